This is an optimization exercise on Yosys and OpenROAD, whose aim is small area, not a production implementation.
The RTL was checked by simulation tests, not by an equivalence proof against the original design.
Runs are listed by start time; runs that overlapped did not see each other's results, and the first one shown may already differ from the original design.
Some runs may be left out. An edit can pass the tests and still lose a function that they never use.

==> flow/design.v <==
`timescale 1ns / 1ps
module Clock_Div(
    input clk_in,
    input [3:0] div,
    input rst,
    output reg clk_out,
    output reg rise,
    output reg fall
    );
 reg [2:0] count;
 reg clk_div2;
 reg clk_div4;
 reg clk_div8;
 reg clk_next;
 always@(posedge clk_in or posedge rst)
  begin
   if(rst)
    begin
     count<=3'b0;
    end
   else
    begin
     if(count==3'b111)
      begin
       count<=3'b0;
      end
     else
      begin
       count<=count+1'b1;
      end
    end
  end
 always@(posedge clk_in or posedge rst)
  begin
   if(rst)
    begin
     clk_div2<=1'b0;
     clk_div4<=1'b0;
     clk_div8<=1'b0;
    end
   else
    begin
     clk_div2<=count[0];
     clk_div4<=count[1];
     clk_div8<=count[2];
    end
  end
 always@(*)
  begin
   case(div)
    4'b0100: begin clk_out=clk_div4; clk_next=count[1]; end
    4'b1000: begin clk_out=clk_div8; clk_next=count[2]; end
    default: begin clk_out=clk_div2; clk_next=count[0]; end
   endcase
   if(rst)
    begin
     clk_out=1'b0;
     clk_next=1'b0;
    end
   rise=~clk_out&clk_next;
   fall=clk_out&~clk_next;
  end
endmodule
`timescale 1ns / 1ps
module SR_Control(
    input [170-1:0] din,
    input clk,
    input clk_div,
    input rise,
    input rst,
    input start,
    output reg din_sr,
    output reg load_sr,
    output clk_sr
    );
reg [4:0] current_state_out, next_state_out;
reg [7:0] count;
parameter s0=5'b00001;
parameter s1=5'b00010;
parameter s2=5'b00100;
parameter s3=5'b01000;
parameter s4=5'b10000;
assign clk_sr=~rst&&~clk_div||~rst&&clk_div&&load_sr;    
always@(posedge clk or posedge rst)
 begin
  if(rst)
   begin
   current_state_out<=s0;
   end
  else if(rise)
   begin
   current_state_out<=next_state_out;
   end
 end  
always@(current_state_out or rst or start or count)
 begin
  if(rst)
   begin
    next_state_out=s0;
   end
  else
   begin
    case(current_state_out)
     s0:
       begin
        if(start) begin next_state_out=s1; end
        else begin next_state_out=s0; end
       end
     s1: begin next_state_out=s2; end
     s2:
       begin
        if(count==170) 
         begin
         next_state_out=s3;
         end
        else
         begin
         next_state_out=s2;
         end
       end
     s3:
       begin
       next_state_out=s4;
       end
     s4:
       begin
       next_state_out=s0;
       end
     default: next_state_out=s0;
    endcase
   end
 end
always@(posedge clk or posedge rst)
begin
 if(rst)
  begin
  count<=8'b0;
  din_sr<=1'b0;
  load_sr<=1'b0;
  end
 else if(rise)
  begin
   case(next_state_out)
    s0:
      begin
      count<=8'b0;
      din_sr<=1'b0;
      load_sr<=1'b0;
      end
    s1:
      begin
      count<=8'b0;
      din_sr<=1'b0;
      load_sr<=1'b0;
      end
    s2:
      begin
       count<=count+1'b1;
       din_sr<=din[count];
       load_sr<=1'b0;
      end
    s3:
      begin
      count<=8'b0;
      din_sr<=1'b0;
      load_sr<=1'b1;
      end
    s4:
      begin
      count<=8'b0;
      din_sr<=1'b0;
      load_sr<=1'b0;
      end
    default:
      begin
      count<=8'b0;
      din_sr<=1'b0;
      load_sr<=1'b0;
      end
   endcase
  end
end
endmodule
`timescale 1ns / 1ps
module Recieve_Data(
    input dout_sr,
    input clk,
    input fall,
    input rst,
    input load_sr,
    output reg [170-1:0] dout
    );
reg [2:0] current_state_in, next_state_in;
reg [170-1:0] dout_tmp;
reg [7:0] cnt;    
parameter s0=3'b001;
parameter s1=3'b010;
parameter s2=3'b100;
always@(posedge clk or posedge rst)
begin
if(rst)
 begin
 current_state_in<=s0;
 end
else if(fall)
 begin
 current_state_in<=next_state_in;
 end
end
always@(current_state_in or rst or load_sr or cnt)
begin
if(rst)
 begin
 next_state_in=s0;
 end
else
 begin
  case(current_state_in)
    s0: next_state_in=(load_sr==1'b1)?s1:s0; 
    s1: next_state_in=s2;     
    s2: next_state_in=(cnt==170)?s0:s2;
    default: next_state_in=s0;
  endcase
 end
end
always@(posedge clk or posedge rst)
begin
 if(rst)
 begin
  cnt<=8'b0;
  dout_tmp<=170'b0;
 end
 else if(fall)
 begin
  case(next_state_in)
   s0:
     begin
     cnt<=8'b0;
     dout_tmp<=170'b0;
     end
   s1:
     begin
     cnt<=8'b0;
     dout_tmp<=170'b0;
     end
   s2:
     begin
     cnt<=cnt+1'b1;
     dout_tmp[cnt]<=dout_sr;
     end
   default:
     begin
     cnt<=8'b0;
     dout_tmp<=170'b0;
     end
   endcase
 end
end
always@(posedge clk or posedge rst)
begin
 if(rst)
  begin
   dout<=170'b0;
  end
 else if(fall)
  begin
   if(cnt==170)
    begin
     dout<=dout_tmp;
    end
   else
    begin
     dout<=dout;
    end
  end
end
endmodule
`timescale 1ns / 1ps
module Top_SR(
    input clk_in,
    input rst,
    input [3:0] div,
    input start,
    input [170-1:0] din,
    input dout_sr,
    output clk_sr,
    output din_sr,
    output load_sr,
    output [170-1:0] dout
    );
wire clk_div;
wire rise;
wire fall;
Clock_Div clock_div_0(
        .clk_in(clk_in),
        .div(div),
        .rst(rst),
        .clk_out(clk_div),
        .rise(rise),
        .fall(fall)
        );
SR_Control sr_control_0(
         .din(din),
         .clk(clk_in),
         .clk_div(clk_div),
         .rise(rise),
         .rst(rst),
         .start(start),
         .din_sr(din_sr),
         .load_sr(load_sr),
         .clk_sr(clk_sr)
        );
Recieve_Data recieve_data_0(
        .dout_sr(dout_sr),
        .clk(clk_in),
        .fall(fall),
        .rst(rst),
        .load_sr(load_sr),
        .dout(dout)
        );                         
endmodule
==> flow/run.sh <==
#!/bin/bash
# synth_recipe.tcl (not shown) runs the flow's synth.tcl, then flattens the netlist and writes it again
# the make line also repeats each setting of config.mk as NAME=value (left out here)
make -C /OpenROAD-flow-scripts/flow DESIGN_CONFIG=/design/flow/config.mk WORK_HOME=/design/flow/orfs CLKGATE_MAP_FILE= SYNTH_SCRIPT=/design/flow/synth_recipe.tcl finish
==> flow/config.mk <==
export PLATFORM = sky130hd
export DESIGN_NAME = Top_SR
export DESIGN_NICKNAME = Top_SR
export VERILOG_FILES = /design/flow/design.v
export SDC_FILE = /design/flow/constraint.sdc
export NUM_CORES = 4
export LEC_CHECK = 0
export CAP_MARGIN = 20
export CORE_MARGIN = 2
export CORE_UTILIZATION = 40
export SLEW_MARGIN = 20
==> flow/constraint.sdc <==
create_clock -name core_clock -period 5.0 [get_ports {clk_in}]
set_input_delay 1.0000 -clock core_clock [delete_from_list [all_inputs] [get_ports {clk_in}]]
set_output_delay 1.0000 -clock core_clock [all_outputs]
set_load 0.01 [all_outputs]
==> results of run 1 <==
-- Yosys cell counts, types with 3 or more instances --
master / count / share of area [%]
o21ai_1: 35 / 0.95
clkbuf_1: 74 / 1.5
nand2b_1: 9 / 0.31
a22oi_1: 3 / 0.12
o21a_1: 4 / 0.16
a2111oi_0: 3 / 0.14
nand3_1: 18 / 0.49
a22o_1: 90 / 4.3
o2bb2ai_1: 30 / 1.4
or2_2: 4 / 0.14
and3b_1: 3 / 0.14
nor2_1: 63 / 1.3
nand2_1: 50 / 1.0
buf_6: 6 / 0.37
mux2_2: 171 / 10
nand3b_1: 3 / 0.12
o31ai_1: 6 / 0.25
nor4_4: 4 / 0.46
xnor2_1: 3 / 0.14
a21oi_1: 13 / 0.35
ha_1: 7 / 0.48
nor4_1: 74 / 2.5
a32o_1: 15 / 0.82
buf_4: 14 / 0.57
buf_2: 59 / 1.6
nand4_1: 25 / 0.85
xor2_1: 3 / 0.14
o21ai_0: 149 / 4.1
o211ai_1: 17 / 0.70
nor3_1: 61 / 1.7
inv_1: 15 / 0.31
a31oi_1: 6 / 0.20
mux4_2: 43 / 5.3
nor2b_1: 12 / 0.41
or3_1: 8 / 0.27
dfrtp_1: 370 / 50
and2_0: 3 / 0.10
a211oi_1: 3 / 0.12
buf_1: 5 / 0.10
mux2i_1: 11 / 0.60
o22ai_1: 5 / 0.17
o311ai_0: 16 / 0.76
nor3b_1: 3 / 0.12
a41oi_1: 5 / 0.24
-- sequential cells by signal (all words and copies together) (netlist names) --
register	flops
clock_div_0.clk_div4	1
sr_control_0.current_state_out	5
sr_control_0.load_sr	1
sr_control_0.din_sr	1
clock_div_0.count	3
clock_div_0.clk_div8	1
sr_control_0.count	8
recieve_data_0.dout	170
clock_div_0.clk_div2	1
recieve_data_0.cnt	8
recieve_data_0.dout_tmp	170
recieve_data_0.current_state_in	3
-- cell type report --
cell class                      count  area (µm²)  share of cell area [%]
Sequential cell                   372        9320                    39.4
Inverter                           17        67.6                   0.286
Antenna cell                        1        2.50                  0.0106
Clock inverter                     15         163                   0.689
Tap cell                          600         751                    3.18
Clock buffer                       57        1170                    4.95
Multi-Input combinational cell   1029        8300                    35.1
Timing Repair Buffer              388        3850                    16.3
-- through the flow --
step	instance area, µm²	setup slack [ns]	TNS (ns)	hold WS [ns]
floorplan	18500	-3.12	-1419.78	0.373
global placement	22200	0.970	0	0.396
detailed placement	22300	0.899	0	0.397
CTS	23600	0.950	0	0.409
global route	23600	0.843	0	0.433
finish	23600	0.964	0	0.410
-- worst min-delay path by stage --
stage | from | to | slack [ns] | cells after the start
2_1_floorplan | clock_div_0.count[2] | clock_div_0.clk_div8 | 0.37 | 0
3_3_place_gp | clock_div_0.count[2] | clock_div_0.clk_div8 | 0.40 | 0
3_5_place_dp | clock_div_0.count[2] | clock_div_0.clk_div8 | 0.40 | 0
4_1_cts | clock_div_0.count[2] | clock_div_0.clk_div8 | 0.41 | 0
5_1_grt | clock_div_0.count[2] | clock_div_0.clk_div8 | 0.43 | 0
6_report | clock_div_0.count[2] | clock_div_0.clk_div8 | 0.41 | 0
-- cells by family (layout without fill, tap and decap cells) --
| logic type | Yosys count | in the layout | share of synthesized area (%) |
|---|---|---|---|
| compound gates | 428 | 428 | 16.5 |
| xor+xnor | 6 | 6 | 0.286 |
| fa+ha+maj | 7 | 7 | 0.477 |
| buf+inv | 176 | 477 | 4.54 |
| flops | 372 | 372 | 50.7 |
| mux | 225 | 225 | 16.4 |
| other cells | 0 | 1 | 0 |
| simple gates | 363 | 363 | 11.1 |
-- critical path, cell delays in order --
cell and delay (ns):
clkdlybuf4s50_1 0.51, nor2b_1 0.19, o21ai_0 0.26, o221a_2 0.47
a21oi_1 0.12, clkdlybuf4s50_1 0.49
-- layer usage --
metal	wire length, µm	vias to the layer above
met4	1440	0
met3	3350	85
li1	-	6574
met5	0	-
met1	25000	7337
met2	25500	577
==> results.txt, run 1 <==
- Status: finished clean
- Setup crit start kind: primary input
- Chip Width: 218 µm
- Fmax: 248 MHz
- Nets: 2035
- Wire per inst: 22.3 µm
- Starting Density: 40.4%
- EDFF count, synth: 0
- Core Rows: 78
- Clk slew on worst S/H paths: 0.05 ns
- Final Slew Violations: 0
- Post-route ant nets: 0
- Via Count: 14.6k
- Fin crit period: 4.04 ns
- Initial antenna violation count: 1
- Worst skew pair latency: 0.56 ns
- Post-Syn Area: 18400 µm²
- TritonRoute pass-1 iters: 5
- Critical path arrival: 3.04 ns
- Synth Flop Type: dfrtp_1
- Number of global-route vias before repair: 14.5k
- Worst r2r path cells: 9
- Die Y: 218 µm
- Worst Tran Pin Value: 1.11 ns
- Tcrit/Tclk final: 80.7%
- CTS tree: built
- GR peak layer: met2
- Hold Buf Count CTS: 0
- Crit Path Class: primary input to output port
- Total gr overflow: 0
- Htree depth: 2
- Synth Register Bits: 372
- CTS-repair resized insts: 0
- Post-DP HPWL: 36.9 mm
- Placeable core region: 45400 µm²
- Max cap viols: 0
- GR Util met1: 33.2%
- Max-slew headroom: 25.9%
- WL final: 55.3 mm
- Avg Vias per Cell: 5.88
- Layout fillers: 3986
- Clock sinks: 372
- Share of flip-flops with an asynchronous set or reset: 100%
- Hold/Removal Path Class: flip-flop to flip-flop
- Leading cell type in the layout, fill and taps excluded: dfrtp_1
- GRT Util Overall: 23.1%
- Pin count of the biggest net entering global routing: 186
- Fin. Hold Viols: 0
- Worst r2r dst: recieve_data_0.dout_tmp[68]
- Crit path launch: div[3]
- Top Ports: 351
- Synthesized netlist cell count: 1577
- Mean Syn Cell Area: 11.6 µm²
- Worst R2R Start: recieve_data_0.cnt[0]
- Clock Tree Buf Depth: 3
- Syn-to-layout area delta: 28.7%
- First-pass GRT wire length: 86.4 mm
- Finished Layout Cells: 2479
- Met3 Resource Use GR: 3.35%
- RSZ-0062 raised after global routing: no
- CP max FO: 13
- Fin util: 52.0%
- FF-to-FF setup slack: 1.17 ns
- GP Congestion: 0.853
- Req. time, crit path: 4.00 ns
- Mapped Nets: 1762
- Seq/Total Area, Yosys: 50.7%
- Cts bufs inserted: 42
- Die footprint: 47600 µm²
- Met2 GRT Util: 36.0%
- Distinct cells, synth: 87
- Drt drc: 0
- Port bufs: 350
- CTS Root Buffer Type: clkbuf_16
- Iter 0 DRT Violations: 1330
- Synth Warn #: 3
- Worst Skew: 0.0163 ns
- Dpl cells: 2405
- Worst setup endpoint: clk_sr
- Share of cells above drive strength 1: 19.1%
- Post-CTS Setup Bufs: 0
- Critical Path Sink Type: output port
- Commonest non-fill, non-tap cells in the layout: dfrtp_1 (367), clkdlybuf4s50_1 (350), mux2_2 (167), o21ai_0 (149), a22o_1 (90)
- Final setup fails: 0
Power of run 1 is not shown: the default activity estimate is doubtful for this run.
==> run 2, diff against run 1 <==
==> flow/design.v (replaced) <==
`timescale 1ns / 1ps
module Clock_Div(
    input clk_in,
    input [3:0] div,
    input rst,
    output reg clk_out,
    output rise,
    output fall
    );
 reg [2:0] count;
 wire clk_next = (div == 4'b0100) ? count[1] :
                 (div == 4'b1000) ? count[2] : count[0];
 always @(posedge clk_in or posedge rst)
  if (rst) begin
   count   <= 3'b0;
   clk_out <= 1'b0;
  end else begin
   count   <= count + 1'b1;
   clk_out <= clk_next;
  end
 assign rise = ~clk_out & clk_next;
 assign fall = clk_out & ~clk_next;
endmodule
`timescale 1ns / 1ps
module SR_Control(
    input [170-1:0] din,
    input clk,
    input clk_div,
    input rise,
    input rst,
    input start,
    output reg din_sr,
    output load_sr,
    output clk_sr
    );
 reg [7:0] c;
 wire idle = (c == 8'd173);
 assign load_sr = (c == 8'd171);
 assign clk_sr = ~rst & (~clk_div | load_sr);
 always @(posedge clk or posedge rst)
  if (rst) begin
   c      <= 8'd173;
   din_sr <= 1'b0;
  end else if (rise) begin
   if (idle) begin
    if (start) c <= 8'd0;
   end else
    c <= c + 1'b1;
   din_sr <= (c < 170) ? din[c] : 1'b0;
  end
endmodule
`timescale 1ns / 1ps
module Recieve_Data(
    input dout_sr,
    input clk,
    input fall,
    input rst,
    input load_sr,
    output reg [170-1:0] dout
    );
 reg [170-1:0] dout_tmp;
 reg [7:0] r;
 wire idle = (r == 8'd171);
 always @(posedge clk or posedge rst)
  if (rst)
   r <= 8'd171;
  else if (fall) begin
   if (idle) begin
    if (load_sr) r <= 8'd0;
   end else
    r <= r + 1'b1;
  end
 always @(posedge clk)
  if (fall)
   dout_tmp <= {dout_sr, dout_tmp[170-1:1]};
 always @(posedge clk or posedge rst)
  if (rst)
   dout <= 170'b0;
  else if (fall && r == 8'd170)
   dout <= dout_tmp;
endmodule
`timescale 1ns / 1ps
module Top_SR(
    input clk_in,
    input rst,
    input [3:0] div,
    input start,
    input [170-1:0] din,
    input dout_sr,
    output clk_sr,
    output din_sr,
    output load_sr,
    output [170-1:0] dout
    );
wire clk_div;
wire rise;
wire fall;
Clock_Div clock_div_0(
        .clk_in(clk_in),
        .div(div),
        .rst(rst),
        .clk_out(clk_div),
        .rise(rise),
        .fall(fall)
        );
SR_Control sr_control_0(
         .din(din),
         .clk(clk_in),
         .clk_div(clk_div),
         .rise(rise),
         .rst(rst),
         .start(start),
         .din_sr(din_sr),
         .load_sr(load_sr),
         .clk_sr(clk_sr)
        );
Recieve_Data recieve_data_0(
        .dout_sr(dout_sr),
        .clk(clk_in),
        .fall(fall),
        .rst(rst),
        .load_sr(load_sr),
        .dout(dout)
        );                         
endmodule
==> run 2 against run 1 <==
Area after synthesis fell by 23%. Via count shrank 45%. Global-route usage shrank 5.9 points. Maximum frequency is 4.7% higher. Critical endpoint unchanged. Largest cell class unchanged. Worst hold slack gained 0.022 ns.
==> results.txt, run 2 <==
- Htree depth: 2 (unchanged)
- Diodes inserted: 0 (-1)
- Worst r2r dst: sr_control_0.din_sr
- Mean Syn Cell Area: 18.6 µm² (+60%)
- Avg Vias per Cell: 4.98 (-15%)
- Top Ports: 351 (unchanged)
- Share of flip-flops with an asynchronous set or reset: 52.9% (-47 points)
- Mapped Nets: 945 (-46%)
- Worst Skew: 0.0114 ns (-0.00486 ns)
- Port bufs: 350 (unchanged)
- Die footprint: 36900 µm² (-22%)
- Seq/Total Area, Yosys: 69.9% (+19 points)
- Leading cell type in the layout, fill and taps excluded: clkdlybuf4s50_1
- CP max FO: 25 (+12)
- Setup crit start kind: flip-flop
- Critical path arrival: 2.86 ns (-0.18 ns)
- Placeable core region: 34700 µm² (-24%)
- CTS Root Buffer Type: clkbuf_16
- GRT Util Overall: 17.2% (-5.9 points)
- Post-DP HPWL: 21.5 mm (-42%)
- Crit path launch: sr_control_0.c[0]
- Fmax: 259 MHz (+4.7%)
- Nets: 1309 (-36%)
- Crit Path Class: flip-flop to output port
- Worst setup endpoint: clk_sr
- Drt drc: 0 (unchanged)
- Final setup fails: 0 (unchanged)
- Post-Syn Area: 14200 µm² (-23%)
- Worst skew pair latency: 0.52 ns (-0.04 ns)
- Hold/Removal Path Class: flip-flop to flip-flop
- Via Count: 8025 (-45%)
- Chip Width: 192 µm (-12%)
- Critical Path Sink Type: output port
- Synth Register Bits: 361 (-3.0%)
- Starting Density: 40.8% (+0.34 points)
- GP Congestion: 0.817 (-4.2%)
- Yosys top cell area share: 36.1% (-14 points)
- Total gr overflow: 0 (unchanged)
- Worst Tran Pin Value: 1.08 ns (-0.0300 ns)
- Status: finished clean
- Req. time, crit path: 4.00 ns (about the same)
- Initial antenna violation count: 1 (unchanged)
- Final Slew Violations: 0 (unchanged)
- Hold Buf Count CTS: 0 (unchanged)
- Clock sinks: 361 (-3.0%)
- Largest cells by area after synthesis: edfxtp_1 (36%), dfrtp_1 (32%), mux2_1 (8.0%), mux4_2 (6.4%), mux2_2 (6.0%)
- Fin. Hold Viols: 0 (unchanged)
- Number of global-route vias before repair: 8357 (-42%)
- TritonRoute pass-1 iters: 4 (-1)
- Max-slew headroom: 27.9% (+2.0 points)
- Cts bufs inserted: 38 (-9.5%)
- Core Rows: 68 (-13%)
- Fin crit period: 3.86 ns (-0.180 ns)
- Regs by FF count: recieve_data_0.dout x170, recieve_data_0.dout_tmp x170
- Worst R2R Start: sr_control_0.c[0]
- Wire per inst: 19.6 µm (-12%)
- Final TNS setup: 0 ns (unchanged)
- Count leader, synth: dfrtp_1
- Synthesized netlist cell count: 762 (-52%)
- Synth Flop Type: dfrtp_1
- Distinct cells, synth: 53 (-39%)
- Max cap viols: 0 (unchanged)
- Iter 0 DRT Violations: 449 (-66%)
- Post-CTS Setup Bufs: 0 (unchanged)
- First-pass GRT wire length: 49.0 mm (-43%)
- Post-route ant nets: 0 (unchanged)
- Syn-to-layout area delta: 36.6%
- Die Y: 192 µm (-12%)
- CTS-repair resized insts: 0 (unchanged)
- Worst r2r path cells: 7 (-2)
- Synth area leader: edfxtp_1
- Dpl cells: 1541 (-36%)
- Finished Layout Cells: 1611 (-35%)
- Clock Tree Buf Depth: 3 (unchanged)
- Clk slew on worst S/H paths: 0.06 ns (about the same)
- Synth Warn #: 3 (unchanged)
- Share of cells above drive strength 1: 17.4% (-1.7 points)
- WL final: 31.5 mm (-43%)
- CTS tree: built
- FF-to-FF setup slack: 1.77 ns (+0.60 ns)
- Pin count of the biggest net entering global routing: 171 (-8.1%)
- RSZ-0062 raised after global routing: no
- Commonest non-fill, non-tap cells in the layout: clkdlybuf4s50_1 (350), dfrtp_1 (181), edfxtp_1 (170), mux2_1 (100), mux2_2 (75)
- EDFF count, synth: 170 (+170)
- Tcrit/Tclk final: 77.1% (-3.6 points)
- Post-synth top cells: dfrtp_1 (181), edfxtp_1 (170), mux2_1 (100), mux2_2 (75), mux4_2 (40)
-- run 2: cell count changes after synthesis, sizes merged, moves of 22 or more --
cell / change
nand2: -37
dfrtp: -189
nor2: -57
nand4: -22
a22o: -90
o2bb2ai: -30
nor4: -78
buf: -52
o21ai: -178
nor3: -59
edfxtp: +170
clkbuf: -69
-- run 2: cell families after synthesis --
kind of cell / synth area share [%]
XOR/XNOR: 0.743
adder cells (fa/ha/maj): 0.442
buffers and inverters: 2.68
AND/OR/NAND/NOR: 2.67
AO/OA/AOI/OAI: 2.13
flip-flops: 69.9
multiplexers: 21.4
-- run 2: worst min path at each step --
stage	start	endpoint	depth (start not counted)
final	recieve_data_0.dout_tmp[39]	recieve_data_0.dout_tmp[38]	0
after global routing	recieve_data_0.dout_tmp[39]	recieve_data_0.dout_tmp[38]	0
after CTS	recieve_data_0.dout_tmp[39]	recieve_data_0.dout_tmp[38]	0
after detailed placement	recieve_data_0.dout_tmp[39]	recieve_data_0.dout_tmp[38]	0
after global placement	recieve_data_0.dout_tmp[25]	recieve_data_0.dout_tmp[24]	0
after floorplan	recieve_data_0.dout_tmp[11]	recieve_data_0.dout_tmp[10]	0
-- run 2: layer usage --
| layer | track usage (%) | up-vias | part of all wire (%) |
|---|---|---|---|
| met2 | 26.1 | 225 | 46 |
| met5 | 0 | - | 0.041 |
| met4 | 5.11 | 2 | 2.2 |
| met3 | 4.66 | 51 | 6.6 |
| met1 | 24.4 | 4103 | 46 |
| li1 | - | 3644 | - |
-- run 2: final cells by class --
| cell class | instances | area (µm²) |
|---|---|---|
| flip-flops and latches | 361 | 9900 |
| well taps | 455 | 569 |
| clock buffers | 60 | 1150 |
| inverters | 11 | 50.0 |
| repair buffers | 362 | 3670 |
| clock inverters | 10 | 116 |
| multi-input cells | 352 | 3880 |
| fillers | 2854 | 15400 |
-- run 2: critical path, cell delays in order, from the launching register on --
cell	delay, ns
dfstp_2	1.03
ha_1	0.31
nand4b_1	0.20
a21oi_1	0.22
clkdlybuf4s50_1	0.56
-- run 2: through the flow --
step	instance area [µm²]	setup WS [ns]	hold WS, ns	utilization [%]
finish	19300	1.14	0.432	55.7
global route	19300	0.898	0.447	55.7
CTS	19300	1.05	0.435	55.7
detailed placement	18100	0.981	0.427	52.1
global placement	18100	1.03	0.421	52.1
floorplan	14200	0.0724	0.420	-
Power of run 2 is not shown: the default activity estimate is doubtful for this run.
==> run 3, diff against run 2 <==
--- a/flow/design.v
+++ b/flow/design.v
@@ -56,11 +56,14 @@
     input fall,
     input rst,
     input load_sr,
-    output reg [170-1:0] dout
+    output [170-1:0] dout
     );
- reg [170-1:0] dout_tmp;
+ reg [170-1:0] tmp_n;
+ reg [170-1:0] dout_n;
+ reg nvalid;
  reg [7:0] r;
  wire idle = (r == 8'd171);
+ wire done = fall && (r == 8'd170);
  always @(posedge clk or posedge rst)
   if (rst)
    r <= 8'd171;
@@ -70,14 +73,18 @@
    end else
     r <= r + 1'b1;
   end
+ always @(posedge clk or posedge rst)
+  if (rst)
+   nvalid <= 1'b1;
+  else if (done)
+   nvalid <= 1'b0;
  always @(posedge clk)
   if (fall)
-   dout_tmp <= {dout_sr, dout_tmp[170-1:1]};
- always @(posedge clk or posedge rst)
-  if (rst)
-   dout <= 170'b0;
-  else if (fall && r == 8'd170)
-   dout <= dout_tmp;
+   tmp_n <= {~dout_sr, tmp_n[170-1:1]};
+ always @(posedge clk)
+  if (done)
+   dout_n <= tmp_n;
+ assign dout = ~(dout_n | {170{nvalid}});
 endmodule
 `timescale 1ns / 1ps
 module Top_SR(
==> run 3 against run 2 <==
Design area fell by 2.4%. Clock skew rose by 0.019 ns. Global-route usage rose by 0.64 points. Register-to-register slack improved by 0.43 ns. Non-clock buffer count fell by 1. First-iteration DRC count rose by 23%. Critical path depth fell by 1. Worst hold slack got worse by 0.011 ns. Sequential share of layout area rose by 5.9 points. Via count fell by 1.8%. Area after synthesis fell by 3.4%. Die area fell by 3.3%.
==> results.txt, run 3 <==
- Mapped Nets: 957 (+1.3%)
- GRT Util Overall: 17.9% (+0.64 points)
- Fin crit period: 3.73 ns (-0.130 ns)
- Max-slew headroom: 31.7% (+3.8 points)
- EDFF count, synth: 340 (+100%)
- Core Rows: 67 (-1.5%)
- Placeable core region: 33600 µm² (-3.2%)
- Die Y: 189 µm (-1.7%)
- Avg Vias per Cell: 4.89 (-1.9%)
- Fin. Hold Viols: 0 (unchanged)
- Fmax: 268 MHz (+3.5%)
- Setup crit start kind: flip-flop
- Post-CTS Setup Bufs: 0 (unchanged)
- Post-DP HPWL: 21.5 mm (about the same)
- Hold/Removal Path Class: flip-flop to flip-flop
- CTS Root Buffer Type: clkbuf_16
- Starting Density: 40.7% (-0.095 points)
- Critical Path Sink Type: output port
- CP max stage delay: 1.14 ns (+0.11 ns)
- Max cap viols: 0 (unchanged)
- Wire per inst: 20.0 µm (+2.0%)
- CTS tree: built
- Status: finished clean
- Worst Skew: 0.0309 ns (+0.0195 ns)
- Synth Flop Type: edfxtp_1
- Layout fillers: 2624 (-8.1%)
- Synth Warn #: 3 (unchanged)
- Met2 GRT Util: 28.1% (+2.0 points)
- Crit Path Class: flip-flop to output port
- RSZ-0062 raised after global routing: no
- Critical path arrival: 2.73 ns (-0.13 ns)
- Via Count: 7877 (-1.8%)
- Pin count of the biggest net entering global routing: 175 (+2.3%)
- Port bufs: 350 (unchanged)
- Distinct cells, synth: 59 (+11%)
- Clk slew on worst S/H paths: 0.06 ns (about the same)
- Largest cells by area after synthesis: edfxtp_1 (75%), nor2_1 (5.0%), mux4_2 (4.9%), dfstp_2 (2.1%), dfrtp_1 (2.0%)
- Post-Syn Area: 13700 µm² (-3.4%)
- Synth area leader: edfxtp_1
- CP Buf/Inv Count: 2 (+1)
- Synthesized netlist cell count: 774 (+1.6%)
- Yosys top cell area share: 74.7% (+39 points)
- Worst R2R Start: sr_control_0.c[0]
- Diodes inserted: 0 (unchanged)
- Hold Path Sink: recieve_data_0.tmp_n[72]
- Hold Buf Count CTS: 0 (unchanged)
- FF-to-FF setup slack: 2.20 ns (+0.43 ns)
- CTS-repair resized insts: 0 (unchanged)
- Count leader, synth: edfxtp_1
- Worst r2r path cells: 7 (unchanged)
- Tcrit/Tclk final: 74.5% (-2.6 points)
- Die footprint: 35700 µm² (-3.3%)
- GR Util met1: 23.3% (-1.1 points)
- Number of global-route vias before repair: 8358 (+0.012%)
- Commonest non-fill, non-tap cells in the layout: clkdlybuf4s50_1 (350), edfxtp_1 (340), nor2_1 (183), clkbuf_16 (38), mux4_2 (30)
- CP max FO: 83 (+230%)
- Regs by FF count: recieve_data_0.dout_n x170, recieve_data_0.tmp_n x170
- Share of cells above drive strength 1: 10.1% (-7.3 points)
- Post-route ant nets: 0 (unchanged)
- GR peak layer: met2
- Initial antenna violation count: 0 (-1)
- Largest delay share family, worst path: flip-flops
- Hold depth: 0 (unchanged)
- Fin util: 56.1% (+0.42 points)
- GP Congestion: 0.800 (-2.1%)
- Cts bufs inserted: 37 (-2.6%)
- First-pass GRT wire length: 49.0 mm (about the same)
- Worst Tran Pin Value: 1.02 ns (-0.0577 ns)
- Synth Register Bits: 362 (+0.28%)
- Htree depth: 2 (unchanged)
- Total gr overflow: 0 (unchanged)
- Final Slew Violations: 0 (unchanged)
- Worst skew pair latency: 0.52 ns (about the same)
- Top Ports: 351 (unchanged)
- Share of flip-flops with an asynchronous set or reset: 6.08% (-47 points)
- Final setup fails: 0 (unchanged)
- Mean Syn Cell Area: 17.7 µm² (-4.9%)
- Leading cell type in the layout, fill and taps excluded: clkdlybuf4s50_1
- Chip Width: 189 µm (-1.7%)
- Post-synth top cells: edfxtp_1 (340), nor2_1 (183), mux4_2 (30), clkbuf_1 (20), mux2i_1 (20)
- WL final: 32.2 mm (+2.0%)
- Slowest stage cell, crit path: dfstp_4
- Clock Tree Buf Depth: 3 (unchanged)
- Cell Chain, Critical Path: buf_4, nor2_1, clkdlybuf4s50_1
- TritonRoute pass-1 iters: 6 (+2)
- Req. time, crit path: 4.00 ns (about the same)
- Syn-to-layout area delta: 38.0%
- Hold path start: recieve_data_0.tmp_n[73]
- Nets: 1322 (+0.99%)
- Clock sinks: 362 (+0.28%)
- Met3 Resource Use GR: 6.51% (+1.8 points)
- Seq/Total Area, Yosys: 78.8% (+8.9 points)
- Drt drc: 0 (unchanged)
- Worst r2r dst: sr_control_0.din_sr
- Iter 0 DRT Violations: 553 (+23%)
-- run 3: cell count changes after synthesis, sizes merged, moves of 14 or more --
cell | before | now
buf | 32 | 15
clkbuf | 6 | 20
dfrtp | 181 | 11
edfxtp | 170 | 340
mux2 | 175 | 6
nor2 | 8 | 183
-- run 3: worst max-delay path by stage --
stage                                from                    endpoint  slack (ns)  depth (start not counted)
floorplan                          div[1]    recieve_data_0.dout_n[0]       -1.33                          5
global placement                   div[1]    recieve_data_0.dout_n[6]        1.17                          7
detailed placement                 div[1]  recieve_data_0.dout_n[169]        1.10                          7
CTS                 recieve_data_0.nvalid                   dout[160]        1.19                          3
global route        recieve_data_0.nvalid                    dout[10]        1.07                          3
finish              recieve_data_0.nvalid                   dout[160]        1.27                          3
-- run 3: routing by layer --
metal | wire [µm] | vias up
li1 | - | 3671
met1 | 13700 | 3901
met2 | 14800 | 251
met3 | 2920 | 54
met4 | 730 | 0
met5 | 0 | -
-- run 3: kinds of logic (layout without fill, tap and decap cells) --
family | count (synthesis) | after routing | synth area share, %
flops | 362 | 362 | 78.8
simple gates | 241 | 241 | 7.63
mux | 61 | 61 | 7.86
buf+inv | 48 | 438 | 1.77
compound gates | 45 | 45 | 2.74
xor+xnor | 12 | 12 | 0.769
fa+ha+maj | 5 | 5 | 0.457
-- run 3: stage by stage --
step                hold WS, ns  instance area, µm²  TNS, ns  worst slack, ns  std cells
floorplan                 0.400               13700  -226.83            -1.33        774
global placement          0.408               17700        0             1.17       1548
detailed placement        0.414               17700        0             1.10       1548
CTS                       0.428               18900        0             1.19       1612
global route              0.434               18900        0             1.07       1612
finish                    0.421               18900        0             1.27       1612
-- run 3: layout make-up --
class / count / area (µm²) / share of cell area, %
clock buffer: 45 / 987 / 5.23
tap: 448 / 561 / 2.97
multi-input combinational: 364 / 2670 / 14.2
sequential: 362 / 10800 / 57.1
inverter: 13 / 52.6 / 0.278
timing repair buffer: 361 / 3620 / 19.2
clock inverter: 19 / 195 / 1.03
Power of run 3 is not shown: the default activity estimate is doubtful for this run.
==> run 4, diff against run 3 <==
==> flow/flow/run.sh (new file) <==
#!/bin/bash
cp standard.sh standard_sh_copy.txt
cat >> "$FLOW_CONFIG" <<'EOC'
export BUFFER_PORTS_ARGS = -buffer_cell sky130_fd_sc_hd__buf_1
export CTS_ARGS = -sink_clustering_enable -repair_clock_nets -dont_use_dummy_load
EOC
bash standard.sh > standard.log 2>&1
==> flow/standard.sh (new file) <==
#!/bin/bash
# synth_recipe.tcl (not shown) runs the flow's synth.tcl, then flattens the netlist and writes it again
# the make line also repeats each setting of config.mk as NAME=value (left out here)
make -C /OpenROAD-flow-scripts/flow DESIGN_CONFIG=/design/flow/config.mk WORK_HOME=/design/flow/orfs CLKGATE_MAP_FILE= SYNTH_SCRIPT=/design/flow/synth_recipe.tcl "${@:-finish}"
--- a/flow/config.mk
+++ b/flow/config.mk
@@ -9,3 +9,5 @@
 export CORE_MARGIN = 2
 export CORE_UTILIZATION = 40
 export SLEW_MARGIN = 20
+export BUFFER_PORTS_ARGS = -buffer_cell sky130_fd_sc_hd__buf_1
+export CTS_ARGS = -sink_clustering_enable -repair_clock_nets -dont_use_dummy_load
removed: flow/run.sh
==> run 4 against run 3 <==
First-iteration DRC count rose by 23%. Clock skew rose by 0.035 ns. Cell count fell by 1.6%. Clock-buffer cell count fell by 6. Routed wire length fell by 7.9%. Design area fell by 13%. Worst hold slack got worse by 0.0079 ns. Utilization fell by 7.2 points. Largest cell class unchanged. Maximum frequency rose by 5.9%. Area after synthesis did not move. Register-to-register slack got worse by 0.04 ns.
==> results.txt, run 4 <==
- Chip Width: 189 µm (unchanged)
- Top Ports: 351 (unchanged)
- GP Congestion: 0.849 (+6.1%)
- Starting Density: 40.7% (unchanged)
- Register Area: 10800 µm² (unchanged)
- Worst Tran Pin Value: 1.09 ns (+0.0654 ns)
- Seq/Total Area, Yosys: 78.8% (unchanged)
- CP max stage delay: 1.23 ns (+0.09 ns)
- Placeable core region: 33600 µm² (unchanged)
- CTS-repair resized insts: 0 (unchanged)
- Critical Path Sink Type: output port
- Post-CTS Setup Bufs: 0 (unchanged)
- RSZ-0062 raised after global routing: no
- CTS Root Buffer Type: clkbuf_16
- Levels on crit path: 3 (unchanged)
- Cell Chain, Critical Path: buf_4, nor2_1, buf_1
- Req. time, crit path: 4.00 ns (about the same)
- Share of flip-flops with an asynchronous set or reset: 6.08% (unchanged)
- WL final: 29.6 mm (-7.9%)
- Synth Warn #: 3 (unchanged)
- Number of global-route vias before repair: 7893 (-5.6%)
- Core Rows: 67 (unchanged)
- TritonRoute pass-1 iters: 4 (-2)
- Leading cell type in the layout, fill and taps excluded: buf_1
- Fin crit period: 3.52 ns (-0.208 ns)
- Clock sinks: 362 (unchanged)
- Crit Path Class: flip-flop to output port
- Hold/Removal Path Class: flip-flop to flip-flop
- Post-Syn Area: 13700 µm² (unchanged)
- Final TNS setup: 0 ns (unchanged)
- Hold depth: 0 (unchanged)
- Post-route ant nets: 0 (unchanged)
- EDFF count, synth: 340 (unchanged)
- Synth Flop Type: edfxtp_1
- Slowest stage cell, crit path: dfstp_4
- Htree depth: 2 (unchanged)
- Largest cells by area after synthesis: edfxtp_1 (75%), nor2_1 (5.0%), mux4_2 (4.9%), dfstp_2 (2.1%), dfrtp_1 (2.0%)
- Fin. Hold Viols: 0 (unchanged)
- Yosys top cell area share: 74.7% (unchanged)
- Status: finished clean
- Setup crit start kind: flip-flop
- Iter 0 DRT Violations: 682 (+23%)
- Crit path launch: recieve_data_0.nvalid
- Max-slew headroom: 27.4% (-4.4 points)
- Worst setup endpoint: dout[132]
- Mean Syn Cell Area: 17.7 µm² (unchanged)
- Port bufs: 350 (unchanged)
- Max cap viols: 0 (unchanged)
- Worst skew pair latency: 0.52 ns (about the same)
- Mapped Nets: 957 (unchanged)
- Clk slew on worst S/H paths: 0.05 ns (about the same)
- Worst r2r dst: sr_control_0.c[6]
- Share of cells above drive strength 1: 9.40% (-0.73 points)
- Synthesized netlist cell count: 774 (unchanged)
- GRT Util Overall: 16.1% (-1.8 points)
- Count leader, synth: edfxtp_1
- Critical path arrival: 2.52 ns (-0.21 ns)
- CTS tree: built
- Worst R2R Start: sr_control_0.c[1]
- Via Count: 7927 (+0.63%)
- Post-DP HPWL: 19.2 mm (-11%)
- Fmax: 284 MHz (+5.9%)
- Drt drc: 0 (unchanged)
- Hold Buf Count CTS: 0 (unchanged)
- First-pass GRT wire length: 44.7 mm (-8.7%)
- Area of the multi-input gates: 2670 µm² (unchanged)
- Worst r2r path cells: 8 (+1)
- Tcrit/Tclk final: 70.4% (-4.2 points)
- Final Slew Violations: 0 (unchanged)
- Cts bufs inserted: 39 (+5.4%)
- Pin count of the biggest net entering global routing: 175 (unchanged)
- Die Y: 189 µm (unchanged)
- Synth Register Bits: 362 (unchanged)
- Wire per inst: 18.7 µm (-6.4%)
- Commonest non-fill, non-tap cells in the layout: buf_1 (350), edfxtp_1 (340), nor2_1 (183), clkbuf_16 (39), mux4_2 (30)
- Largest delay share family, worst path: flip-flops
- Distinct cells, synth: 59 (unchanged)
- Final setup fails: 0 (unchanged)
- Nets: 1323 (+0.076%)
- CP Buf/Inv Count: 2 (unchanged)
- FF-to-FF setup slack: 2.16 ns (-0.04 ns)
- Die footprint: 35700 µm² (unchanged)
- Clock Tree Buf Depth: 3 (unchanged)
- WHS: 0.413 ns (-0.00790 ns)
- CP max FO: 103 (+24%)
- Avg Vias per Cell: 5.00 (+2.3%)
- Regs by FF count: recieve_data_0.dout_n x170, recieve_data_0.tmp_n x170
- Total gr overflow: 0 (unchanged)
- Diodes inserted: 0 (unchanged)
- Post-synth top cells: edfxtp_1 (340), nor2_1 (183), mux4_2 (30), clkbuf_1 (20), mux2i_1 (20)
- Syn-to-layout area delta: 20.3%
- Worst Skew: 0.0656 ns (+0.0347 ns)
- Initial antenna violation count: 0 (unchanged)
- Layout fillers: 2911 (+11%)
- Synth area leader: edfxtp_1
run 4: cell counts after synthesis:
No cell type changed its count.
run 4: stage by stage:
step | area [µm²] | util, % | setup slack (ns) | std cells
2_1_floorplan | 13700 | - | -1.33 | 774
3_3_place_gp | 15500 | 46.0 | 1.62 | 1547
3_5_place_dp | 15500 | 46.0 | 1.56 | 1547
4_1_cts | 16500 | 48.9 | 1.45 | 1586
5_1_grt | 16500 | 48.9 | 1.30 | 1586
6_report | 16500 | 48.9 | 1.48 | 1586
run 4: logic make-up (layout without fill, tap and decap cells):
group	after synthesis	after routing	synth area share (%)
buffers and inverters	48	412	1.77
DFF	362	362	78.8
AOI/OAI and AO/OA	45	45	2.74
adders and majority gates	5	5	0.457
and+or+nand+nor	241	241	7.63
xor gates and xnor gates	12	12	0.769
muxes	61	61	7.86
run 4: cell type report:
class	count	area share [%]
inverters	13	0.319
flip-flops and latches	362	65.5
repair buffers	360	8.59
multi-input cells	364	16.2
clock buffers	39	5.93
well taps	448	3.41
run 4: worst reg2reg max path: cells and delay by family, from the launching register on:
| family | cells | cell delay [ns] |
|---|---|---|
| AO/OA/AOI/OAI | 1 | 0.56 |
| XOR/XNOR | 1 | 0.13 |
| adder cells (fa/ha/maj) | 1 | 0.18 |
| buffers and inverters | 2 | 0.53 |
| flip-flops | 1 | 0.78 |
| AND/OR/NAND/NOR | 3 | 0.58 |
run 4: how the worst min path moves through the flow:
| stage | start | endpoint | slack [ns] |
|---|---|---|---|
| detailed placement | recieve_data_0.tmp_n[0] | recieve_data_0.dout_n[0] | 0.42 |
| floorplan | recieve_data_0.tmp_n[0] | recieve_data_0.dout_n[0] | 0.40 |
| finish | recieve_data_0.tmp_n[81] | recieve_data_0.dout_n[81] | 0.41 |
| global route | recieve_data_0.tmp_n[0] | recieve_data_0.dout_n[0] | 0.44 |
| CTS | recieve_data_0.tmp_n[81] | recieve_data_0.dout_n[81] | 0.42 |
| global placement | recieve_data_0.tmp_n[0] | recieve_data_0.dout_n[0] | 0.40 |
run 4: routing by layer:
metal / share of wire (%) / wire [µm] / GRT usage [%]
met2: 46 / 13700 / 24.9
met4: 2.1 / 625 / 4.69
met3: 6.7 / 1970 / 3.41
met1: 45 / 13300 / 23.1
met5: 0 / 0 / 0
Power of run 4 is not shown: the default activity estimate is doubtful for this run.
==> run 5, diff against run 4 <==
==> flow/flow/run.sh (replaced) <==
#!/bin/bash
cat >> "$FLOW_CONFIG" <<'EOC'
export BUFFER_PORTS_ARGS = -buffer_cell sky130_fd_sc_hd__buf_1
export CTS_ARGS = -sink_clustering_enable -repair_clock_nets -dont_use_dummy_load -buf_list {sky130_fd_sc_hd__clkbuf_4 sky130_fd_sc_hd__clkbuf_8} -sink_clustering_size 20
EOC
bash standard.sh > standard.log 2>&1
--- a/flow/config.mk
+++ b/flow/config.mk
@@ -10,4 +10,4 @@
 export CORE_UTILIZATION = 40
 export SLEW_MARGIN = 20
 export BUFFER_PORTS_ARGS = -buffer_cell sky130_fd_sc_hd__buf_1
-export CTS_ARGS = -sink_clustering_enable -repair_clock_nets -dont_use_dummy_load
+export CTS_ARGS = -sink_clustering_enable -repair_clock_nets -dont_use_dummy_load -buf_list {sky130_fd_sc_hd__clkbuf_4 sky130_fd_sc_hd__clkbuf_8} -sink_clustering_size 20
==> run 5 against run 4 <==
Still clean. First-iteration DRC count decreased by 12%. Clock skew decreased by 0.0076 ns. Utilization decreased by 0.65 points. Synthesized cell count unchanged. Area after synthesis unchanged. Non-clock buffer count unchanged. Via count increased by 0.23%. Largest cell class unchanged.
==> results.txt, run 5 <==
- Initial antenna violation count: 0 (unchanged)
- Iter 0 DRT Violations: 597 (-12%)
- Top Ports: 351 (unchanged)
- CTS Root Buffer Type: clkbuf_8
- Drt drc: 0 (unchanged)
- Clk slew on worst S/H paths: 0.05 ns (about the same)
- Worst skew pair latency: 0.57 ns (+0.05 ns)
- Crit Path Class: flip-flop to output port
- Nets: 1339 (+1.2%)
- Core Rows: 67 (unchanged)
- Yosys top cell area share: 74.7% (unchanged)
- Number of global-route vias before repair: 7956 (+0.80%)
- Chip Width: 189 µm (unchanged)
- GRT Util Overall: 16.0% (-0.10 points)
- GP Congestion: 0.849 (unchanged)
- Synth Flop Type: edfxtp_1
- Final Slew Violations: 0 (unchanged)
- Synthesized netlist cell count: 774 (unchanged)
- Pin count of the biggest net entering global routing: 175 (unchanged)
- Cts bufs inserted: 55 (+41%)
- Port bufs: 350 (unchanged)
- Total gr overflow: 0 (unchanged)
- Area of the multi-input gates: 2670 µm² (unchanged)
- TritonRoute pass-1 iters: 4 (unchanged)
- Final setup fails: 0 (unchanged)
- Worst Tran Pin Value: 1.12 ns (+0.0274 ns)
- Critical path arrival: 2.56 ns (+0.04 ns)
- Fin crit period: 3.56 ns (+0.0378 ns)
- Regs by FF count: recieve_data_0.dout_n x170, recieve_data_0.tmp_n x170
- CP max FO: 103 (unchanged)
- Syn-to-layout area delta: 18.7%
- Post-synth top cells: edfxtp_1 (340), nor2_1 (183), mux4_2 (30), clkbuf_1 (20), mux2i_1 (20)
- Commonest non-fill, non-tap cells in the layout: buf_1 (350), edfxtp_1 (340), nor2_1 (183), clkbuf_8 (55), mux4_2 (30)
- Critical Path Sink Type: output port
- Post-DP HPWL: 19.2 mm (unchanged)
- Layout fillers: 2965 (+1.9%)
- Max cap viols: 0 (unchanged)
- Fin. Hold Viols: 0 (unchanged)
- Clock Tree Buf Depth: 3 (unchanged)
- Starting Density: 40.7% (unchanged)
- Largest cells by area after synthesis: edfxtp_1 (75%), nor2_1 (5.0%), mux4_2 (4.9%), dfstp_2 (2.1%), dfrtp_1 (2.0%)
- Crit path launch: recieve_data_0.nvalid
- Wire per inst: 18.5 µm (-1.0%)
- Share of cells above drive strength 1: 10.7% (+1.3 points)
- EDFF count, synth: 340 (unchanged)
- Post-route ant nets: 0 (unchanged)
- Hold/Removal Path Class: flip-flop to flip-flop
- CP max stage delay: 1.23 ns (about the same)
- Worst Skew: 0.0580 ns (-0.00760 ns)
- Register Area: 10800 µm² (unchanged)
- Mean Syn Cell Area: 17.7 µm² (unchanged)
- WL final: 29.6 mm (about the same)
- Clock sinks: 362 (unchanged)
- Synth Warn #: 3 (unchanged)
- Synth Register Bits: 362 (unchanged)
- Post-CTS Setup Bufs: 0 (unchanged)
- Die Y: 189 µm (unchanged)
- Fmax: 281 MHz (-1.1%)
- Placeable core region: 33600 µm² (unchanged)
- Avg Vias per Cell: 4.96 (-0.77%)
- Distinct cells, synth: 59 (unchanged)
- Tcrit/Tclk final: 71.1% (+0.76 points)
- Status: finished clean
- Synth area leader: edfxtp_1
- Share of flip-flops with an asynchronous set or reset: 6.08% (unchanged)
- Slowest stage cell, crit path: dfstp_4
- Diodes inserted: 0 (unchanged)
- Hold path start: recieve_data_0.tmp_n[81]
- Worst R2R Start: sr_control_0.c[0]
- Fin util: 48.3% (-0.65 points)
- Largest delay share family, worst path: flip-flops
- CTS-repair resized insts: 0 (unchanged)
- RSZ-0062 raised after global routing: no
- First-pass GRT wire length: 44.6 mm (-0.38%)
- Hold Buf Count CTS: 0 (unchanged)
- Mapped Nets: 957 (unchanged)
- Die footprint: 35700 µm² (unchanged)
- Via Count: 7945 (+0.23%)
- Post-Syn Area: 13700 µm² (unchanged)
- Cell Chain, Critical Path: buf_4, nor2_1, buf_1
- Leading cell type in the layout, fill and taps excluded: buf_1
- CP Buf/Inv Count: 2 (unchanged)
- Max-slew headroom: 25.5% (-1.8 points)
- Setup crit start kind: flip-flop
- Htree depth: 2 (unchanged)
- Req. time, crit path: 4.00 ns (about the same)
- Seq/Total Area, Yosys: 78.8% (unchanged)
- Count leader, synth: edfxtp_1
- CTS tree: built
-- run 5: path summary, 6_finish.rpt --
path                                       endpoint  slack (ns)  cells past startpoint
max                                       dout[117]        1.44                      3
min                        recieve_data_0.tmp_n[80]        0.42                      0
max reg2reg                     sr_control_0.din_sr        2.15                      7
min reg2reg                recieve_data_0.tmp_n[80]        0.42                      0
max in group asynchronous         sr_control_0.c[1]        3.77                      2
min in group asynchronous      clock_div_0.count[0]        0.65                      2
-- run 5: final cells by class --
class | instances | share of cell area, %
sequential | 362 | 66.4
multi-input combinational | 364 | 16.5
tap | 448 | 3.45
inverter | 13 | 0.324
clock buffer | 55 | 4.66
timing repair buffer | 360 | 8.71
-- run 5: logic make-up (layout without fill, tap and decap cells) --
logic type | count (synthesis) | count (layout) | share of synthesized area [%]
adder cells (fa/ha/maj) | 5 | 5 | 0.457
AND/OR/NAND/NOR | 241 | 241 | 7.63
XOR/XNOR | 12 | 12 | 0.769
flip-flops | 362 | 362 | 78.8
multiplexers | 61 | 61 | 7.86
AO/OA/AOI/OAI | 45 | 45 | 2.74
buffers and inverters | 48 | 428 | 1.77
-- run 5: per-layer routing --
layer / track usage, % / vias to the layer above / share of wire [%]
met5: 0 / - / 0
met4: 4.57 / 0 / 1.8
met3: 3.56 / 45 / 6.7
met2: 24.8 / 280 / 46
met1: 22.9 / 3960 / 45
li1: - / 3660 / -
-- run 5: through the flow --
step           setup WS [ns]  cells  setup TNS [ns]  instance area [µm²]  hold slack (ns)
2_1_floorplan          -1.33    774         -226.83                13700            0.400
3_3_place_gp            1.62   1547               0                15500            0.405
3_5_place_dp            1.56   1547               0                15500            0.419
4_1_cts                 1.41   1602               0                16200            0.415
5_1_grt                 1.25   1602               0                16200            0.416
6_report                1.44   1602               0                16200            0.424
Power of run 5 is not shown: the default activity estimate is doubtful for this run.
==> run 6, diff against run 5 <==
==> flow/flow/run.sh (replaced) <==
#!/bin/bash
cat >> "$FLOW_CONFIG" <<'EOC'
export BUFFER_PORTS_ARGS = -buffer_cell sky130_fd_sc_hd__buf_1
export CTS_ARGS = -sink_clustering_enable -repair_clock_nets -dont_use_dummy_load -buf_list sky130_fd_sc_hd__clkbuf_16 -sink_clustering_size 25 -sink_clustering_max_diameter 60
EOC
bash standard.sh > standard.log 2>&1
--- a/flow/config.mk
+++ b/flow/config.mk
@@ -10,4 +10,4 @@
 export CORE_UTILIZATION = 40
 export SLEW_MARGIN = 20
 export BUFFER_PORTS_ARGS = -buffer_cell sky130_fd_sc_hd__buf_1
-export CTS_ARGS = -sink_clustering_enable -repair_clock_nets -dont_use_dummy_load -buf_list {sky130_fd_sc_hd__clkbuf_4 sky130_fd_sc_hd__clkbuf_8} -sink_clustering_size 20
+export CTS_ARGS = -sink_clustering_enable -repair_clock_nets -dont_use_dummy_load -buf_list sky130_fd_sc_hd__clkbuf_16 -sink_clustering_size 25 -sink_clustering_max_diameter 60
==> run 6 against run 5 <==
Flip-flop and latch count stayed put. Worst hold slack worse by 0.0049 ns. Clock-buffer cell count is 28 lower. First-iteration DRC count is 16% higher. Routed wire length is 1.4% lower. Largest cell class unchanged.
==> results.txt, run 6 <==
- Clk slew on worst S/H paths: 0.05 ns (about the same)
- Seq/Total Area, Yosys: 78.8% (unchanged)
- Largest cells by area after synthesis: edfxtp_1 (75%), nor2_1 (5.0%), mux4_2 (4.9%), dfstp_2 (2.1%), dfrtp_1 (2.0%)
- Max-slew headroom: 28.1% (+2.6 points)
- Diodes inserted: 0 (unchanged)
- Port bufs: 350 (unchanged)
- Distinct cells, synth: 59 (unchanged)
- Regs by FF count: recieve_data_0.dout_n x170, recieve_data_0.tmp_n x170
- Cts bufs inserted: 27 (-51%)
- Largest delay share family, worst path: flip-flops
- Share of flip-flops with an asynchronous set or reset: 6.08% (unchanged)
- RSZ-0062 raised after global routing: no
- Iter 0 DRT Violations: 692 (+16%)
- Post-CTS Setup Bufs: 0 (unchanged)
- Post-DP HPWL: 19.2 mm (unchanged)
- Hold/Removal Path Class: flip-flop to flip-flop
- Count leader, synth: edfxtp_1
- Pin count of the biggest net entering global routing: 175 (unchanged)
- CTS Root Buffer Type: clkbuf_16
- Drt drc: 0 (unchanged)
- Avg Vias per Cell: 4.97 (+0.20%)
- Leading cell type in the layout, fill and taps excluded: buf_1
- Final Slew Violations: 0 (unchanged)
- Clock Tree Buf Depth: 3 (unchanged)
- Synth Flop Type: edfxtp_1
- Mean Syn Cell Area: 17.7 µm² (unchanged)
- CTS tree: built
- Clock sinks: 362 (unchanged)
- Mapped Nets: 957 (unchanged)
- Status: finished clean
- WHS: 0.419 ns (-0.00488 ns)
- Fin. Hold Viols: 0 (unchanged)
- CP Buf/Inv Count: 2 (unchanged)
- Post-synth top cells: edfxtp_1 (340), nor2_1 (183), mux4_2 (30), clkbuf_1 (20), mux2i_1 (20)
- Critical Path Sink Type: output port
- Post-Syn Area: 13700 µm² (unchanged)
- Worst Tran Pin Value: 1.08 ns (-0.0384 ns)
- Yosys top cell area share: 74.7% (unchanged)
- Post-synthesis simple-gate area fraction: 7.63% (unchanged)
- Adder-cell area share of the yosys netlist: 0.457% (unchanged)
- Total gr overflow: 0 (unchanged)
- Worst skew pair latency: 0.55 ns (-0.02 ns)
- Synth Area in Compound Gates: 2.74% (unchanged)
- Crit Path Class: flip-flop to output port
- Commonest non-fill, non-tap cells in the layout: buf_1 (350), edfxtp_1 (340), nor2_1 (183), mux4_2 (30), clkbuf_16 (27)
- Placeable core region: 33600 µm² (unchanged)
- Synth area leader: edfxtp_1
- Wire per inst: 18.5 µm (+0.31%)
- Starting Density: 40.7% (unchanged)
- TritonRoute pass-1 iters: 4 (unchanged)
- Setup crit start kind: flip-flop
- Synth Area in XOR/XNOR: 0.769% (unchanged)
- First-pass GRT wire length: 43.9 mm (-1.6%)
- Fin crit period: 3.58 ns (+0.0206 ns)
- Htree depth: 1 (-1)
- Die footprint: 35700 µm² (unchanged)
- CP max FO: 103 (unchanged)
- Critical path arrival: 2.58 ns (+0.02 ns)
- Tcrit/Tclk final: 71.5% (+0.41 points)
- Post-Place Worst Slack: 1.56 ns (unchanged)
- Finished Layout Cells: 1574 (-1.7%)
- Nets: 1311 (-2.1%)
- Hold Buf Count CTS: 0 (unchanged)
- EDFF count, synth: 340 (unchanged)
- WL final: 29.2 mm (-1.4%)
- CP max stage delay: 1.23 ns (about the same)
- GP Congestion: 0.849 (unchanged)
- Dpl cells: 1547 (unchanged)
- Initial antenna violation count: 0 (unchanged)
- Worst Skew: 0.0673 ns (+0.00926 ns)
- Core Rows: 67 (unchanged)
- GRT Util Overall: 15.8% (-0.26 points)
- Via Count: 7822 (-1.5%)
- Final setup fails: 0 (unchanged)
- Share of cells above drive strength 1: 8.44% (-2.2 points)
- Die Y: 189 µm (unchanged)
- Post-route ant nets: 0 (unchanged)
- Max cap viols: 0 (unchanged)
- Cell Chain, Critical Path: buf_4, nor2_1, buf_1
- Top Ports: 351 (unchanged)
- Synth Warn #: 3 (unchanged)
- Fmax: 280 MHz (-0.58%)
- Slowest stage cell, crit path: dfstp_4
- Mux contribution to synthesized area: 7.86% (unchanged)
- Final worst slack: 1.42 ns (-0.0206 ns)
- Number of global-route vias before repair: 7738 (-2.7%)
- Largest family of logic cells by synthesized area: multiplexers
- CTS-repair resized insts: 0 (unchanged)
- Synthesized netlist cell count: 774 (unchanged)
- Syn-to-layout area delta: 18.1%
- Synth Register Bits: 362 (unchanged)
- Req. time, crit path: 4.00 ns (about the same)
- Chip Width: 189 µm (unchanged)
-- run 6: cell types whose count changed in the layout (fill, tap and decap cells not counted) --
cell       previous run  this run
clkbuf_16             0        27
clkbuf_8             55         0
-- run 6: cell type report --
type	instances	area, µm²
clock buffers	27	676
fillers	2947	17500
inverters	13	52.6
multi-input cells	364	2670
flip-flops and latches	362	10800
well taps	448	561
repair buffers	360	1410
-- run 6: final timing paths --
| kind | from | cells past startpoint | endpoint | slack [ns] |
|---|---|---|---|---|
| max | recieve_data_0.nvalid | 3 | dout[132] | 1.42 |
| min in group asynchronous | rst | 2 | clock_div_0.count[2] | 0.63 |
| min | recieve_data_0.tmp_n[83] | 0 | recieve_data_0.dout_n[83] | 0.42 |
| max reg2reg | sr_control_0.c[1] | 8 | sr_control_0.c[6] | 2.15 |
| max in group asynchronous | rst | 2 | sr_control_0.c[1] | 3.74 |
| min reg2reg | recieve_data_0.tmp_n[83] | 0 | recieve_data_0.dout_n[83] | 0.42 |
-- run 6: stage by stage --
| stage | setup TNS [ns] | area (µm²) | util (%) |
|---|---|---|---|
| after floorplan | -226.83 | 13700 | - |
| after global placement | 0 | 15500 | 46.0 |
| after detailed placement | 0 | 15500 | 46.0 |
| after CTS | 0 | 16200 | 48.1 |
| after global routing | 0 | 16200 | 48.1 |
| final | 0 | 16200 | 48.1 |
-- run 6: per-layer routing --
layer | vias up | track usage [%] | part of all wire [%]
met5 | - | 0 | 0
met1 | 3920 | 23.1 | 46
met4 | 0 | 3.67 | 1.8
li1 | 3614 | - | -
met2 | 246 | 24.7 | 46
met3 | 42 | 2.69 | 6.2
-- run 6: cell families after synthesis --
kind of cell / after synthesis
DFF: 362
and+or+nand+nor: 241
muxes: 61
buffers and inverters: 48
AOI/OAI and AO/OA: 45
xor gates and xnor gates: 12
adders and majority gates: 5
-- run 6: worst reg2reg max path: cells and delay by family, from the launching register on --
family | cells | cell delay, ns
buffers and inverters | 2 | 0.53
DFF | 1 | 0.79
adders and majority gates | 1 | 0.18
AOI/OAI and AO/OA | 1 | 0.56
and+or+nand+nor | 3 | 0.58
xor gates and xnor gates | 1 | 0.13
Power of run 6 is not shown: the default activity estimate is doubtful for this run.
==> run 7, diff against run 6 <==
==> flow/flow/run.sh (replaced) <==
#!/bin/bash
cat >> "$FLOW_CONFIG" <<'EOC'
export BUFFER_PORTS_ARGS = -buffer_cell sky130_fd_sc_hd__buf_1
export CTS_ARGS = -sink_clustering_enable -repair_clock_nets -dont_use_dummy_load -buf_list sky130_fd_sc_hd__clkbuf_8 -sink_clustering_size 12 -sink_clustering_max_diameter 50
EOC
bash standard.sh > standard.log 2>&1
--- a/flow/config.mk
+++ b/flow/config.mk
@@ -10,4 +10,4 @@
 export CORE_UTILIZATION = 40
 export SLEW_MARGIN = 20
 export BUFFER_PORTS_ARGS = -buffer_cell sky130_fd_sc_hd__buf_1
-export CTS_ARGS = -sink_clustering_enable -repair_clock_nets -dont_use_dummy_load -buf_list sky130_fd_sc_hd__clkbuf_16 -sink_clustering_size 25 -sink_clustering_max_diameter 60
+export CTS_ARGS = -sink_clustering_enable -repair_clock_nets -dont_use_dummy_load -buf_list sky130_fd_sc_hd__clkbuf_8 -sink_clustering_size 12 -sink_clustering_max_diameter 50
==> run 7 against run 6 <==
Still clean on timing, DRC and antenna. Cell count grew 0.83%. Sequential share of layout area grew 0.52 points. Design area shrank 0.77%. Area after synthesis is the same. First-iteration DRC count shrank 6.8%. Register-to-register slack is essentially flat. Synthesized cell count is the same. Routed wire length grew 0.51%. Non-clock buffer count is the same. Maximum frequency grew 0.45%. Largest cell class unchanged.
==> results.txt, run 7 <==
- Post-synthesis simple-gate area fraction: 7.63% (unchanged)
- Regs by FF count: recieve_data_0.dout_n x170, recieve_data_0.tmp_n x170
- Mean Syn Cell Area: 17.7 µm² (unchanged)
- CP max FO: 103 (unchanged)
- First-pass GRT wire length: 44.1 mm (+0.63%)
- Pin count of the biggest net entering global routing: 175 (unchanged)
- Synth Area in Compound Gates: 2.74% (unchanged)
- Avg Vias per Cell: 4.98 (+0.30%)
- Placed standard-cell area: 15500 µm² (unchanged)
- Nets: 1324 (+0.99%)
- Fin. Hold Viols: 0 (unchanged)
- Synth Register Bits: 362 (unchanged)
- CP Buf/Inv Count: 2 (unchanged)
- Chip Width: 189 µm (unchanged)
- Post-CTS Setup Bufs: 0 (unchanged)
- Largest family of logic cells by synthesized area: multiplexers
- Top Ports: 351 (unchanged)
- Synthesized netlist cell count: 774 (unchanged)
- Layout fillers: 2977 (+1.0%)
- Dpl cells: 1547 (unchanged)
- GP Congestion: 0.849 (unchanged)
- Initial antenna violation count: 0 (unchanged)
- CTS tree: built
- Largest cells by area after synthesis: edfxtp_1 (75%), nor2_1 (5.0%), mux4_2 (4.9%), dfstp_2 (2.1%), dfrtp_1 (2.0%)
- Share of flip-flops with an asynchronous set or reset: 6.08% (unchanged)
- Area of the multi-input gates: 2670 µm² (unchanged)
- Register Area: 10800 µm² (unchanged)
- Synth Area in XOR/XNOR: 0.769% (unchanged)
- Slowest stage cell, crit path: dfstp_4
- Post-DP HPWL: 19.2 mm (unchanged)
- Setup crit start kind: flip-flop
- Hold depth: 0 (unchanged)
- Req. time, crit path: 4.00 ns (about the same)
- Worst skew pair latency: 0.54 ns (about the same)
- Critical path arrival: 2.56 ns (-0.02 ns)
- Cts bufs inserted: 40 (+48%)
- Critical Path Sink Type: output port
- Die footprint: 35700 µm² (unchanged)
- Count leader, synth: edfxtp_1
- Leading cell type in the layout, fill and taps excluded: buf_1
- Synth area leader: edfxtp_1
- Starting Density: 40.7% (unchanged)
- RSZ-0062 raised after global routing: no
- Max cap viols: 0 (unchanged)
- Adder-cell area share of the yosys netlist: 0.457% (unchanged)
- Tcrit/Tclk final: 71.2% (-0.32 points)
- Cell Chain, Critical Path: buf_4, nor2_1, buf_1
- Commonest non-fill, non-tap cells in the layout: buf_1 (350), edfxtp_1 (340), nor2_1 (183), clkbuf_8 (40), mux4_2 (30)
- Final Slew Violations: 0 (unchanged)
- Number of global-route vias before repair: 7836 (+1.3%)
- Worst Tran Pin Value: 1.10 ns (+0.0237 ns)
- Core Rows: 67 (unchanged)
- Yosys top cell area share: 74.7% (unchanged)
- Post-synth top cells: edfxtp_1 (340), nor2_1 (183), mux4_2 (30), clkbuf_1 (20), mux2i_1 (20)
- Worst R2R Start: sr_control_0.c[1]
- Post-Place Worst Slack: 1.56 ns (unchanged)
- Final setup fails: 0 (unchanged)
- Synth Flop Type: edfxtp_1
- Total gr overflow: 0 (unchanged)
- Htree depth: 2 (+1)
- Iter 0 DRT Violations: 645 (-6.8%)
- Diodes inserted: 0 (unchanged)
- CTS Root Buffer Type: clkbuf_8
- FF-to-FF setup slack: 2.15 ns (about the same)
- Clock sinks: 362 (unchanged)
- WL final: 29.3 mm (+0.51%)
- Post-Syn Area: 13700 µm² (unchanged)
- Hold Path Sink: recieve_data_0.tmp_n[100]
- Port bufs: 350 (unchanged)
- Distinct cells, synth: 59 (unchanged)
- Max-slew headroom: 26.5% (-1.6 points)
- Drt drc: 0 (unchanged)
- Fin util: 47.7% (-0.37 points)
- Final instance area: 16000 µm² (-0.77%)
- Placeable core region: 33600 µm² (unchanged)
- Share of cells above drive strength 1: 9.48% (+1.0 points)
- Clk slew on worst S/H paths: 0.08 ns (+0.03 ns)
- Post-route ant nets: 0 (unchanged)
- Largest delay share family, worst path: flip-flops
- Hold Buf Count CTS: 0 (unchanged)
- CTS-repair resized insts: 0 (unchanged)
- Hold/Removal Path Class: flip-flop to flip-flop
- Final worst slack: 1.44 ns (+0.0159 ns)
- TritonRoute pass-1 iters: 5 (+1)
- Mapped Nets: 957 (unchanged)
- Worst r2r path cells: 8 (unchanged)
- Die Y: 189 µm (unchanged)
- Wire per inst: 18.5 µm (-0.31%)
- Seq/Total Area, Yosys: 78.8% (unchanged)
- Status: finished clean
- Worst Skew: 0.0547 ns (-0.0126 ns)
- Crit Path Class: flip-flop to output port
- Syn-to-layout area delta: 17.2%
- Mux contribution to synthesized area: 7.86% (unchanged)
- Via Count: 7910 (+1.1%)
- Finished Layout Cells: 1587 (+0.83%)
- Fmax: 281 MHz (+0.45%)
- CP max stage delay: 1.24 ns (about the same)
- Worst r2r dst: sr_control_0.c[6]
- GRT Util Overall: 15.9% (+0.19 points)
- Synth Warn #: 3 (unchanged)
- Clock Tree Buf Depth: 3 (unchanged)
- Hold path start: recieve_data_0.tmp_n[101]
- EDFF count, synth: 340 (unchanged)
- Fin crit period: 3.56 ns (-0.0159 ns)
run 7: cell counts after synthesis:
Identical to the previous run, type by type.
run 7: area by class of cell:
| cell class | instances | area share [%] |
|---|---|---|
| multi-input combinational | 364 | 16.7 |
| sequential | 362 | 67.2 |
| clock buffer | 40 | 3.43 |
| inverter | 13 | 0.328 |
| tap | 448 | 3.50 |
| timing repair buffer | 360 | 8.82 |
run 7: logic make-up after synthesis:
family | count (synthesis)
and+or+nand+nor | 241
buffers and inverters | 48
xor gates and xnor gates | 12
DFF | 362
adders and majority gates | 5
AOI/OAI and AO/OA | 45
muxes | 61
run 7: metal layers:
| metal | GRT usage (%) | part of all wire (%) |
|---|---|---|
| met4 | 4.48 | 2.0 |
| met2 | 24.7 | 46 |
| met5 | 0 | 0 |
| met1 | 22.9 | 45 |
| met3 | 3.35 | 7.0 |
run 7: stage by stage:
stage	TNS, ns	hold slack [ns]
after floorplan	-226.83	0.400
after global placement	0	0.405
after detailed placement	0	0.419
after CTS	0	0.411
after global routing	0	0.422
final	0	0.410
run 7: how the worst max path moves through the flow:
stage,depth (start not counted),start,slack (ns),end
2_1_floorplan,5,div[1],-1.33,recieve_data_0.dout_n[0]
4_1_cts,3,recieve_data_0.nvalid,1.41,dout[132]
5_1_grt,3,recieve_data_0.nvalid,1.25,dout[131]
6_report,3,recieve_data_0.nvalid,1.44,dout[132]
3_3_place_gp,7,div[1],1.62,recieve_data_0.dout_n[168]
3_5_place_dp,7,div[1],1.56,recieve_data_0.dout_n[169]
Power of run 7 is not shown: the default activity estimate is doubtful for this run.
==> run 8, diff against run 7 <==
--- a/flow/design.v
+++ b/flow/design.v
@@ -34,19 +34,26 @@
     output clk_sr
     );
  reg [7:0] c;
- wire idle = (c == 8'd173);
- assign load_sr = (c == 8'd171);
+ wire idle = ~c[7] & ~c[6];
+ wire [255:0] tbl = {3'b0, din, 83'b0};
+ wire [3:0] sel = 4'b1 << c[1:0];
+ wire [63:0] grp;
+ genvar g;
+ generate for (g = 0; g < 64; g = g + 1) begin : G
+  assign grp[g] = |(tbl[4*g +: 4] & sel);
+ end endgenerate
+ assign load_sr = (c == 8'd254);
  assign clk_sr = ~rst & (~clk_div | load_sr);
  always @(posedge clk or posedge rst)
   if (rst) begin
-   c      <= 8'd173;
+   c      <= 8'd0;
    din_sr <= 1'b0;
   end else if (rise) begin
    if (idle) begin
-    if (start) c <= 8'd0;
+    if (start) c <= 8'd83;
    end else
     c <= c + 1'b1;
-   din_sr <= (c < 170) ? din[c] : 1'b0;
+   din_sr <= grp[c[7:2]];
   end
 endmodule
 `timescale 1ns / 1ps
@@ -62,14 +69,14 @@
  reg [170-1:0] dout_n;
  reg nvalid;
  reg [7:0] r;
- wire idle = (r == 8'd171);
- wire done = fall && (r == 8'd170);
+ wire idle = ~r[7] & ~r[6];
+ wire done = fall & (&r);
  always @(posedge clk or posedge rst)
   if (rst)
-   r <= 8'd171;
+   r <= 8'd0;
   else if (fall) begin
    if (idle) begin
-    if (load_sr) r <= 8'd0;
+    if (load_sr) r <= 8'd85;
    end else
     r <= r + 1'b1;
   end
==> run 8 against run 7 <==
Non-clock buffer count up 4. Maximum frequency is 2.1% higher. Utilization rose by 0.20 points. Design area is 2.6% lower. Critical path type unchanged. Synthesized cell count rose by 9.3%. Flip-flop and latch count stayed put. Sequential share of layout area rose by 1.7 points. Global-route usage increased by 0.73 points. Still clean. Cell count grew 3.4%.
==> results.txt, run 8 <==
- Status: finished clean
- Max cap viols: 0 (unchanged)
- Mapped Nets: 1030 (+7.6%)
- Core Rows: 66 (-1.5%)
- FF-to-FF setup slack: 2.23 ns (+0.08 ns)
- Htree depth: 2 (unchanged)
- Placeable core region: 32600 µm² (-3.0%)
- Drt drc: 0 (unchanged)
- Slowest stage cell, crit path: dfstp_4
- CTS Root Buffer Type: clkbuf_8
- Clock sinks: 362 (unchanged)
- Final setup fails: 0 (unchanged)
- Via Count: 8434 (+6.6%)
- Distinct cells, synth: 45 (-24%)
- Seq/Total Area, Yosys: 81.1% (+2.3 points)
- First-pass GRT wire length: 42.9 mm (-2.8%)
- Fin. Hold Viols: 0 (unchanged)
- Top Ports: 351 (unchanged)
- GP Congestion: 0.768 (-9.6%)
- Fmax: 287 MHz (+2.1%)
- Syn-to-layout area delta: 17.7%
- Count leader, synth: edfxtp_1
- Die footprint: 34700 µm² (-2.9%)
- Post-route ant nets: 0 (unchanged)
- Yosys top cell area share: 76.9% (+2.3 points)
- Post-Syn Area: 13300 µm² (-2.9%)
- Share of flip-flops with an asynchronous set or reset: 6.08% (unchanged)
- Worst Skew: 0.0726 ns (+0.0179 ns)
- Post-synth top cells: edfxtp_1 (340), nor2_1 (184), a22oi_1 (75), clkbuf_1 (46), nand3_1 (42)
- Hold Path Sink: recieve_data_0.tmp_n[20]
- Final instance area: 15600 µm² (-2.6%)
- Cell Chain, Critical Path: buf_4, nor2_1, buf_1
- Chip Width: 186 µm (-1.4%)
- Share of cells above drive strength 1: 5.50% (-4.0 points)
- Crit Path Class: flip-flop to output port
- Iter 0 DRT Violations: 618 (-4.2%)
- Register Area: 10800 µm² (-0.13%)
- Area of the multi-input gates: 2300 µm² (-14%)
- Port bufs: 350 (unchanged)
- EDFF count, synth: 340 (unchanged)
- CTS tree: built
- Regs by FF count: recieve_data_0.dout_n x170, recieve_data_0.tmp_n x170
- Hold path start: recieve_data_0.tmp_n[21]
- Clk slew on worst S/H paths: 0.07 ns (about the same)
- Worst R2R Start: sr_control_0.c[0]
- Pin count of the biggest net entering global routing: 103 (-41%)
- Initial antenna violation count: 0 (unchanged)
- Commonest non-fill, non-tap cells in the layout: buf_1 (350), edfxtp_1 (340), nor2_1 (184), a22oi_1 (75), nand3_1 (42)
- CTS-repair resized insts: 0 (unchanged)
- Diodes inserted: 0 (unchanged)
- RSZ-0062 raised after global routing: no
- WL final: 31.2 mm (+6.3%)
- Hold depth: 0 (unchanged)
- Avg Vias per Cell: 5.14 (+3.1%)
- Hold/Removal Path Class: flip-flop to flip-flop
- Worst r2r dst: sr_control_0.din_sr
- CP max stage delay: 1.27 ns (+0.03 ns)
- Post-DP HPWL: 21.1 mm (+9.5%)
- GRT Util Overall: 16.7% (+0.73 points)
- Critical path arrival: 2.49 ns (-0.07 ns)
- CP Buf/Inv Count: 2 (unchanged)
- Worst r2r path cells: 8 (unchanged)
- Synthesized netlist cell count: 846 (+9.3%)
- Placed standard-cell area: 15100 µm² (-2.5%)
- Tcrit/Tclk final: 69.8% (-1.4 points)
- Largest delay share family, worst path: flip-flops
- Synth Warn #: 3 (unchanged)
- Fin crit period: 3.49 ns (-0.0724 ns)
- Worst Tran Pin Value: 0.990 ns (-0.112 ns)
- Layout fillers: 2896 (-2.7%)
- Cts bufs inserted: 38 (-5.0%)
- Synth area leader: edfxtp_1
- Starting Density: 40.7% (about the same)
- Critical Path Sink Type: output port
- Mean Syn Cell Area: 15.7 µm² (-11%)
- Final Slew Violations: 0 (unchanged)
- Req. time, crit path: 4.00 ns (about the same)
- Wire per inst: 19.0 µm (+2.8%)
- TritonRoute pass-1 iters: 7 (+2)
- Hold Buf Count CTS: 0 (unchanged)
- Setup crit start kind: flip-flop
- Number of global-route vias before repair: 7868 (+0.41%)
- Die Y: 186 µm (-1.4%)
- Nets: 1385 (+4.6%)
- Leading cell type in the layout, fill and taps excluded: buf_1
- Synth Register Bits: 362 (unchanged)
- Worst skew pair latency: 0.55 ns (about the same)
- Largest cells by area after synthesis: edfxtp_1 (77%), nor2_1 (5.2%), a22oi_1 (4.2%), dfrtp_1 (4.0%), nand3_1 (1.6%)
- Total gr overflow: 0 (unchanged)
- Synth Flop Type: edfxtp_1
- Post-CTS Setup Bufs: 0 (unchanged)
- CP max FO: 102 (-0.97%)
- Clock Tree Buf Depth: 3 (unchanged)
- Max-slew headroom: 34.0% (+7.4 points)
==> run 8: cell count changes after synthesis, moves of 6 or more <==
cell,previous run,this run
nand4_1,4,14
nor3_1,3,9
a22oi_1,2,75
dfstp_2,11,1
and2_1,7,1
dfrtp_1,11,21
buf_4,7,0
clkbuf_1,20,46
o21ai_1,4,10
nand2_1,10,25
nand3_1,7,42
mux4_2,30,0
mux2i_1,20,0
==> run 8: through the flow <==
stage | setup TNS [ns] | cells | setup slack [ns] | utilization [%] | hold WS [ns]
final | 0 | 1641 | 1.51 | 47.9 | 0.387
after global routing | 0 | 1641 | 1.32 | 47.9 | 0.406
after CTS | 0 | 1641 | 1.43 | 47.9 | 0.380
after detailed placement | 0 | 1603 | 1.59 | 46.3 | 0.405
after global placement | 0 | 1603 | 1.63 | 46.3 | 0.402
after floorplan | -219.82 | 846 | -1.29 | - | 0.400
==> run 8: logic make-up after synthesis <==
logic type / after synthesis / share of synthesized area (%)
buffers and inverters: 60 / 1.72
flip-flops: 362 / 81.1
AND/OR/NAND/NOR: 292 / 9.61
multiplexers: 1 / 0.0848
AO/OA/AOI/OAI: 118 / 6.49
adder cells (fa/ha/maj): 6 / 0.566
XOR/XNOR: 7 / 0.462
==> run 8: worst reg2reg max path, stage by stage (launching register included) <==
cell and delay, ns:
dfrtp_1 0.43, inv_1 0.10, ha_1 0.42, a22oi_1 0.28, nand3_1 0.15, a311oi_1 0.68
nand4_1 0.26, o21ai_1 0.16, o221ai_1 0.14
==> run 8: worst max-delay path by stage <==
stage | endpoint | slack (ns) | cells after the start | from
after global placement | recieve_data_0.tmp_n[53] | 1.63 | 7 | div[1]
after floorplan | recieve_data_0.dout_n[0] | -1.29 | 5 | div[1]
final | dout[13] | 1.51 | 3 | recieve_data_0.nvalid
after detailed placement | recieve_data_0.tmp_n[53] | 1.59 | 7 | div[1]
after CTS | dout[13] | 1.43 | 3 | recieve_data_0.nvalid
after global routing | dout[147] | 1.32 | 3 | recieve_data_0.nvalid
==> run 8: area by class of cell <==
| class | instances | area share [%] |
|---|---|---|
| flip-flops and latches | 362 | 68.9 |
| multi-input cells | 424 | 14.7 |
| inverters | 11 | 0.296 |
| clock buffers | 38 | 3.35 |
| repair buffers | 364 | 9.16 |
| well taps | 442 | 3.54 |
==> run 8: per-layer routing <==
| layer | vias up | track usage (%) | wire [µm] |
|---|---|---|---|
| li1 | 3873 | - | - |
| met1 | 4070 | 20.6 | 12400 |
| met2 | 414 | 28.0 | 14800 |
| met3 | 77 | 3.13 | 2390 |
| met4 | 0 | 9.04 | 1530 |
| met5 | - | 0 | 0 |
Power of run 8 is not shown: the default activity estimate is doubtful for this run.
==> run 9, diff against run 8 <==
==> flow/flow/run.sh (replaced) <==
#!/bin/bash
cat >> "$FLOW_CONFIG" <<'EOC'
export BUFFER_PORTS_ARGS = -buffer_cell sky130_fd_sc_hd__buf_1
export CTS_ARGS = -sink_clustering_enable -repair_clock_nets -dont_use_dummy_load -buf_list sky130_fd_sc_hd__clkbuf_16 -sink_clustering_size 30 -sink_clustering_max_diameter 80
EOC
bash standard.sh > standard.log 2>&1
--- a/flow/config.mk
+++ b/flow/config.mk
@@ -10,4 +10,4 @@
 export CORE_UTILIZATION = 40
 export SLEW_MARGIN = 20
 export BUFFER_PORTS_ARGS = -buffer_cell sky130_fd_sc_hd__buf_1
-export CTS_ARGS = -sink_clustering_enable -repair_clock_nets -dont_use_dummy_load -buf_list sky130_fd_sc_hd__clkbuf_8 -sink_clustering_size 12 -sink_clustering_max_diameter 50
+export CTS_ARGS = -sink_clustering_enable -repair_clock_nets -dont_use_dummy_load -buf_list sky130_fd_sc_hd__clkbuf_16 -sink_clustering_size 30 -sink_clustering_max_diameter 80
==> run 9 against run 8 <==
Still clean on timing, DRC and antenna. Sequential share of layout area grew 0.43 points. Worst hold slack gained 0.038 ns. Die area is the same. Synthesized cell count is the same. Clock-buffer cell count shrank 21. Critical path depth is the same. Maximum frequency grew 1.3%. Routed wire length shrank 2.2%. Via count shrank 1.8%. First-iteration DRC count shrank 6.5%. Worst setup slack gained 0.043 ns. Clock skew shrank 0.0032 ns. Critical path type unchanged. Critical endpoint is now dout[95].
==> results.txt, run 9 <==
- Placeable core region: 32600 µm² (unchanged)
- Top Ports: 351 (unchanged)
- Worst skew pair latency: 0.51 ns (-0.04 ns)
- Final Slew Violations: 0 (unchanged)
- CP max FO: 102 (unchanged)
- Worst r2r path cells: 8 (unchanged)
- Hold depth: 0 (unchanged)
- GRT Util Overall: 16.2% (-0.50 points)
- Clk slew on worst S/H paths: 0.10 ns (+0.03 ns)
- Status: finished clean
- Yosys top cell area share: 76.9% (unchanged)
- Die footprint: 34700 µm² (unchanged)
- Fin crit period: 3.44 ns (-0.0432 ns)
- Syn-to-layout area delta: 16.9%
- Hold path start: recieve_data_0.tmp_n[137]
- Pin count of the biggest net entering global routing: 103 (unchanged)
- Worst Skew: 0.0694 ns (-0.00321 ns)
- Post-synth top cells: edfxtp_1 (340), nor2_1 (184), a22oi_1 (75), clkbuf_1 (46), nand3_1 (42)
- Fmax: 290 MHz (+1.3%)
- Post-route ant nets: 0 (unchanged)
- Diodes inserted: 0 (unchanged)
- Max-slew headroom: 34.9% (+0.89 points)
- Drt drc: 0 (unchanged)
- Share of cells above drive strength 1: 3.82% (-1.7 points)
- Post-DP HPWL: 21.1 mm (unchanged)
- Fin. Hold Viols: 0 (unchanged)
- Nets: 1364 (-1.5%)
- Iter 0 DRT Violations: 578 (-6.5%)
- First-pass GRT wire length: 41.9 mm (-2.4%)
- Port bufs: 350 (unchanged)
- Largest cells by area after synthesis: edfxtp_1 (77%), nor2_1 (5.2%), a22oi_1 (4.2%), dfrtp_1 (4.0%), nand3_1 (1.6%)
- GP Congestion: 0.768 (unchanged)
- Critical path arrival: 2.44 ns (-0.05 ns)
- Hold Buf Count CTS: 0 (unchanged)
- Core Rows: 66 (unchanged)
- WL final: 30.5 mm (-2.2%)
- Number of global-route vias before repair: 7636 (-2.9%)
- Share of flip-flops with an asynchronous set or reset: 6.08% (unchanged)
- Tcrit/Tclk final: 68.9% (-0.86 points)
- Post-CTS Setup Bufs: 0 (unchanged)
- Htree depth: 1 (-1)
- CTS Root Buffer Type: clkbuf_16
- Wire per inst: 18.8 µm (-0.91%)
- Crit Path Class: flip-flop to output port
- Commonest non-fill, non-tap cells in the layout: buf_1 (350), edfxtp_1 (340), nor2_1 (184), a22oi_1 (75), nand3_1 (42)
- TritonRoute pass-1 iters: 5 (-2)
- Cts bufs inserted: 17 (-55%)
- Chip Width: 186 µm (unchanged)
- Total gr overflow: 0 (unchanged)
- Synthesized netlist cell count: 846 (unchanged)
- Mapped Nets: 1030 (unchanged)
- Initial antenna violation count: 0 (unchanged)
- Avg Vias per Cell: 5.11 (-0.55%)
- Die Y: 186 µm (unchanged)
- Synth Warn #: 3 (unchanged)
- Hold/Removal Path Class: flip-flop to flip-flop
- Starting Density: 40.7% (unchanged)
- RSZ-0062 raised after global routing: no
- EDFF count, synth: 340 (unchanged)
- Leading cell type in the layout, fill and taps excluded: buf_1
- Worst R2R Start: sr_control_0.c[0]
- Hold Path Sink: recieve_data_0.tmp_n[136]
- Critical Path Sink Type: output port
- Seq/Total Area, Yosys: 81.1% (unchanged)
- Max cap viols: 0 (unchanged)
- Regs by FF count: recieve_data_0.dout_n x170, recieve_data_0.tmp_n x170
- Worst r2r dst: sr_control_0.din_sr
- FF-to-FF setup slack: 2.23 ns (about the same)
- Synth Register Bits: 362 (unchanged)
- Mean Syn Cell Area: 15.7 µm² (unchanged)
- Setup crit start kind: flip-flop
- CTS-repair resized insts: 0 (unchanged)
- Worst Tran Pin Value: 0.977 ns (-0.0134 ns)
- Clock sinks: 362 (unchanged)
- CTS tree: built
- Finished Layout Cells: 1620 (-1.3%)
- Final setup fails: 0 (unchanged)
- Via Count: 8280 (-1.8%)
- Post-Syn Area: 13300 µm² (unchanged)
- Synth area leader: edfxtp_1
- Clock Tree Buf Depth: 3 (unchanged)
- Distinct cells, synth: 45 (unchanged)
- Final TNS setup: 0 ns (unchanged)
- Synth Flop Type: edfxtp_1
- Req. time, crit path: 4.00 ns (about the same)
- Count leader, synth: edfxtp_1
- Dpl cells: 1603 (unchanged)
-- run 9: cell counts after synthesis --
No cell type changed its count.
-- run 9: metrics by stage --
step	util [%]	setup slack (ns)	hold WS, ns	instance area [µm²]
5_1_grt	47.6	1.37	0.425	15500
4_1_cts	47.6	1.49	0.427	15500
3_5_place_dp	46.3	1.59	0.405	15100
3_3_place_gp	46.3	1.63	0.402	15100
2_1_floorplan	-	-1.29	0.400	13300
6_report	47.6	1.56	0.425	15500
-- run 9: worst max-delay path, stage by stage (launching register included) --
cell	delay (ns)
dfstp_4	1.26
buf_4	0.45
nor2_1	0.11
buf_1	0.14
-- run 9: routing by layer --
layer | routed length (µm) | part of all wire (%) | track usage [%]
met1 | 12100 | 40 | 20.0
met2 | 14600 | 48 | 27.6
met3 | 2430 | 8.0 | 2.96
met4 | 1390 | 4.6 | 7.69
met5 | 0 | 0 | 0
-- run 9: logic make-up (layout without fill, tap and decap cells) --
| group | count (synthesis) | in the layout | share of synthesized area [%] |
|---|---|---|---|
| AO/OA/AOI/OAI | 118 | 118 | 6.49 |
| XOR/XNOR | 7 | 7 | 0.462 |
| adder cells (fa/ha/maj) | 6 | 6 | 0.566 |
| buffers and inverters | 60 | 392 | 1.72 |
| flip-flops | 362 | 362 | 81.1 |
| multiplexers | 1 | 1 | 0.0848 |
| AND/OR/NAND/NOR | 292 | 292 | 9.61 |
-- run 9: worst max path at each step --
| stage | from | to | slack (ns) | depth (start not counted) |
|---|---|---|---|---|
| final | recieve_data_0.nvalid | dout[95] | 1.56 | 3 |
| after global routing | recieve_data_0.nvalid | dout[147] | 1.37 | 3 |
| after CTS | recieve_data_0.nvalid | dout[13] | 1.49 | 3 |
| after detailed placement | div[1] | recieve_data_0.tmp_n[53] | 1.59 | 7 |
| after global placement | div[1] | recieve_data_0.tmp_n[53] | 1.63 | 7 |
| after floorplan | div[1] | recieve_data_0.dout_n[0] | -1.29 | 5 |
-- run 9: layout make-up --
cell class | count | area (µm²)
multi-input cells | 424 | 2300
flip-flops and latches | 362 | 10800
repair buffers | 364 | 1430
well taps | 442 | 553
clock buffers | 17 | 425
inverters | 11 | 46.3
fillers | 2906 | 17100
Power of run 9 is not shown: the default activity estimate is doubtful for this run.
==> run 10, diff against run 9 <==
==> flow/flow/run.sh (replaced) <==
#!/bin/bash
cat >> "$FLOW_CONFIG" <<'EOC'
export BUFFER_PORTS_ARGS = -buffer_cell sky130_fd_sc_hd__buf_1
export CTS_ARGS = -sink_clustering_enable -repair_clock_nets -dont_use_dummy_load -buf_list sky130_fd_sc_hd__clkbuf_8 -sink_clustering_size 14 -sink_clustering_max_diameter 40
EOC
bash standard.sh > standard.log 2>&1
--- a/flow/config.mk
+++ b/flow/config.mk
@@ -10,4 +10,4 @@
 export CORE_UTILIZATION = 40
 export SLEW_MARGIN = 20
 export BUFFER_PORTS_ARGS = -buffer_cell sky130_fd_sc_hd__buf_1
-export CTS_ARGS = -sink_clustering_enable -repair_clock_nets -dont_use_dummy_load -buf_list sky130_fd_sc_hd__clkbuf_16 -sink_clustering_size 30 -sink_clustering_max_diameter 80
+export CTS_ARGS = -sink_clustering_enable -repair_clock_nets -dont_use_dummy_load -buf_list sky130_fd_sc_hd__clkbuf_8 -sink_clustering_size 14 -sink_clustering_max_diameter 40
==> run 10 against run 9 <==
Flip-flop and latch count is the same. Maximum frequency shrank 0.48%. Critical endpoint is now dout[13]. Die area is the same. Sequential share of layout area shrank 0.62 points. Worst setup slack lost 0.017 ns. Global-route usage grew 0.40 points. Area after synthesis is the same. Non-clock buffer count is the same. Critical path type unchanged.
==> results.txt, run 10 <==
- Status: finished clean
- Critical path arrival: 2.46 ns (+0.02 ns)
- CTS Root Buffer Type: clkbuf_8
- Cell Chain, Critical Path: buf_4, nor2_1, buf_1
- Fin. Hold Viols: 0 (unchanged)
- Max-slew headroom: 32.6% (-2.2 points)
- Setup crit start kind: flip-flop
- Hold/Removal Path Class: flip-flop to flip-flop
- Share of flip-flops with an asynchronous set or reset: 6.08% (unchanged)
- Synth Warn #: 3 (unchanged)
- Clock Tree Buf Depth: 3 (unchanged)
- Total gr overflow: 0 (unchanged)
- Via Count: 8453 (+2.1%)
- Tcrit/Tclk final: 69.2% (+0.33 points)
- Drt drc: 0 (unchanged)
- RSZ-0062 raised after global routing: no
- Iter 0 DRT Violations: 602 (+4.2%)
- Htree depth: 2 (+1)
- First-pass GRT wire length: 42.7 mm (+1.9%)
- Avg Vias per Cell: 5.14 (+0.60%)
- Hold Buf Count CTS: 0 (unchanged)
- Die footprint: 34700 µm² (unchanged)
- Final Slew Violations: 0 (unchanged)
- TritonRoute pass-1 iters: 7 (+2)
- Req. time, crit path: 4.00 ns (about the same)
- CTS tree: built
- Post-route ant nets: 0 (unchanged)
- CP max FO: 102 (unchanged)
- Largest delay share family, worst path: flip-flops
- Core Rows: 66 (unchanged)
- Synth area leader: edfxtp_1
- Worst Tran Pin Value: 1.01 ns (+0.0311 ns)
- Area of the multi-input gates: 2300 µm² (unchanged)
- Worst skew pair latency: 0.57 ns (+0.06 ns)
- Fmax: 289 MHz (-0.48%)
- Worst r2r dst: sr_control_0.din_sr
- Final TNS setup: 0 ns (unchanged)
- Leading cell type in the layout, fill and taps excluded: buf_1
- Share of cells above drive strength 1: 5.74% (+1.9 points)
- Post-Syn Area: 13300 µm² (unchanged)
- Hold depth: 0 (unchanged)
- Distinct cells, synth: 45 (unchanged)
- EDFF count, synth: 340 (unchanged)
- Count leader, synth: edfxtp_1
- Mapped Nets: 1030 (unchanged)
- Register Area: 10800 µm² (unchanged)
- Final instance area: 15700 µm² (+0.89%)
- GRT Util Overall: 16.6% (+0.40 points)
- Worst R2R Start: sr_control_0.c[0]
- Largest cells by area after synthesis: edfxtp_1 (77%), nor2_1 (5.2%), a22oi_1 (4.2%), dfrtp_1 (4.0%), nand3_1 (1.6%)
- Hold Path Sink: recieve_data_0.tmp_n[17]
- Fin crit period: 3.46 ns (+0.0167 ns)
- Syn-to-layout area delta: 18.0%
- WL final: 31.1 mm (+1.9%)
- Placed standard-cell area: 15100 µm² (unchanged)
- Pin count of the biggest net entering global routing: 103 (unchanged)
- Post-DP HPWL: 21.1 mm (unchanged)
- CP max stage delay: 1.26 ns (about the same)
- CP Buf/Inv Count: 2 (unchanged)
- FF-to-FF setup slack: 2.22 ns (about the same)
- Layout fillers: 2907 (+0.034%)
- Chip Width: 186 µm (unchanged)
- Starting Density: 40.7% (unchanged)
- Diodes inserted: 0 (unchanged)
- Wire per inst: 18.9 µm (+0.39%)
- Post-CTS Setup Bufs: 0 (unchanged)
- CTS-repair resized insts: 0 (unchanged)
- Top Ports: 351 (unchanged)
- Cts bufs inserted: 41 (+24)
- Initial antenna violation count: 0 (unchanged)
- Commonest non-fill, non-tap cells in the layout: buf_1 (350), edfxtp_1 (340), nor2_1 (184), a22oi_1 (75), nand3_1 (42)
- Placeable core region: 32600 µm² (unchanged)
- Post-synth top cells: edfxtp_1 (340), nor2_1 (184), a22oi_1 (75), clkbuf_1 (46), nand3_1 (42)
- Clock sinks: 362 (unchanged)
- Worst Skew: 0.106 ns (+0.0366 ns)
- Critical Path Sink Type: output port
- Seq/Total Area, Yosys: 81.1% (unchanged)
- Final setup fails: 0 (unchanged)
- Synth Flop Type: edfxtp_1
- Clk slew on worst S/H paths: 0.08 ns (-0.02 ns)
- Number of global-route vias before repair: 7878 (+3.2%)
- Synth Register Bits: 362 (unchanged)
- Synthesized netlist cell count: 846 (unchanged)
- Nets: 1388 (+1.8%)
- Worst r2r path cells: 8 (unchanged)
- Hold path start: recieve_data_0.tmp_n[18]
- Crit Path Class: flip-flop to output port
- Yosys top cell area share: 76.9% (unchanged)
- Mean Syn Cell Area: 15.7 µm² (unchanged)
- Regs by FF count: recieve_data_0.dout_n x170, recieve_data_0.tmp_n x170
- Port bufs: 350 (unchanged)
- GP Congestion: 0.768 (unchanged)
- Slowest stage cell, crit path: dfstp_4
- Max cap viols: 0 (unchanged)
- Die Y: 186 µm (unchanged)
-- run 10: changes by cell type in the layout (fill, tap and decap cells not counted) --
cell       before  now
clkbuf_8        0   41
clkbuf_16      17    0
-- run 10: cell type report --
cell class / instances / share of cell area [%]
Sequential cell: 362 / 68.7
Multi-Input combinational cell: 424 / 14.7
Inverter: 11 / 0.296
Timing Repair Buffer: 364 / 9.14
Clock buffer: 41 / 3.60
Tap cell: 442 / 3.53
-- run 10: how the worst max path moves through the flow --
stage / from / endpoint / depth (start not counted)
detailed placement: div[1] / recieve_data_0.tmp_n[53] / 7
global route: recieve_data_0.nvalid / dout[147] / 3
global placement: div[1] / recieve_data_0.tmp_n[53] / 7
CTS: recieve_data_0.nvalid / dout[13] / 3
floorplan: div[1] / recieve_data_0.dout_n[0] / 5
finish: recieve_data_0.nvalid / dout[13] / 3
-- run 10: per-stage QoR --
stage               setup slack [ns]  cells  utilization [%]  hold slack (ns)
floorplan                      -1.29    846                -            0.400
global placement                1.63   1603             46.3            0.402
detailed placement              1.59   1603             46.3            0.405
CTS                             1.45   1644             48.0            0.409
global route                    1.34   1644             48.0            0.423
finish                          1.54   1644             48.0            0.418
-- run 10: kinds of logic after synthesis --
logic type                 after synthesis  share of synthesized area, %
muxes                                    1                        0.0848
buffers and inverters                   60                          1.72
and+or+nand+nor                        292                          9.61
xor gates and xnor gates                 7                         0.462
DFF                                    362                          81.1
adders and majority gates                6                         0.566
AOI/OAI and AO/OA                      118                          6.49
-- run 10: metal layers --
layer | global-route usage [%] | wire [µm] | up-vias
met4 | 9.04 | 1470 | 0
li1 | - | - | 3876
met2 | 27.8 | 14800 | 397
met5 | 0 | 0 | -
met1 | 20.3 | 12500 | 4109
met3 | 3.21 | 2340 | 71
Power of run 10 is not shown: the default activity estimate is doubtful for this run.
==> run 11, diff against run 10 <==
--- a/flow/design.v
+++ b/flow/design.v
@@ -70,16 +70,22 @@
  reg nvalid;
  reg [7:0] r;
  wire idle = ~r[7] & ~r[6];
- wire done = fall & (&r);
+ wire done;
+ wire en = fall & (~idle | load_sr);
+ wire jump = fall & idle & load_sr;
+ wire [7:0] t;
+ assign t[0] = en;
+ genvar i;
+ generate for (i = 1; i < 8; i = i + 1) begin : T
+  assign t[i] = t[i-1] & r[i-1];
+ end endgenerate
+ wire [7:0] set = {1'b0, jump, 1'b0, jump, 1'b0, jump, 2'b0};
+ assign done = t[7] & r[7];
  always @(posedge clk or posedge rst)
   if (rst)
    r <= 8'd0;
-  else if (fall) begin
-   if (idle) begin
-    if (load_sr) r <= 8'd85;
-   end else
-    r <= r + 1'b1;
-  end
+  else
+   r <= r ^ (t | set);
  always @(posedge clk or posedge rst)
   if (rst)
    nvalid <= 1'b1;
==> flow/flow/run.sh (replaced) <==
#!/bin/bash
cat >> "$FLOW_CONFIG" <<'EOC'
export BUFFER_PORTS_ARGS = -buffer_cell sky130_fd_sc_hd__buf_1
export CTS_ARGS = -sink_clustering_enable -repair_clock_nets -dont_use_dummy_load -buf_list sky130_fd_sc_hd__clkbuf_16 -sink_clustering_size 30 -sink_clustering_max_diameter 80
EOC
bash standard.sh > standard.log 2>&1
--- a/flow/config.mk
+++ b/flow/config.mk
@@ -10,4 +10,4 @@
 export CORE_UTILIZATION = 40
 export SLEW_MARGIN = 20
 export BUFFER_PORTS_ARGS = -buffer_cell sky130_fd_sc_hd__buf_1
-export CTS_ARGS = -sink_clustering_enable -repair_clock_nets -dont_use_dummy_load -buf_list sky130_fd_sc_hd__clkbuf_8 -sink_clustering_size 14 -sink_clustering_max_diameter 40
+export CTS_ARGS = -sink_clustering_enable -repair_clock_nets -dont_use_dummy_load -buf_list sky130_fd_sc_hd__clkbuf_16 -sink_clustering_size 30 -sink_clustering_max_diameter 80
==> run 11 against run 10 <==
Still clean on timing, DRC and antenna. Flip-flop and latch count is the same. Worst hold slack gained 0.0032 ns. Maximum frequency shrank 13%. Non-clock buffer count grew 8. Global-route usage shrank 0.12 points. Largest cell class unchanged. Routed wire length shrank 3.0%. Area after synthesis shrank 0.94%.
==> results.txt, run 11 <==
- Status: finished clean
- Final instance area: 15500 µm² (-1.0%)
- Clk slew on worst S/H paths: 0.10 ns (+0.02 ns)
- Placeable core region: 32500 µm² (-0.51%)
- Commonest non-fill, non-tap cells in the layout: buf_1 (350), edfxtp_1 (340), nor2_1 (177), a22oi_1 (40), a21oi_1 (33)
- Post-DP HPWL: 21.2 mm (+0.59%)
- GP Congestion: 0.822 (+7.0%)
- Hold Path Sink: recieve_data_0.dout_n[105]
- Worst r2r path cells: 13 (+5)
- Core Rows: 66 (unchanged)
- RSZ-0062 raised after global routing: no
- Iter 0 DRT Violations: 640 (+6.3%)
- Total gr overflow: 0 (unchanged)
- Met2 GRT Util: 29.7% (+1.9 points)
- Yosys top cell area share: 77.6% (+0.73 points)
- Final Slew Violations: 0 (unchanged)
- GR peak layer: met2
- Max-slew headroom: 35.6% (+3.0 points)
- Synth Register Bits: 362 (unchanged)
- Via Count: 7959 (-5.8%)
- Fin crit period: 3.97 ns (+0.507 ns)
- Hold/Removal Path Class: flip-flop to flip-flop
- Critical Path Sink Type: flip-flop
- Max cap viols: 0 (unchanged)
- Synth area leader: edfxtp_1
- Post-Syn Area: 13100 µm² (-0.94%)
- Final setup fails: 0 (unchanged)
- Chip Width: 185 µm (-0.46%)
- Distinct cells, synth: 47 (+4.4%)
- TritonRoute pass-1 iters: 5 (-2)
- Regs by FF count: recieve_data_0.dout_n x170, recieve_data_0.tmp_n x170
- Die footprint: 34300 µm² (-0.92%)
- Number of global-route vias before repair: 7873 (-0.063%)
- Post-route ant nets: 0 (unchanged)
- Hold path start: recieve_data_0.tmp_n[105]
- Nets: 1338 (-3.6%)
- First-pass GRT wire length: 42.7 mm (about the same)
- Setup crit start kind: flip-flop
- Initial antenna violation count: 1 (+1)
- Worst r2r dst: recieve_data_0.dout_n[64]
- Mean Syn Cell Area: 16.3 µm² (+4.0%)
- Die Y: 185 µm (-0.46%)
- Final TNS setup: 0 ns (unchanged)
- EDFF count, synth: 340 (unchanged)
- CP dominant cell by count: ha_1
- Seq/Total Area, Yosys: 81.8% (+0.77 points)
- Top Ports: 351 (unchanged)
- Largest delay share family, worst path: simple AND/OR/NAND/NOR gates
- Leading cell type in the layout, fill and taps excluded: buf_1
- Share of cells above drive strength 1: 3.92% (-1.8 points)
- Wire per inst: 19.0 µm (+0.34%)
- Largest cells by area after synthesis: edfxtp_1 (78%), nor2_1 (5.1%), dfrtp_1 (4.0%), a22oi_1 (2.3%), a21oi_1 (1.3%)
- GRT Util Overall: 16.4% (-0.12 points)
- Worst Skew: 0.0651 ns (-0.0409 ns)
- CTS-repair resized insts: 0 (unchanged)
- Slowest stage cell, crit path: dfrtp_1
- GR Util met1: 18.2% (-2.1 points)
- Critical path arrival: 4.14 ns (+1.68 ns)
- Mapped Nets: 994 (-3.5%)
- WHS: 0.421 ns (+0.00316 ns)
- Port bufs: 350 (unchanged)
- Worst skew pair latency: 0.51 ns (-0.06 ns)
- Tcrit/Tclk final: 79.4% (+10 points)
- Hold Buf Count CTS: 0 (unchanged)
- Worst Tran Pin Value: 0.965 ns (-0.0437 ns)
- Hold depth: 0 (unchanged)
- Syn-to-layout area delta: 17.9% (about the same)
- FF-to-FF setup slack: 1.03 ns (-1.19 ns)
- Met3 Resource Use GR: 4.97% (+1.8 points)
- CTS Root Buffer Type: clkbuf_16
- Synth Warn #: 3 (unchanged)
- Cell Chain, Critical Path: inv_1, nor3_1, nand4_1, a21oi_1, ha_1, ha_1, and2_1, ha_1, and2_1, ha_1, and2_1, ha_4, buf_12
- CTS tree: built
- Post-CTS Setup Bufs: 0 (unchanged)
- Placed standard-cell area: 15100 µm² (-0.16%)
- Clock sinks: 362 (unchanged)
- Drt drc: 0 (unchanged)
- Synthesized netlist cell count: 806 (-4.7%)
- Share of flip-flops with an asynchronous set or reset: 6.08% (unchanged)
- Count leader, synth: edfxtp_1
- CP max FO: 49 (-52%)
- Starting Density: 40.5% (-0.18 points)
- Req. time, crit path: 5.17 ns (+1.17 ns)
- CP Buf/Inv Count: 2 (unchanged)
- Clock Tree Buf Depth: 3 (unchanged)
- Worst R2R Start: sr_control_0.c[4]
- Htree depth: 1 (-1)
- Diodes inserted: 0 (unchanged)
- Avg Vias per Cell: 5.01 (-2.6%)
- Crit Path Class: flip-flop to flip-flop
- Cts bufs inserted: 17 (-59%)
- Pin count of the biggest net entering global routing: 97 (-5.8%)
- Post-synth top cells: edfxtp_1 (340), nor2_1 (177), a22oi_1 (40), a21oi_1 (33), clkbuf_1 (32)
- Fin. Hold Viols: 0 (unchanged)
- Fmax: 252 MHz (-13%)
- WL final: 30.2 mm (-3.0%)
- CP max stage delay: 0.61 ns (-0.65 ns)
- Synth Flop Type: edfxtp_1
==> run 11: layout make-up <==
type / count / area [µm²]
Tap cell: 442 / 553
Fill cell: 2879 / 17000
Inverter: 13 / 52.6
Timing Repair Buffer: 372 / 1550
Multi-Input combinational cell: 384 / 2150
Clock buffer: 17 / 425
Sequential cell: 362 / 10800
==> run 11: worst max path at each step <==
stage | startpoint | end | slack (ns) | depth (start not counted)
2_1_floorplan | div[3] | recieve_data_0.tmp_n[0] | 0.54 | 5
3_5_place_dp | div[1] | recieve_data_0.dout_n[63] | 0.66 | 15
3_3_place_gp | div[1] | recieve_data_0.dout_n[95] | 0.68 | 15
6_report | sr_control_0.c[4] | recieve_data_0.dout_n[64] | 1.03 | 13
4_1_cts | sr_control_0.c[4] | recieve_data_0.dout_n[77] | 0.99 | 13
5_1_grt | sr_control_0.c[4] | recieve_data_0.dout_n[63] | 0.74 | 13
==> run 11: cell families (layout without fill, tap and decap cells) <==
family | Yosys count | in the layout | share of synthesized area (%)
xor gates and xnor gates | 6 | 6 | 0.400
buffers and inverters | 60 | 402 | 1.92
muxes | 2 | 2 | 0.247
adders and majority gates | 10 | 10 | 0.952
AOI/OAI and AO/OA | 140 | 140 | 7.76
and+or+nand+nor | 226 | 226 | 6.87
DFF | 362 | 362 | 81.8
==> run 11: layer usage <==
metal	wire, µm	up-vias	part of all wire, %
met5	0	-	0
met4	963	0	3.2
met3	2710	57	9.0
met2	15100	315	50
met1	11400	3872	38
li1	-	3715	-
==> run 11: metrics by stage <==
step / cells / setup WS, ns / utilization [%]
final: 1590 / 1.03 / 47.8
after global routing: 1590 / 0.745 / 47.8
after CTS: 1590 / 0.994 / 47.8
after detailed placement: 1573 / 0.664 / 46.4
after global placement: 1573 / 0.680 / 46.4
after floorplan: 806 / 0.542 / -
Power of run 11 is not shown: the default activity estimate is doubtful for this run.
==> run 12, diff against run 11 <==
--- a/flow/config.mk
+++ b/flow/config.mk
@@ -7,7 +7,8 @@
 export LEC_CHECK = 0
 export CAP_MARGIN = 20
 export CORE_MARGIN = 2
-export CORE_UTILIZATION = 40
+export CORE_UTILIZATION = 65
+export PLACE_DENSITY = 0.75
 export SLEW_MARGIN = 20
 export BUFFER_PORTS_ARGS = -buffer_cell sky130_fd_sc_hd__buf_1
 export CTS_ARGS = -sink_clustering_enable -repair_clock_nets -dont_use_dummy_load -buf_list sky130_fd_sc_hd__clkbuf_16 -sink_clustering_size 30 -sink_clustering_max_diameter 80
==> run 12 against run 11 <==
Still clean on timing, DRC and antenna. Clock-buffer cell count shrank 1. Worst hold slack worse by 0.0079 ns. Sequential share of layout area increased by 1.3 points. Area after synthesis did not move. Cell count decreased by 11%. Critical path depth is the same. Global-route usage grew 8.8 points. Maximum frequency is 2.0% higher. Synthesized cell count is the same. Non-clock buffer count shrank 5. Register-to-register slack better by 0.08 ns. Utilization increased by 28 points. Critical path type unchanged. Largest cell class unchanged.
==> results.txt, run 12 <==
- CP max stage delay: 0.60 ns (about the same)
- Synth Register Bits: 362 (unchanged)
- Setup crit start kind: flip-flop
- Share of cells above drive strength 1: 3.42% (-0.50 points)
- Synth Warn #: 3 (unchanged)
- Yosys top cell area share: 77.6% (unchanged)
- GRT Util Overall: 25.2% (+8.8 points)
- Die Y: 146 µm (-21%)
- Post-route ant nets: 0 (unchanged)
- Mux contribution to synthesized area: 0.247% (unchanged)
- Hold Buf Count CTS: 0 (unchanged)
- Final Slew Violations: 0 (unchanged)
- Max cap viols: 0 (unchanged)
- Largest delay share family, worst path: simple AND/OR/NAND/NOR gates
- RSZ-0062 raised after global routing: no
- Via Count: 8008 (+0.62%)
- Post-CTS Setup Bufs: 0 (unchanged)
- Hold/Removal Path Class: flip-flop to flip-flop
- Synth Flop Type: edfxtp_1
- TritonRoute pass-1 iters: 6 (+1)
- DRT met1 WL: 10.4 mm (-8.4%)
- Wire per inst: 19.6 µm (+3.5%)
- Clock sinks: 362 (unchanged)
- Largest family of logic cells by synthesized area: compound AO/OA/AOI/OAI gates
- Adder-cell area share of the yosys netlist: 0.952% (unchanged)
- Leading cell type in the layout, fill and taps excluded: buf_1
- Routed wl met2: 13.9 mm (-8.1%)
- Clk slew on worst S/H paths: 0.10 ns (about the same)
- Post-synth top cells: edfxtp_1 (340), nor2_1 (177), a22oi_1 (40), a21oi_1 (33), clkbuf_1 (32)
- EDFF count, synth: 340 (unchanged)
- Largest cells by area after synthesis: edfxtp_1 (78%), nor2_1 (5.1%), dfrtp_1 (4.0%), a22oi_1 (2.3%), a21oi_1 (1.3%)
- Share of flip-flops with an asynchronous set or reset: 6.08% (unchanged)
- Total gr overflow: 0 (unchanged)
- Worst Tran Pin Value: 0.880 ns (-0.0844 ns)
- Placeable core region: 20000 µm² (-38%)
- Synth Area in Compound Gates: 7.76% (unchanged)
- Count leader, synth: edfxtp_1
- Final setup fails: 0 (unchanged)
- Drt drc: 0 (unchanged)
- CTS tree: built
- Iter 0 DRT Violations: 697 (+8.9%)
- Starting Density: 65.6% (+25 points)
- Status: finished clean
- Fin. Hold Viols: 0 (unchanged)
- Synth Area in XOR/XNOR: 0.400% (unchanged)
- Post-synthesis simple-gate area fraction: 6.87% (unchanged)
- Port bufs: 350 (unchanged)
- Cts bufs inserted: 16 (-1)
- Max-slew headroom: 41.3% (+5.6 points)
- Hold depth: 0 (unchanged)
- Worst skew pair latency: 0.50 ns (about the same)
- Number of global-route vias before repair: 7879 (+0.076%)
- Critical path arrival: 4.04 ns (-0.10 ns)
- Slowest stage cell, crit path: dfrtp_1
- Levels on crit path: 13 (unchanged)
- Avg Vias per Cell: 5.67 (+13%)
- Chip Width: 146 µm (-21%)
- Worst r2r path cells: 13 (unchanged)
- First-pass GRT wire length: 41.3 mm (-3.2%)
- Cell Chain, Critical Path: inv_1, nor3_1, nand4_1, a21oi_1, ha_1, ha_1, and2_1, ha_1, and2_1, ha_1, and2_1, ha_4, buf_4
- Commonest non-fill, non-tap cells in the layout: buf_1 (350), edfxtp_1 (340), nor2_1 (177), a22oi_1 (40), a21oi_1 (33)
- Diodes inserted: 0 (unchanged)
- Req. time, crit path: 5.14 ns (-0.03 ns)
- Initial antenna violation count: 0 (-1)
- Top sig layer: met4
- Post-DP HPWL: 19.0 mm (-10%)
- Crit Path Class: flip-flop to flip-flop
- CTS-repair resized insts: 0 (unchanged)
- Top Ports: 351 (unchanged)
- GP Congestion: 0.953 (+16%)
- Regs by FF count: recieve_data_0.dout_n x170, recieve_data_0.tmp_n x170
- Worst Skew: 0.0525 ns (-0.0126 ns)
- Final TNS setup: 0 ns (unchanged)
- CP dominant cell by count: ha_1
- Core Rows: 52 (-21%)
- Critical Path Sink Type: flip-flop
- Mapped Nets: 994 (unchanged)
- CTS Root Buffer Type: clkbuf_16
- CP max FO: 39 (-20%)
- Met3 wire len: 2.22 mm (-18%)
- Mean Syn Cell Area: 16.3 µm² (unchanged)
- Tcrit/Tclk final: 77.8% (-1.5 points)
- Nets: 1332 (-0.45%)
- Post-Syn Area: 13100 µm² (unchanged)
- WL final: 27.7 mm (-8.1%)
- Distinct cells, synth: 47 (unchanged)
- Synth area leader: edfxtp_1
- Fmax: 257 MHz (+2.0%)
- Seq/Total Area, Yosys: 81.8% (unchanged)
- CP Buf/Inv Count: 2 (unchanged)
- Pin count of the biggest net entering global routing: 124 (+28%)
- Synthesized netlist cell count: 806 (unchanged)
- Syn-to-layout area delta: 15.6%
- Clock Tree Buf Depth: 3 (unchanged)
- Htree depth: 1 (unchanged)
- Fin crit period: 3.89 ns (-0.0769 ns)
- Die footprint: 21400 µm² (-38%)
[run 12: cell counts after synthesis]
Identical to the previous run, type by type.
[run 12: through the flow]
step | std cells | setup WS [ns] | util (%) | cell area (µm²) | hold WS, ns
after CTS | 1411 | 1.10 | 75.7 | 15200 | 0.412
after global routing | 1412 | 0.780 | 75.9 | 15200 | 0.428
after global placement | 1395 | 0.829 | 73.7 | 14800 | 0.407
after detailed placement | 1395 | 0.673 | 73.7 | 14800 | 0.419
after floorplan | 806 | 0.542 | - | 13200 | 0.400
final | 1412 | 1.11 | 75.9 | 15200 | 0.413
[run 12: cell type report]
cell class              instances  area [µm²]
well taps                     270         338
inverters                      13        52.6
clock buffers                  16         400
multi-input cells             384        2150
fillers                      1267        4840
repair buffers                367        1500
flip-flops and latches        362       10800
[run 12: cell families after synthesis]
kind of cell / count (synthesis)
adder cells (fa/ha/maj): 10
AO/OA/AOI/OAI: 140
buffers and inverters: 60
flip-flops: 362
AND/OR/NAND/NOR: 226
multiplexers: 2
XOR/XNOR: 6
[run 12: layer usage]
layer	up-vias	GRT usage, %
met3	77	5.75
met1	3847	31.0
met2	371	43.5
met4	0	10.9
met5	-	0
li1	3713	-
[run 12: path summary, 6_finish.rpt]
kind	from	to	slack (ns)
setup / recovery	sr_control_0.c[4]	recieve_data_0.dout_n[37]	1.11
hold / removal	recieve_data_0.tmp_n[133]	recieve_data_0.dout_n[133]	0.41
setup reg to reg	sr_control_0.c[4]	recieve_data_0.dout_n[37]	1.11
hold reg to reg	recieve_data_0.tmp_n[133]	recieve_data_0.dout_n[133]	0.41
max in group asynchronous	rst	sr_control_0.c[5]	3.75
min in group asynchronous	rst	recieve_data_0.r[5]	0.66
[run 12: worst reg2reg max path: stages (launching register included)]
cell     delay [ns]
dfrtp_1        0.60
inv_1          0.25
nor3_1         0.41
nand4_1        0.26
a21oi_1        0.19
ha_1           0.16
ha_1           0.15
and2_1         0.14
ha_1           0.16
and2_1         0.13
ha_1           0.16
and2_1         0.18
ha_4           0.29
buf_4          0.48
Power of run 12 is not shown: the default activity estimate is doubtful for this run.
==> run 13, diff against run 12 <==
--- a/flow/config.mk
+++ b/flow/config.mk
@@ -7,8 +7,8 @@
 export LEC_CHECK = 0
 export CAP_MARGIN = 20
 export CORE_MARGIN = 2
-export CORE_UTILIZATION = 65
-export PLACE_DENSITY = 0.75
+export CORE_UTILIZATION = 75
+export PLACE_DENSITY = 0.85
 export SLEW_MARGIN = 20
 export BUFFER_PORTS_ARGS = -buffer_cell sky130_fd_sc_hd__buf_1
 export CTS_ARGS = -sink_clustering_enable -repair_clock_nets -dont_use_dummy_load -buf_list sky130_fd_sc_hd__clkbuf_16 -sink_clustering_size 30 -sink_clustering_max_diameter 80
==> run 13 against run 12 <==
The flow now stops in detailed placement. Synthesized cell count unchanged. Area after synthesis unchanged.
==> results.txt, run 13 <==
- Status: stopped before the end
- Stop stage: detailed placement
- Log Error: [ERROR DPL-0033] detailed placement checks failed during check placement.
- Die Y: 136 µm (-6.7%)
- Share of flip-flops with an asynchronous set or reset: 6.08% (unchanged)
- Port bufs: 350 (unchanged)
- Synth Warn #: 3 (unchanged)
- Core Rows: 48 (-7.7%)
- Post-synthesis simple-gate area fraction: 6.87% (unchanged)
- Synth Register Bits: 362 (unchanged)
- Mean Syn Cell Area: 16.3 µm² (unchanged)
- Mapped Nets: 994 (unchanged)
- Synth area leader: edfxtp_1
- Count leader, synth: edfxtp_1
- Synth Area in Compound Gates: 7.76% (unchanged)
- Seq/Total Area, Yosys: 81.8% (unchanged)
- Post-synth top cells: edfxtp_1 (340), nor2_1 (177), a22oi_1 (40), a21oi_1 (33), clkbuf_1 (32)
- Post-DP HPWL: 22.3 mm (+17%)
- Adder-cell area share of the yosys netlist: 0.952% (unchanged)
- Starting Density: 76.3% (+11 points)
- Distinct cells, synth: 47 (unchanged)
- Largest family of logic cells by synthesized area: compound AO/OA/AOI/OAI gates
- Synth Flop Type: edfxtp_1
- Synthesized netlist cell count: 806 (unchanged)
- Chip Width: 136 µm (-6.7%)
- Synth Area in XOR/XNOR: 0.400% (unchanged)
- GP Congestion: 1.03 (+8.1%)
- Post-Syn Area: 13100 µm² (unchanged)
- Largest cells by area after synthesis: edfxtp_1 (78%), nor2_1 (5.1%), dfrtp_1 (4.0%), a22oi_1 (2.3%), a21oi_1 (1.3%)
- EDFF count, synth: 340 (unchanged)
- Mux contribution to synthesized area: 0.247% (unchanged)
- Yosys top cell area share: 77.6% (unchanged)
- Top Ports: 351 (unchanged)
[run 13: cell counts after synthesis]
Identical to the previous run, type by type.
[run 13: kinds of logic after synthesis]
kind of cell               after synthesis
buffers and inverters                   60
DFF                                    362
and+or+nand+nor                        226
muxes                                    2
AOI/OAI and AO/OA                      140
xor gates and xnor gates                 6
adders and majority gates               10
[run 13: worst max path at each step]
stage	from	end	slack, ns
after global placement	div[1]	recieve_data_0.dout_n[122]	0.89
after floorplan	div[3]	recieve_data_0.tmp_n[0]	0.54
[run 13: stage by stage]
stage	std cells	instance area, µm²	hold slack [ns]	setup slack [ns]
3_3_place_gp	1347	14700	0.405	0.885
2_1_floorplan	806	13200	0.400	0.542
==> run 14, diff against run 13 <==
--- a/flow/config.mk
+++ b/flow/config.mk
@@ -7,8 +7,8 @@
 export LEC_CHECK = 0
 export CAP_MARGIN = 20
 export CORE_MARGIN = 2
-export CORE_UTILIZATION = 75
-export PLACE_DENSITY = 0.85
+export CORE_UTILIZATION = 70
+export PLACE_DENSITY = 0.8
 export SLEW_MARGIN = 20
 export BUFFER_PORTS_ARGS = -buffer_cell sky130_fd_sc_hd__buf_1
 export CTS_ARGS = -sink_clustering_enable -repair_clock_nets -dont_use_dummy_load -buf_list sky130_fd_sc_hd__clkbuf_16 -sink_clustering_size 30 -sink_clustering_max_diameter 80
==> run 14 against run 13 <==
The run now finishes clean. Area after synthesis unchanged. Synthesized cell count unchanged.
==> results.txt, run 14 <==
- Distinct cells, synth: 47 (unchanged)
- Leading cell type in the layout, fill and taps excluded: buf_1
- CTS Root Buffer Type: clkbuf_16
- Tcrit/Tclk final: 79.9%
- Clock sinks: 362
- Mean Syn Cell Area: 16.3 µm² (unchanged)
- Post-Syn Area: 13100 µm² (unchanged)
- Max cap viols: 0
- Clock Tree Buf Depth: 3
- Synth Flop Type: edfxtp_1
- Final Slew Violations: 0
- Wire per inst: 23.9 µm
- CTS-repair resized insts: 0
- Die footprint: 19900 µm²
- Via Count: 8516
- Post-route ant nets: 0
- GRT Util Overall: 32.3%
- Nets: 1329
- Cts bufs inserted: 16
- Hold path start: recieve_data_0.tmp_n[4]
- Yosys top cell area share: 77.6% (unchanged)
- CP dominant cell by count: ha_1
- First-pass GRT wire length: 47.2 mm
- Final setup fails: 0
- Clk slew on worst S/H paths: 0.11 ns
- Fmax: 250 MHz
- Share of cells above drive strength 1: 3.25%
- CP max FO: 45
- TritonRoute pass-1 iters: 6
- Port bufs: 350 (unchanged)
- Critical Path Sink Type: flip-flop
- Critical path arrival: 4.15 ns
- Crit Path Class: flip-flop to flip-flop
- Synthesized netlist cell count: 806 (unchanged)
- CP max stage delay: 0.58 ns
- Share of flip-flops with an asynchronous set or reset: 6.08% (unchanged)
- RSZ-0062 raised after global routing: no
- Fin crit period: 4.00 ns
- Pin count of the biggest net entering global routing: 93
- Hold Buf Count CTS: 0
- Final TNS setup: 0 ns
- GP Congestion: 0.934 (-9.4%)
- Crit path launch: sr_control_0.c[4]
- Commonest non-fill, non-tap cells in the layout: buf_1 (350), edfxtp_1 (340), nor2_1 (177), a22oi_1 (40), a21oi_1 (33)
- Fin util: 81.6%
- Synth Warn #: 3 (unchanged)
- Seq/Total Area, Yosys: 81.8% (unchanged)
- WL final: 32.9 mm
- Worst R2R Start: sr_control_0.c[4]
- Placeable core region: 18600 µm²
- Worst Tran Pin Value: 0.921 ns
- CP Buf/Inv Count: 2
- Cell Chain, Critical Path: inv_1, nor3_1, nand4_1, a21oi_1, ha_1, ha_1, and2_1, ha_1, and2_1, ha_1, and2_1, ha_4, buf_12
- Starting Density: 70.8% (-5.5 points)
- Slowest stage cell, crit path: dfrtp_1
- Drt drc: 0
- Post-CTS Setup Bufs: 0
- Worst skew pair latency: 0.51 ns
- Avg Vias per Cell: 6.20
- EDFF count, synth: 340 (unchanged)
- Post-synth top cells: edfxtp_1 (340), nor2_1 (177), a22oi_1 (40), a21oi_1 (33), clkbuf_1 (32)
- Number of global-route vias before repair: 8127
- Mapped Nets: 994 (unchanged)
- Worst Skew: 0.0605 ns
- Iter 0 DRT Violations: 779
- Htree depth: 1
- Largest delay share family, worst path: simple AND/OR/NAND/NOR gates
- Post-DP HPWL: 21.4 mm (-3.9%)
- Core Rows: 50 (+4.2%)
- Total gr overflow: 0
- Req. time, crit path: 5.16 ns
- Syn-to-layout area delta: 15.4%
- Synth Register Bits: 362 (unchanged)
- Max-slew headroom: 38.6%
- Chip Width: 141 µm (+3.4%)
- Fin. Hold Viols: 0
- Largest cells by area after synthesis: edfxtp_1 (78%), nor2_1 (5.1%), dfrtp_1 (4.0%), a22oi_1 (2.3%), a21oi_1 (1.3%)
- Regs by FF count: recieve_data_0.dout_n x170, recieve_data_0.tmp_n x170
- Synth area leader: edfxtp_1
- Die Y: 141 µm (+3.4%)
- Status: finished clean
- Top Ports: 351 (unchanged)
- Hold/Removal Path Class: flip-flop to flip-flop
- Setup crit start kind: flip-flop
- CTS tree: built
- Initial antenna violation count: 1
- Count leader, synth: edfxtp_1
-- run 14: cell counts after synthesis --
Identical to the previous run, type by type.
-- run 14: final cells by class --
class / count / area, µm²
sequential: 362 / 10800
fill: 959 / 3410
multi-input combinational: 384 / 2150
timing repair buffer: 364 / 1510
clock buffer: 16 / 400
tap: 234 / 293
inverter: 13 / 52.6
antenna: 1 / 2.50
-- run 14: final timing paths --
check / to / slack, ns / depth (start not counted)
setup / recovery: recieve_data_0.dout_n[168] / 1.00 / 13
hold / removal: recieve_data_0.dout_n[4] / 0.42 / 0
setup reg to reg: recieve_data_0.dout_n[168] / 1.00 / 13
hold reg to reg: recieve_data_0.dout_n[4] / 0.42 / 0
max in group asynchronous: sr_control_0.c[2] / 3.67 / 2
min in group asynchronous: recieve_data_0.r[1] / 0.70 / 2
-- run 14: layer usage --
layer	routed length, µm	track usage, %	vias to the layer above	share of wire [%]
met2	16900	56.9	549	51
li1	-	-	3702	-
met4	1310	12.1	0	4.0
met1	11700	40.8	4181	36
met3	2960	5.98	84	9.0
met5	0	0	-	0
-- run 14: through the flow --
step	instances	worst slack [ns]	hold slack (ns)	instance area (µm²)
CTS	1373	1.01	0.427	15200
global route	1374	0.689	0.432	15200
finish	1374	1.00	0.425	15200
global placement	1357	0.699	0.422	14800
detailed placement	1357	0.638	0.412	14800
floorplan	806	0.542	0.400	13200
-- run 14: cells by family (layout without fill, tap and decap cells) --
| logic type | count (synthesis) | in the layout | synth area share (%) |
|---|---|---|---|
| muxes | 2 | 2 | 0.247 |
| adders and majority gates | 10 | 10 | 0.952 |
| xor gates and xnor gates | 6 | 6 | 0.400 |
| DFF | 362 | 362 | 81.8 |
| buffers and inverters | 60 | 393 | 1.92 |
| AOI/OAI and AO/OA | 140 | 140 | 7.76 |
| and+or+nand+nor | 226 | 226 | 6.87 |
| other | 0 | 1 | 0 |
Power of run 14 is not shown: the default activity estimate is doubtful for this run.
==> run 15, diff against run 14 <==
==> flow/config.mk (replaced) <==
export PLATFORM = sky130hd
export DESIGN_NAME = Top_SR
export DESIGN_NICKNAME = Top_SR
export VERILOG_FILES = /design/flow/design.v
export SDC_FILE = /design/flow/constraint.sdc
export NUM_CORES = 4
export LEC_CHECK = 0
export CAP_MARGIN = 0
export CORE_MARGIN = 2
export CORE_UTILIZATION = 65
export PLACE_DENSITY = 0.75
export SLEW_MARGIN = 0
export BUFFER_PORTS_ARGS = -buffer_cell sky130_fd_sc_hd__buf_1
export CTS_ARGS = -sink_clustering_enable -repair_clock_nets -dont_use_dummy_load -buf_list sky130_fd_sc_hd__clkbuf_16 -sink_clustering_size 30 -sink_clustering_max_diameter 80
==> run 15 against run 14 <==
Critical path depth unchanged. Via count is 5.9% lower. Sequential share of layout area is essentially flat. Non-clock buffer count rose by 2. Clock skew decreased by 0.0090 ns. Critical endpoint is now recieve_data_0.dout_n[3]. Highest routed layer unchanged.
==> results.txt, run 15 <==
- First-pass GRT wire length: 41.3 mm (-12%)
- Final worst slack: 1.11 ns (+0.106 ns)
- Worst Skew: 0.0516 ns (-0.00898 ns)
- GP Congestion: 0.953 (+2.1%)
- Hold/Removal Path Class: flip-flop to flip-flop
- Post-synth top cells: edfxtp_1 (340), nor2_1 (177), a22oi_1 (40), a21oi_1 (33), clkbuf_1 (32)
- Cts bufs inserted: 16 (unchanged)
- Max cap viols: 0 (unchanged)
- CTS tree: built
- Fmax: 257 MHz (+2.7%)
- Wire per inst: 19.6 µm (-18%)
- Mapped Nets: 994 (unchanged)
- Synth area leader: edfxtp_1
- Post-route ant nets: 0 (unchanged)
- Core Rows: 52 (+4.0%)
- Worst Tran Pin Value: 1.14 ns (+0.218 ns)
- Status: finished clean
- Share of cells above drive strength 1: 3.33% (+0.082 points)
- CTS Root Buffer Type: clkbuf_16
- CP max FO: 39 (-13%)
- Fin crit period: 3.89 ns (-0.106 ns)
- Avg Vias per Cell: 5.68 (-8.3%)
- RSZ-0062 raised after global routing: no
- Placeable core region: 20000 µm² (+7.9%)
- Drt drc: 0 (unchanged)
- Largest cells by area after synthesis: edfxtp_1 (78%), nor2_1 (5.1%), dfrtp_1 (4.0%), a22oi_1 (2.3%), a21oi_1 (1.3%)
- Die footprint: 21400 µm² (+7.5%)
- Post-CTS Setup Bufs: 0 (unchanged)
- Setup crit start kind: flip-flop
- Post-Syn Area: 13100 µm² (unchanged)
- Pin count of the biggest net entering global routing: 124 (+33%)
- WHS: 0.410 ns (-0.0146 ns)
- Layout fillers: 1271 (+33%)
- Crit Path Class: flip-flop to flip-flop
- Register Area: 10800 µm² (unchanged)
- Clk slew on worst S/H paths: 0.10 ns (about the same)
- Fin util: 75.7% (-5.9 points)
- Starting Density: 65.6% (-5.2 points)
- Via Count: 8017 (-5.9%)
- Distinct cells, synth: 47 (unchanged)
- Nets: 1331 (+0.15%)
- Syn-to-layout area delta: 15.4% (about the same)
- Critical Path Sink Type: flip-flop
- Req. time, crit path: 5.14 ns (-0.02 ns)
- Final setup fails: 0 (unchanged)
- Share of flip-flops with an asynchronous set or reset: 6.08% (unchanged)
- Final TNS setup: 0 ns (unchanged)
- Yosys top cell area share: 77.6% (unchanged)
- Synth Warn #: 3 (unchanged)
- Clock sinks: 362 (unchanged)
- Worst skew pair latency: 0.50 ns (about the same)
- Synth Register Bits: 362 (unchanged)
- Chip Width: 146 µm (+3.7%)
- Critical path arrival: 4.03 ns (-0.12 ns)
- Regs by FF count: recieve_data_0.dout_n x170, recieve_data_0.tmp_n x170
- Synthesized netlist cell count: 806 (unchanged)
- Port bufs: 350 (unchanged)
- Mean Syn Cell Area: 16.3 µm² (unchanged)
- Area of the multi-input gates: 2150 µm² (-0.12%)
- Iter 0 DRT Violations: 708 (-9.1%)
- CTS-repair resized insts: 0 (unchanged)
- Hold Buf Count CTS: 0 (unchanged)
- Htree depth: 1 (unchanged)
- WL final: 27.7 mm (-16%)
- TritonRoute pass-1 iters: 5 (-1)
- EDFF count, synth: 340 (unchanged)
- Leading cell type in the layout, fill and taps excluded: buf_1
- Count leader, synth: edfxtp_1
- Diodes inserted: 0 (-1)
- Final Slew Violations: 0 (unchanged)
- Fin. Hold Viols: 0 (unchanged)
- Max-slew headroom: 24.1% (-14 points)
- Die Y: 146 µm (+3.7%)
- Synth Flop Type: edfxtp_1
- Commonest non-fill, non-tap cells in the layout: buf_1 (350), edfxtp_1 (340), nor2_1 (177), a22oi_1 (40), a21oi_1 (33)
- Post-DP HPWL: 19.0 mm (-11%)
- Initial antenna violation count: 0 (-1)
- Total gr overflow: 0 (unchanged)
- Number of global-route vias before repair: 7879 (-3.1%)
- Tcrit/Tclk final: 77.8% (-2.1 points)
- Top Ports: 351 (unchanged)
- Clock Tree Buf Depth: 3 (unchanged)
- Seq/Total Area, Yosys: 81.8% (unchanged)
- Post-Place Worst Slack: 0.673 ns (+0.0351 ns)
- GRT Util Overall: 25.2% (-7.1 points)
[run 15: cell types whose count changed in the layout (fill, tap and decap cells not counted), sizes merged]
cell	previous run	this run
diode	1	0
buf	364	366
[run 15: worst max-delay path, cell delays in order (launching register included)]
cell and delay [ns]:
dfrtp_1 0.59, inv_1 0.25, nor3_1 0.41, nand4_1 0.26, a21oi_1 0.19, ha_1 0.16
ha_1 0.15, and2_1 0.14, ha_1 0.16, and2_1 0.13, ha_1 0.16, and2_1 0.18
ha_4 0.29, buf_4 0.48
[run 15: cell type report]
class / instances / area share, %
Timing Repair Buffer: 366 / 9.70
Sequential cell: 362 / 70.9
Clock buffer: 16 / 2.64
Multi-Input combinational cell: 384 / 14.1
Tap cell: 270 / 2.23
Inverter: 13 / 0.346
[run 15: logic make-up (layout without fill, tap and decap cells)]
kind of cell | count (synthesis) | count (layout) | synth area share (%)
mux | 2 | 2 | 0.247
flops | 362 | 362 | 81.8
xor+xnor | 6 | 6 | 0.400
fa+ha+maj | 10 | 10 | 0.952
buf+inv | 60 | 395 | 1.92
compound gates | 140 | 140 | 7.76
simple gates | 226 | 226 | 6.87
[run 15: path summary, 6_finish.rpt]
path | startpoint | to | slack, ns | depth (start not counted)
max | sr_control_0.c[4] | recieve_data_0.dout_n[3] | 1.11 | 13
max in group asynchronous | rst | sr_control_0.c[5] | 3.75 | 2
min reg2reg | recieve_data_0.tmp_n[133] | recieve_data_0.dout_n[133] | 0.41 | 0
min in group asynchronous | rst | recieve_data_0.r[5] | 0.66 | 2
min | recieve_data_0.tmp_n[133] | recieve_data_0.dout_n[133] | 0.41 | 0
max reg2reg | sr_control_0.c[4] | recieve_data_0.dout_n[3] | 1.11 | 13
[run 15: metal layers]
| layer | track usage [%] | up-vias | wire, µm |
|---|---|---|---|
| li1 | - | 3716 | - |
| met1 | 31.0 | 3857 | 10400 |
| met2 | 43.5 | 368 | 13800 |
| met3 | 5.75 | 76 | 2300 |
| met4 | 10.9 | 0 | 1180 |
| met5 | 0 | - | 0 |
[run 15: stage by stage]
stage	area, µm²	cells
after floorplan	13200	806
after global placement	14800	1395
after detailed placement	14800	1395
after CTS	15200	1411
after global routing	15200	1411
final	15200	1411
Power of run 15 is not shown: the default activity estimate is doubtful for this run.
==> run 16, diff against run 15 <==
==> flow/flow/run.sh (replaced) <==
#!/bin/bash
cat >> "$FLOW_CONFIG" <<'EOC'
export BUFFER_PORTS_ARGS = -buffer_cell sky130_fd_sc_hd__buf_1
export CTS_ARGS = -sink_clustering_enable -repair_clock_nets -dont_use_dummy_load -buf_list sky130_fd_sc_hd__clkbuf_16 -sink_clustering_size 35 -sink_clustering_max_diameter 60
EOC
bash standard.sh > standard.log 2>&1
--- a/flow/config.mk
+++ b/flow/config.mk
@@ -11,4 +11,4 @@
 export PLACE_DENSITY = 0.75
 export SLEW_MARGIN = 0
 export BUFFER_PORTS_ARGS = -buffer_cell sky130_fd_sc_hd__buf_1
-export CTS_ARGS = -sink_clustering_enable -repair_clock_nets -dont_use_dummy_load -buf_list sky130_fd_sc_hd__clkbuf_16 -sink_clustering_size 30 -sink_clustering_max_diameter 80
+export CTS_ARGS = -sink_clustering_enable -repair_clock_nets -dont_use_dummy_load -buf_list sky130_fd_sc_hd__clkbuf_16 -sink_clustering_size 35 -sink_clustering_max_diameter 60
==> run 16 against run 15 <==
Via count is 0.89% lower. Routed wire length barely moved. Worst setup slack improved by 0.029 ns. Synthesized cell count did not move. Worst hold slack improved by 0.017 ns. Flip-flop and latch count did not move. Clock-buffer cell count grew 1. Register-to-register slack better by 0.03 ns. Clock skew increased by 0.030 ns. Area after synthesis unchanged. Non-clock buffer count unchanged.
==> results.txt, run 16 <==
- Req. time, crit path: 5.14 ns (about the same)
- Commonest non-fill, non-tap cells in the layout: buf_1 (350), edfxtp_1 (340), nor2_1 (177), a22oi_1 (40), a21oi_1 (33)
- Slowest stage cell, crit path: dfrtp_1
- Max-slew headroom: 27.1% (+3.0 points)
- Hold Buf Count CTS: 0 (unchanged)
- Syn-to-layout area delta: 15.6%
- Critical path arrival: 4.00 ns (-0.03 ns)
- Largest cells by area after synthesis: edfxtp_1 (78%), nor2_1 (5.1%), dfrtp_1 (4.0%), a22oi_1 (2.3%), a21oi_1 (1.3%)
- Core Rows: 52 (unchanged)
- EDFF count, synth: 340 (unchanged)
- Htree depth: 1 (unchanged)
- Hold/Removal Path Class: flip-flop to flip-flop
- Cts bufs inserted: 17 (+1)
- Setup crit start kind: flip-flop
- Fmax: 259 MHz (+0.76%)
- Yosys top cell area share: 77.6% (unchanged)
- CP max FO: 39 (unchanged)
- Worst skew pair latency: 0.52 ns (+0.02 ns)
- Via Count: 7946 (-0.89%)
- Fin util: 75.8% (+0.12 points)
- Post-CTS Setup Bufs: 0 (unchanged)
- Mapped Nets: 994 (unchanged)
- Number of global-route vias before repair: 7848 (-0.39%)
- Synth Warn #: 3 (unchanged)
- Initial antenna violation count: 0 (unchanged)
- GR Util met1: 31.3% (+0.25 points)
- Status: finished clean
- Mux contribution to synthesized area: 0.247% (unchanged)
- Adder-cell area share of the yosys netlist: 0.952% (unchanged)
- Synth Area in Compound Gates: 7.76% (unchanged)
- Synthesized netlist cell count: 806 (unchanged)
- GP Congestion: 0.953 (unchanged)
- Largest family of logic cells by synthesized area: compound AO/OA/AOI/OAI gates
- First-pass GRT wire length: 41.4 mm (+0.15%)
- Share of cells above drive strength 1: 3.42% (+0.085 points)
- TritonRoute pass-1 iters: 5 (unchanged)
- Clock sinks: 362 (unchanged)
- Mean Syn Cell Area: 16.3 µm² (unchanged)
- Chip Width: 146 µm (unchanged)
- CP max stage delay: 0.58 ns (about the same)
- Synth area leader: edfxtp_1
- Met2 GRT Util: 43.5% (about the same)
- Regs by FF count: recieve_data_0.dout_n x170, recieve_data_0.tmp_n x170
- Synth Flop Type: edfxtp_1
- Distinct cells, synth: 47 (unchanged)
- FF-to-FF setup slack: 1.14 ns (+0.03 ns)
- Clk slew on worst S/H paths: 0.10 ns (about the same)
- Diodes inserted: 0 (unchanged)
- Layout fillers: 1278 (+0.55%)
- Die footprint: 21400 µm² (unchanged)
- Total gr overflow: 0 (unchanged)
- Seq/Total Area, Yosys: 81.8% (unchanged)
- CTS tree: built
- Post-DP HPWL: 19.0 mm (unchanged)
- Share of flip-flops with an asynchronous set or reset: 6.08% (unchanged)
- Register Area: 10800 µm² (unchanged)
- RSZ-0062 raised after global routing: no
- Avg Vias per Cell: 5.63 (-0.96%)
- Die Y: 146 µm (unchanged)
- Hold depth: 0 (unchanged)
- Critical Path Sink Type: flip-flop
- Synth Area in XOR/XNOR: 0.400% (unchanged)
- Crit Path Class: flip-flop to flip-flop
- Post-route ant nets: 0 (unchanged)
- Synth Register Bits: 362 (unchanged)
- Nets: 1332 (+0.075%)
- Drt drc: 0 (unchanged)
- Port bufs: 350 (unchanged)
- Wire per inst: 19.6 µm (-0.11%)
- CTS-repair resized insts: 0 (unchanged)
- Worst Skew: 0.0817 ns (+0.0302 ns)
- Iter 0 DRT Violations: 633 (-11%)
- Final TNS setup: 0 ns (unchanged)
- GR peak layer: met2
- WL final: 27.7 mm (about the same)
- Post-Syn Area: 13100 µm² (unchanged)
- Placeable core region: 20000 µm² (unchanged)
- Pin count of the biggest net entering global routing: 124 (unchanged)
- Area of the multi-input gates: 2150 µm² (unchanged)
- Tcrit/Tclk final: 77.2% (-0.59 points)
- Fin crit period: 3.86 ns (-0.0294 ns)
- Post-synthesis simple-gate area fraction: 6.87% (unchanged)
- Leading cell type in the layout, fill and taps excluded: buf_1
- Post-synth top cells: edfxtp_1 (340), nor2_1 (177), a22oi_1 (40), a21oi_1 (33), clkbuf_1 (32)
- Fin. Hold Viols: 0 (unchanged)
- GRT Util Overall: 25.3% (+0.049 points)
- Met3 Resource Use GR: 5.94% (+0.19 points)
- Top Ports: 351 (unchanged)
- CTS Root Buffer Type: clkbuf_16
- Final Slew Violations: 0 (unchanged)
- Max cap viols: 0 (unchanged)
- Final setup fails: 0 (unchanged)
- Clock Tree Buf Depth: 3 (unchanged)
- CP dominant cell by count: ha_1
- Count leader, synth: edfxtp_1
- Worst Tran Pin Value: 1.09 ns (-0.0452 ns)
- Starting Density: 65.6% (unchanged)
- Cell Chain, Critical Path: inv_1, nor3_1, nand4_1, a21oi_1, ha_1, ha_1, and2_1, ha_1, and2_1, ha_1, and2_1, ha_4, buf_4
- Worst r2r path cells: 13 (unchanged)
[run 16: cell counts after synthesis]
No cell type changed its count.
[run 16: critical path: cells and delay by family, from the launching register on]
family	cells	cell delay, ns
AO/OA/AOI/OAI	1	0.19
adder cells (fa/ha/maj)	5	0.91
buffers and inverters	2	0.73
flip-flops	1	0.58
AND/OR/NAND/NOR	5	1.12
[run 16: per-layer routing]
metal | vias up | share of wire, %
met5 | - | 0
met4 | 0 | 4.1
met3 | 71 | 7.5
met2 | 354 | 50
met1 | 3809 | 38
li1 | 3712 | -
[run 16: layout make-up]
class                           count  area share [%]
Inverter                           13           0.346
Clock buffer                       17            2.80
Tap cell                          270            2.22
Timing Repair Buffer              366            9.68
Sequential cell                   362            70.8
Multi-Input combinational cell    384            14.1
[run 16: worst paths after layout]
| kind | from | end |
|---|---|---|
| max | sr_control_0.c[4] | recieve_data_0.dout_n[37] |
| min in group asynchronous | rst | recieve_data_0.r[5] |
| min | recieve_data_0.tmp_n[101] | recieve_data_0.dout_n[101] |
| max in group asynchronous | rst | sr_control_0.c[4] |
| min reg2reg | recieve_data_0.tmp_n[101] | recieve_data_0.dout_n[101] |
| max reg2reg | sr_control_0.c[4] | recieve_data_0.dout_n[37] |
[run 16: logic make-up (layout without fill, tap and decap cells)]
| group | count (synthesis) | in the layout |
|---|---|---|
| xor gates and xnor gates | 6 | 6 |
| muxes | 2 | 2 |
| DFF | 362 | 362 |
| adders and majority gates | 10 | 10 |
| and+or+nand+nor | 226 | 226 |
| AOI/OAI and AO/OA | 140 | 140 |
| buffers and inverters | 60 | 396 |
[run 16: metrics by stage]
stage	hold WS [ns]	area, µm²	std cells	setup WS [ns]
2_1_floorplan	0.400	13200	806	0.542
3_3_place_gp	0.407	14800	1395	0.829
3_5_place_dp	0.419	14800	1395	0.673
4_1_cts	0.427	15200	1412	1.12
5_1_grt	0.434	15200	1412	0.803
6_report	0.428	15200	1412	1.14
Power of run 16 is not shown: the default activity estimate is doubtful for this run.

[static timing again, ports no longer ideal]
In the flow no input, the clock included, has a driving cell. The finished layouts below were timed again as built, in two steps.
Step 1 assumes that a clkbuf_16 drives the clock port and a buf_2 every other input.
Step 2 also shifts input and output timing later by t, the mid clock arrival at the registers, as if the neighbouring blocks saw the same clock.
a / b / c = ideal ports / drivers / drivers and shift; a / b = the first two.
| run | t (ns) | slack for setup (ns) | hold slack, ns | worst setup path at the end | pins driven straight from the clock port |
|---|---|---|---|---|---|
| run 1 | 0.597 | 0.964 / 0.943 / 0.943 | 0.410 / 0.410 / 0.410 | input to output | 1 |
| run 2 | 0.570 | 1.144 / 1.095 / 1.040 | 0.432 / 0.432 / 0.432 | input to register | 1 |
| run 3 | 0.553 | 1.274 / 1.224 / 1.135 | 0.421 / 0.421 / 0.421 | input to register | 1 |
| run 4 | 0.537 | 1.482 / 1.432 / 1.599 | 0.413 / 0.413 / 0.413 | input to register | 1 |
| run 5 | 0.578 | 1.444 / 1.400 / 1.592 | 0.424 / 0.424 / 0.424 | input to register | 1 |
| run 6 | 0.566 | 1.424 / 1.375 / 1.595 | 0.419 / 0.419 / 0.419 | input to register | 1 |
| run 7 | 0.566 | 1.440 / 1.391 / 1.593 | 0.410 / 0.410 / 0.410 | input to register | 1 |
| run 8 | 0.559 | 1.512 / 1.468 / 1.572 | 0.387 / 0.387 / 0.387 | input to register | 1 |
| run 9 | 0.522 | 1.555 / 1.509 / 1.638 | 0.425 / 0.425 / 0.425 | input to register | 1 |
| run 10 | 0.555 | 1.539 / 1.497 / 1.598 | 0.418 / 0.418 / 0.418 | input to register | 1 |
| run 11 | 0.528 | 1.031 / 1.031 / 0.670 | 0.421 / 0.421 / 0.421 | input to register | 1 |
| run 12 | 0.522 | 1.108 / 1.108 / 0.674 | 0.413 / 0.413 / 0.413 | input to register | 1 |
| run 14 | 0.524 | 1.004 / 1.004 / 0.608 | 0.425 / 0.425 / 0.425 | input to register | 1 |
| run 15 | 0.522 | 1.110 / 1.110 / 0.647 | 0.410 / 0.410 / 0.410 | input to register | 1 |
| run 16 | 0.523 | 1.140 / 1.140 / 0.684 | 0.428 / 0.428 / 0.428 | input to register | 1 |
After both steps setup and hold are still met in every run listed. The setup slack of run 15, which loses most, moves by 0.000 ns with the drivers and by -0.463 ns with both steps.
